This is an optimization exercise on Yosys and OpenROAD, whose aim is a short achievable clock period and few clock cycles, not a production implementation.
The RTL was checked by simulation tests, not by an equivalence proof against the original design.
Order is by start time. A run may have started before the one above it ended, and the first run may already hold edits.
Some runs may be left out. An edit can pass the tests and still lose a function that they never use.
Power and IR drop assume default switching activity.

==> design/flow/design.v <==
module MUX #(parameter LENGTH = 1) (
  input  [LENGTH-1:0] in_1, 
  input  [LENGTH-1:0] in_2, 
  input               select,
  output [LENGTH-1:0] out
);
  assign out = select == 1'b0 ? in_1 : in_2;
endmodule
module MUX3 #(parameter LENGTH = 1) (
  input  [LENGTH-1:0] in_1,
  input  [LENGTH-1:0] in_2,
  input  [LENGTH-1:0] in_3,
  input  [1:0]        select,
  output [LENGTH-1:0] out
);
  assign out = 
    select == 2'b00 ? in_1 :
    select == 2'b01 ? in_2 :
    in_3;
endmodule
module ALU(
  input             cin,
  input      [3:0]  exec_cmd,
  input      [31:0] val_1,
  input      [31:0] val_2,
  output     [3:0]  status_bits,
  output reg [31:0] alu_res
);
  reg v, cout;
  wire z, n;
  assign n = alu_res[31];
  assign z = (alu_res == 32'b0) ? 1'b1 : 1'b0;
  assign status_bits = {z, cout, n, v};
  always @(*) begin
    alu_res = 32'b0;
    cout = 1'b0;
    v = 1'b0;
    case(exec_cmd)
      4'b0001: begin
        alu_res = val_2;
      end
      4'b1001: begin
        alu_res = ~val_2;
      end
      4'b0010: begin
        { cout, alu_res } = val_1 + val_2;
        v = ((val_1[31] == val_2[31]) & (alu_res[31] == ~val_1[31]));
      end
      4'b0011: begin
        { cout, alu_res } = val_1 + val_2 + cin;
        v = ((val_1[31] == val_2[31]) & (alu_res[31] == ~val_1[31]));
      end
      4'b0100: begin
        { cout, alu_res } = { val_1[31], val_1 } - { val_2[31], val_2 };
        v = ((val_1[31] == ~val_2[31]) & (alu_res[31] == ~val_1[31]));
      end
      4'b0101: begin
        { cout, alu_res } = { val_1[31], val_1 } - { val_2[31], val_2 } - { 32'b0, ~cin };
        v = cout ^ alu_res[31];
      end
      4'b0110: begin
        alu_res = val_1 & val_2;
      end
      4'b0111: begin
        alu_res = val_1 | val_2;
      end
      4'b1000: begin
        alu_res = val_1 ^ val_2;
      end
    endcase
  end
endmodule
module Condition_Check (
  input      [3:0] cond,
  input      [3:0] status,
  output reg       result
);
  wire z, c, n, v;
  assign { z, c, n, v } = status;
  always @(*) begin
    result = 1'b0;
    case (cond)
      4'b0000: begin
        result = z;
      end
      4'b0001: begin
        result = ~z;
      end
      4'b0010: begin
        result = c;
      end
      4'b0011: begin
        result = ~c;
      end
      4'b0100: begin
        result = n;
      end
      4'b0101: begin
        result = ~n;
      end
      4'b0110: begin
        result = v;
      end
      4'b0111: begin
        result = ~v;
      end
      4'b1000: begin
        result = c & ~z;
      end
      4'b1001: begin
        result = ~c & z;
      end
      4'b1010: begin
        result = (n & v) | (~n & ~v);
      end
      4'b1011: begin
        result = (n & ~v) | (~n & v);
      end
      4'b1100: begin
        result = ~z & ((n & v) | (~n & ~v));
      end
      4'b1101: begin
        result = z & ((n & ~v) | (~n & v));
      end
      4'b1110: begin
        result = 1'b1;
      end
      default begin
        result = 1'b0;
      end
    endcase
  end
endmodule
module Control_Unit(
  input            s_in,
  input      [1:0] mode,
  input      [3:0] op_code,
  output reg       MEM_r_en,
  output reg       MEM_w_en,
  output reg       WB_en,
  output reg       s_out,
  output reg       b,
  output reg [3:0] exec_cmd
);
  always @(op_code, mode, s_in) begin
    exec_cmd = 4'b0000;
    MEM_r_en = 1'b0;
    MEM_w_en = 1'b0;
    WB_en = 1'b0;
    b = 1'b0;
    s_out = s_in;
    case (mode)
      2'b00: begin
        case (op_code)
          4'b1101: begin
            WB_en = 1'b1;
            exec_cmd = 4'b0001;
          end
          4'b1111: begin
            WB_en = 1'b1;
            exec_cmd = 4'b1001;
          end
          4'b0100: begin
            WB_en = 1'b1;
            exec_cmd = 4'b0010;
          end
          4'b0101: begin
            WB_en = 1'b1;
            exec_cmd = 4'b0011;
          end
          4'b0010: begin
            WB_en = 1'b1;
            exec_cmd = 4'b0100;
          end
          4'b0110: begin
            WB_en = 1'b1;
            exec_cmd = 4'b0101;
          end
          4'b0000: begin
            WB_en = 1'b1;
            exec_cmd = 4'b0110;
          end
          4'b1100: begin
            WB_en = 1'b1;
            exec_cmd = 4'b0111;
          end
          4'b0001: begin
            WB_en = 1'b1;
            exec_cmd = 4'b1000;
          end
          4'b1010: begin
            exec_cmd = 4'b0100;
          end
          4'b1000: begin
            exec_cmd = 4'b0110;
          end 
        endcase
      end
      2'b01: begin
        case (s_in)
          1'b1: begin
            MEM_r_en = 1'b1;
            exec_cmd = 4'b0010;
            WB_en = 1'b1;
          end
          1'b0: begin
            MEM_w_en = 1'b1;
            exec_cmd = 4'b0010;
          end
        endcase
      end
      2'b10: begin
        b = 1'b1;
      end
    endcase
  end
endmodule
module Val2_Generator(
  input             imm,
  input             MEM_write_or_read_en,
  input      [11:0] shift_operand,
  input      [31:0] rm,
  output reg [31:0] val_2
);
  always @(*) begin
    if (MEM_write_or_read_en) begin
      val_2 = { 20'b0, shift_operand };
    end
    else if (imm) begin
      val_2 = { 24'b0, shift_operand[7:0] };
      val_2 = { val_2, val_2 } >> { shift_operand[11:8], 1'b0 };
    end
    else begin
      if (shift_operand[6:5] == 2'b00)
        val_2 = rm << shift_operand[11:7];
      else if (shift_operand[6:5] == 2'b01)
        val_2 = rm >> shift_operand[11:7];
      else if (shift_operand[6:5] == 2'b10)
        val_2 = rm >>> shift_operand[11:7];
      else if (shift_operand[6:5] == 2'b11) begin
        val_2 = { rm, rm } >> shift_operand[11:7];
      end
      else
        val_2 = rm << shift_operand[11:7];
    end
  end
endmodule
module Register_File (
  input clk, rst, write_back_en,
  input [3:0] src_1, src_2, WB_dest,
  input [31:0] WB_result,
  output [31:0] reg_1, reg_2
);
  reg [31:0] registers[0:14];
  assign reg_1 = registers[src_1];
  assign reg_2 = registers[src_2];
  integer i;
  always @(negedge clk, posedge rst) begin
    if (rst) begin
      for (i = 0; i < 15; i = i + 1)
        registers[i] <= i;
    end
    else if (write_back_en) begin
      registers[WB_dest] = WB_result;
    end
    else begin
      for (i = 0; i < 15; i = i + 1)
        registers[i] <= registers[i];
    end
	end
endmodule
module Status_Register (
  input            clk,
  input            rst,
  input            s,
  input      [3:0] status_bits_in,
  output reg [3:0] status_bits_out
);
	always @(negedge clk, posedge rst) 
	begin
		if (rst) begin
		  status_bits_out <= 4'b0;
		end
		else if (s) begin
      status_bits_out <= status_bits_in;
    end
    else begin
      status_bits_out <= status_bits_out;
    end
	end
endmodule
module Forwarding_Unit (
  input enable,
  input [3:0] src_1, src_2,
  input [3:0] WB_dest, MEM_dest,
  input WB_wb_en, MEM_wb_en,
  output reg [1:0] sel_src_1, sel_src_2
);
  always @(*) begin
    sel_src_1 = 2'b00;
    sel_src_2 = 2'b00;
    if (enable) begin
      if (WB_wb_en == 1'b1) begin
        if (WB_dest == src_1) begin
          sel_src_1 = 2'b10;
        end
        if (WB_dest == src_2) begin
          sel_src_2 = 2'b10; 
        end 
      end
      if (MEM_wb_en == 1'b1) begin
        if (MEM_dest == src_1) begin
          sel_src_1 = 2'b01;
        end
        if (MEM_dest == src_2) begin
          sel_src_2 = 2'b01; 
        end
      end
    end
  end
endmodule
module Hazard_Detection_Unit(
  input forwarding_enable, EXE_WB_en, MEM_WB_en, two_src, EXE_MEM_r_en,
  input [3:0] src_1, src_2, EXE_dest, MEM_dest,
	output reg hazard_detected
);
  always @(*) begin
    hazard_detected = 1'b0;
    if (~forwarding_enable) begin
      if (src_1 == EXE_dest & EXE_WB_en == 1'b1)
        hazard_detected = 1'b1;
      else if (src_1 == MEM_dest & MEM_WB_en == 1'b1)
        hazard_detected = 1'b1;
      else if (src_2 == EXE_dest & EXE_WB_en == 1'b1 & two_src == 1'b1)
        hazard_detected = 1'b1;
      else if (src_2 == MEM_dest & MEM_WB_en == 1'b1 & two_src == 1'b1)
        hazard_detected = 1'b1;
      else
        hazard_detected = 1'b0;
    end
    else if (EXE_MEM_r_en) begin
      if (src_1 == EXE_dest & EXE_WB_en == 1'b1)
        hazard_detected = 1'b1;
      else if (src_2 == EXE_dest & EXE_WB_en == 1'b1 & two_src == 1'b1)
        hazard_detected = 1'b1;
      else
        hazard_detected = 1'b0;
    end
    else
      hazard_detected = 1'b0;
  end
endmodule
module PC (
  input             clk,
  input             rst,
  input             freeze,
  input      [31:0] pc_in,
  output reg [31:0] pc_out
);
  always @(posedge clk, posedge rst) begin
    if (rst) pc_out <= 32'b0;
    else if (freeze) pc_out <= pc_out;
    else pc_out <= pc_in;
  end
endmodule
module IF_Stage (
  input         clk,
  input         rst,
  input         freeze,
  input         branch_taken,
  input  [31:0] branch_addr,
  input  [31:0] instruction_in,
  output [31:0] pc,
  output [31:0] instruction_address,
  output [31:0] instruction
);
  wire[31:0] mux_in, mux_out, pc_increment, pc_in, pc_out;
  MUX #(.LENGTH(32)) mux (
    .in_1(mux_in),
    .in_2(branch_addr),
    .select(branch_taken),
    .out(mux_out)
  );
  PC pc_module(
    .clk(clk),
    .rst(rst),
    .freeze(freeze),
    .pc_in(pc_in),
    .pc_out(pc_out)
  );
  assign instruction_address = pc_out;
  assign instruction = instruction_in;
  assign pc_in = mux_out;
  assign pc_increment = pc_out + 4;
  assign mux_in = pc_increment;
  assign pc = pc_increment;
endmodule
module IF_Stage_Reg (
  input             clk,
  input             rst,
  input             freeze,
  input             flush,
  input      [31:0] pc_in,
  input      [31:0] instruction_in,
  output reg [31:0] pc_out,
  output reg [31:0] instruction_out
);
  always @(posedge clk, posedge rst) begin
    if (rst) begin
      pc_out <= 32'b0;
      instruction_out <= 32'b0;
    end
    else if (flush) begin
      pc_out <= 32'b0;
      instruction_out <= 32'b0;
    end
    else if (freeze) begin
      pc_out <= pc_out;
      instruction_out <= instruction_out;
    end
    else begin
      pc_out <= pc_in;
      instruction_out <= instruction_in;
    end
  end
endmodule 
module ID_Stage (
  input clk, rst, hazard, WB_wb_en,
  input [3:0] WB_dest, status,
  input [31:0] pc_in, instruction, WB_value,
  output two_src, imm_out, MEM_r_en_out, MEM_w_en_out, WB_enable_out, s_out, b_out,
  output [3:0] dest, exec_cmd_out, src_1, src_2,
  output [11:0] shift_operand,
  output [23:0] signed_immed_24,
  output [31:0] pc_out, val_rm, val_rn
);
  wire [3:0] mux_1_out;
  wire MEM_w_en;
  assign src_1 = instruction[19:16];  
  assign src_2 = mux_1_out;
  MUX #(.LENGTH(4)) mux_1 (
    .in_1(instruction[3:0]),  
    .in_2(instruction[15:12]),  
    .select(MEM_w_en),
    .out(mux_1_out)
  );
  Register_File register_file (
    .clk(clk),
    .rst(rst),
    .write_back_en(WB_wb_en),
    .src_1(instruction[19:16]),  
    .src_2(mux_1_out),
    .WB_dest(WB_dest),
    .WB_result(WB_value),
    .reg_1(val_rn),
    .reg_2(val_rm)
  );
  wire MEM_r_en, WB_enable, s, b;
  wire [3:0] exec_cmd;
  Control_Unit control_unit (
		.mode(instruction[27:26]),  
    .op_code(instruction[24:21]),  
		.s_in(instruction[20]),  
		.exec_cmd(exec_cmd),
		.MEM_r_en(MEM_r_en),
    .MEM_w_en(MEM_w_en),
		.WB_en(WB_enable),
    .s_out(s),
		.b(b)
	);
  wire [8:0] control_unit_out;
  assign control_unit_out = {
    exec_cmd,
    MEM_r_en,
    MEM_w_en,
    WB_enable,
    s,
    b
  };
  wire condition_check_out;
  Condition_Check condition_check (
    .cond(instruction[31:28]),  
    .status(status),
    .result(condition_check_out)
  );
  wire [8:0] mux_2_out;
  MUX #(.LENGTH(9)) mux_2 (
    .in_1(control_unit_out),
    .in_2(9'b0),
    .select((~condition_check_out) | hazard),
    .out(mux_2_out)
  );
  assign {
    exec_cmd_out,
    MEM_r_en_out,
    MEM_w_en_out,
    WB_enable_out,
    s_out,
    b_out
  } = mux_2_out;
  assign two_src = ~instruction[25] | MEM_w_en;
  assign pc_out = pc_in;
  assign imm_out = instruction[25];  
  assign dest = instruction[15:12];  
  assign shift_operand = instruction[11:0];  
  assign signed_immed_24 = instruction[23:0];  
endmodule
module ID_Stage_Reg (
  input clk, rst, flush, freeze, imm_in, MEM_r_en_in, MEM_w_en_in, WB_enable_in, s_in, b_in,
  input [3:0] status_in, exec_cmd_in, dest_in, src_1_in, src_2_in,
  input [11:0] shift_operand_in,
  input [23:0] signed_immed_24_in,
  input [31:0] pc_in, val_rm_in, val_rn_in, 
  output reg imm_out, MEM_r_en_out, MEM_w_en_out, WB_enable_out, s_out, b_out,
  output reg [3:0] status_out, exec_cmd_out, dest_out, src_1_out, src_2_out,
  output reg [11:0] shift_operand_out,
  output reg [23:0] signed_immed_24_out,
  output reg [31:0] pc_out, val_rm_out, val_rn_out
);
  always @(posedge clk, posedge rst) begin
    if (rst) begin
      status_out <= 4'b0;
      imm_out <= 1'b0;
      MEM_r_en_out <= 1'b0;
      MEM_w_en_out <= 1'b0;
      WB_enable_out <= 1'b0;
      s_out <= 1'b0;
      b_out <= 1'b0;
      exec_cmd_out <= 4'b0;
      dest_out <= 4'b0;
      src_1_out <= 32'b0;
      src_2_out <= 32'b0;
      shift_operand_out <= 12'b0;
      signed_immed_24_out <= 24'b0;
      pc_out <= 32'b0;
      val_rm_out <= 32'b0;
      val_rn_out <= 32'b0;
    end
    else if (flush & ~freeze) begin
      status_out <= 4'b0;
      imm_out <= 1'b0;
      MEM_r_en_out <= 1'b0;
      MEM_w_en_out <= 1'b0;
      WB_enable_out <= 1'b0;
      s_out <= 1'b0;
      b_out <= 1'b0;
      exec_cmd_out <= 4'b0;
      dest_out <= 4'b0;
      src_1_out <= 32'b0;
      src_2_out <= 32'b0;
      shift_operand_out <= 12'b0;
      signed_immed_24_out <= 24'b0;
      pc_out <= 32'b0;
      val_rm_out <= 32'b0;
      val_rn_out <= 32'b0;
    end
    else if (freeze) begin
      status_out <= status_out;
      imm_out <= imm_out;
      MEM_r_en_out <= MEM_r_en_out;
      MEM_w_en_out <= MEM_w_en_out;
      WB_enable_out <= WB_enable_out;
      s_out <= s_out;
      b_out <= b_out;
      exec_cmd_out <= exec_cmd_out;
      dest_out <= dest_out;
      src_1_out <= src_1_out;
      src_2_out <= src_2_out;
      shift_operand_out <= shift_operand_out;
      signed_immed_24_out <= signed_immed_24_out;
      pc_out <= pc_out;
      val_rm_out <= val_rm_out;
      val_rn_out <= val_rn_out;
    end
    else begin
      status_out <= status_in;
      imm_out <= imm_in;
      MEM_r_en_out <= MEM_r_en_in;
      MEM_w_en_out <= MEM_w_en_in;
      WB_enable_out <= WB_enable_in;
      s_out <= s_in;
      b_out <= b_in;
      exec_cmd_out <= exec_cmd_in;
      dest_out <= dest_in;
      src_1_out <= src_1_in;
      src_2_out <= src_2_in;
      shift_operand_out <= shift_operand_in;
      signed_immed_24_out <= signed_immed_24_in;
      pc_out <= pc_in;
      val_rm_out <= val_rm_in;
      val_rn_out <= val_rn_in;
    end
  end
endmodule 
module EXE_Stage (
  input clk, rst, MEM_r_en_in, MEM_w_en_in, WB_en_in, imm,
  input [1:0] sel_src_1, sel_src_2,
  input [3:0] status, exec_cmd, dest_in,
  input [11:0] shift_operand,
  input [23:0] signed_immed_24,
  input [31:0] val_rm_in, val_rn, pc_in, WB_value, MEM_alu_res,
  output WB_en_out, MEM_r_en_out, MEM_w_en_out, branch_taken,
  output [31:0] branch_address, alu_res,
  output [3:0] status_bits,
  output [31:0] val_rm_out,
  output [3:0] dest_out
);
  wire MEM_write_or_read_en;
  wire [31:0] val_1, val_2, mux_2_out;
  assign MEM_r_en_out = MEM_r_en_in;
  assign MEM_w_en_out = MEM_w_en_in;
  assign WB_en_out = WB_en_in;
  assign dest_out = dest_in;
  assign val_rm_out = mux_2_out;
  assign MEM_write_or_read_en = MEM_r_en_in | MEM_w_en_in;
  MUX3 #(.LENGTH(32)) mux_1 (
    .in_1(val_rn),
    .in_2(MEM_alu_res),
    .in_3(WB_value),
    .select(sel_src_1),
    .out(val_1)
  );
  MUX3 #(.LENGTH(32)) mux_2 (
    .in_1(val_rm_in),
    .in_2(MEM_alu_res),
    .in_3(WB_value),
    .select(sel_src_2),
    .out(mux_2_out)
  );
  Val2_Generator val2_generator(
    .rm(mux_2_out),
    .shift_operand(shift_operand),
    .imm(imm),
    .MEM_write_or_read_en(MEM_write_or_read_en),
    .val_2(val_2)
  );
  ALU alu(
    .val_1(val_1), 
    .val_2(val_2),
    .exec_cmd(exec_cmd),
    .cin(status[2]),
    .alu_res(alu_res),
    .status_bits(status_bits)
  );
  assign branch_address = pc_in + { { 6{ signed_immed_24[23] } }, signed_immed_24, 2'b0 };
endmodule
module EXE_Stage_Reg (
  input             clk,
  input             rst,
  input             freeze,
  input             WB_en_in,
  input             MEM_r_en_in,
  input             MEM_w_en_in,
  input      [3:0]  dest_in,
  input      [31:0] alu_res_in,
  input      [31:0] val_rm_in,
  output reg        WB_en_out,
  output reg        MEM_r_en_out,
  output reg        MEM_w_en_out,
  output reg [3:0]  dest_out,
  output reg [31:0] alu_res_out,
  output reg [31:0] val_rm_out
);
  always @(posedge clk, posedge rst) begin
    if (rst) begin
      WB_en_out <= 1'b0;
      MEM_r_en_out <= 1'b0;
      MEM_w_en_out <= 1'b0;
      alu_res_out <= 32'b0;
      val_rm_out <= 32'b0;
      dest_out <= 4'b0;
    end
    else if (freeze) begin
      WB_en_out <= WB_en_out;
      MEM_r_en_out <= MEM_r_en_out;
      MEM_w_en_out <= MEM_w_en_out;
      alu_res_out <= alu_res_out;
      val_rm_out <= val_rm_out;
      dest_out <= dest_out;
    end
    else begin
      WB_en_out <= WB_en_in;
      MEM_r_en_out <= MEM_r_en_in;
      MEM_w_en_out <= MEM_w_en_in;
      alu_res_out <= alu_res_in;
      val_rm_out <= val_rm_in;
      dest_out <= dest_in;
    end
  end
endmodule
module SRAM_Controller(
  input clk, rst, write_en, read_en,
  input [31:0] address, write_data,
  output ready, SRAM_UB_N, SRAM_LB_N, SRAM_WE_N, SRAM_CE_N, SRAM_OE_N,
  output [16:0] SRAM_ADDR,
  output [31:0] read_data,
  output [31:0] SRAM_DQ_OUT,
  input  [31:0] SRAM_DQ_IN
);
  assign SRAM_UB_N = 1'b0;
  assign SRAM_LB_N = 1'b0;
  assign SRAM_CE_N = 1'b0;
  assign SRAM_OE_N = 1'b0;
  wire [31:0] base_address;
  assign base_address = address - 1024;
  wire [16:0] final_address;
  assign final_address = base_address[17:2];
  reg [1:0] present_state, next_state;
  parameter IDLE_STATE = 2'b00, READ_STATE = 2'b01, WRITE_STATE = 2'b10;
  reg [2:0] sram_counter, sram_next_counter;
  always @(posedge clk, posedge rst) begin
    if (rst) begin
      present_state <= 0;
      sram_counter <= 0;
    end
    else begin
      present_state <= next_state;
      sram_counter <= sram_next_counter;
    end
  end
  always @(*) begin
    next_state <= (present_state == IDLE_STATE && read_en) 
      ? READ_STATE 
      : (present_state == IDLE_STATE && write_en) 
        ? WRITE_STATE 
        : (present_state == READ_STATE && sram_counter != 3'd5) 
          ? READ_STATE 
          : (present_state == WRITE_STATE && sram_counter != 3'd5) 
            ? WRITE_STATE 
            : IDLE_STATE;
    sram_next_counter <= (present_state == READ_STATE && sram_counter != 3'd5) 
      ? sram_counter + 1 
      : (present_state == WRITE_STATE && sram_counter != 3'd5) 
        ? sram_counter + 1 
        : 3'b0;
  end
  assign ready = (present_state == READ_STATE && sram_counter != 3'd5) 
    ? 1'b0 
    : (present_state == WRITE_STATE && sram_counter != 3'd5) 
      ? 1'b0 
      : ((present_state == IDLE_STATE) && (read_en || write_en)) 
        ? 1'b0 
        : 1'b1;
  assign SRAM_DQ_OUT = write_data;
  assign SRAM_WE_N = (present_state == WRITE_STATE && sram_counter != 3'd5) ? 1'b0 : 1'b1;
  assign SRAM_ADDR = final_address;
  assign read_data = SRAM_DQ_IN;
endmodule
module MEM_Stage (
  input clk, rst, WB_en_in, MEM_r_en_in, MEM_w_en,
  input [3:0] dest_in,
  input [31:0] alu_res_in, val_rm,
  output WB_en_out, MEM_r_en_out, SRAM_WE_N, ready,
  output [16:0] SRAM_ADDR, 
  output [3:0] dest_out,
  output [31:0] data_mem_out, alu_res_out,
  output [31:0] SRAM_DQ_OUT,
  input  [31:0] SRAM_DQ_IN
);
  wire [3:0] SRAM_controller;
  assign alu_res_out = alu_res_in;
  assign WB_en_out = WB_en_in;
  assign MEM_r_en_out = MEM_r_en_in;
  assign dest_out = dest_in;
  SRAM_Controller sram_controller (
    .clk(clk), 
    .rst(rst), 
    .write_en(MEM_w_en), 
    .read_en(MEM_r_en_in),
    .address(alu_res_in), 
    .write_data(val_rm),
    .ready(ready), 
    .SRAM_UB_N(SRAM_controller[0]), 
    .SRAM_LB_N(SRAM_controller[1]), 
    .SRAM_WE_N(SRAM_WE_N), 
    .SRAM_CE_N(SRAM_controller[2]), 
    .SRAM_OE_N(SRAM_controller[3]),
    .SRAM_ADDR(SRAM_ADDR),
    .read_data(data_mem_out),
    .SRAM_DQ_OUT(SRAM_DQ_OUT),
    .SRAM_DQ_IN(SRAM_DQ_IN)
);
endmodule
module MEM_Stage_Reg (
  input clk, rst, freeze, WB_en_in, MEM_r_en_in, 
  input [3:0] dest_in,
  input [31:0] alu_res_in, data_mem_in,
  output reg WB_en_out, MEM_r_en_out, 
  output reg [3:0] dest_out,
  output reg [31:0] alu_res_out, data_mem_out
);
  always @(posedge clk, posedge rst) begin
    if (rst) begin
      WB_en_out <= 1'b0;
      MEM_r_en_out <= 1'b0;
      alu_res_out <= 32'b0;
      dest_out <= 4'b0;
      data_mem_out <= 32'b0;
    end
    else if (freeze) begin
      WB_en_out <= WB_en_out;
      MEM_r_en_out <= MEM_r_en_out;
      alu_res_out <= alu_res_out;
      dest_out <= dest_out;
      data_mem_out <= data_mem_out;
    end
    else begin
      WB_en_out <= WB_en_in;
      MEM_r_en_out <= MEM_r_en_in;
      alu_res_out <= alu_res_in;
      dest_out <= dest_in;
      data_mem_out <= data_mem_in;
    end
  end
endmodule
module WB_Stage(
	input         clk,
	input         rst,
	input         MEM_r_en,
	input  [31:0] alu_res,
	input  [31:0] data_mem,
	output [31:0] WB_value
);
  MUX #(.LENGTH(32)) mux (
    .in_1(alu_res),
    .in_2(data_mem),
    .select(MEM_r_en),
    .out(WB_value)
  );
endmodule
module ARM (
  input         clk,
  input         rst,
  output [31:0] IMEM_ADDR,
  input  [31:0] IMEM_DATA,
  output        SRAM_WE_N,
  output [16:0] SRAM_ADDR,
  output [31:0] SRAM_DQ_OUT,
  input  [31:0] SRAM_DQ_IN
);
  wire [3:0] SW = 4'b1000;
  wire branch_taken, s, WB_en, hazard, SRAM_freeze;
  wire [1:0] sel_src_1, sel_src_2;
  wire [3:0] status_bits, WB_dest, src_1, src_2, forwarding_src_1, forwarding_src_2;
  wire [31:0] branch_address, WB_value, MEM_alu_res_in;
  wire [31:0] IF_pc_out, IF_instruction_out;
  IF_Stage if_stage (
    .clk(clk),
    .rst(rst),
    .freeze(hazard | ~SRAM_freeze),
    .branch_taken(branch_taken),
    .branch_addr(branch_address),
    .instruction_in(IMEM_DATA),
    .pc(IF_pc_out),
    .instruction_address(IMEM_ADDR),
    .instruction(IF_instruction_out)
  );
  wire [31:0] ID_pc_in, ID_instruction_in;
  IF_Stage_Reg if_stage_reg (
    .clk(clk),
    .rst(rst),
    .freeze(hazard | ~SRAM_freeze),
    .flush(branch_taken),
    .pc_in(IF_pc_out),
    .instruction_in(IF_instruction_out),
    .pc_out(ID_pc_in),
    .instruction_out(ID_instruction_in)
  );
  wire ID_two_src, ID_imm, ID_MEM_r_en, ID_MEM_w_en, ID_WB_enable, ID_s, ID_b;
  wire [3:0] ID_dest, ID_exec_cmd;
  wire [11:0] ID_shift_operand;
  wire [23:0] ID_signed_immed_24;
  wire [31:0] ID_pc_out, ID_val_rm, ID_val_rn;
  ID_Stage id_stage (
    .clk(clk),
    .rst(rst),
    .hazard(hazard),
    .WB_value(WB_value),
    .WB_wb_en(WB_en),
    .status(status_bits),
    .WB_dest(WB_dest),
    .pc_in(ID_pc_in),
    .instruction(ID_instruction_in),
    .two_src(ID_two_src),
    .imm_out(ID_imm),
    .MEM_r_en_out(ID_MEM_r_en),
    .MEM_w_en_out(ID_MEM_w_en),
    .WB_enable_out(ID_WB_enable),
    .s_out(ID_s),
    .b_out(ID_b),
    .dest(ID_dest),
    .exec_cmd_out(ID_exec_cmd),
    .src_1(src_1),
    .src_2(src_2),
    .shift_operand(ID_shift_operand),
    .signed_immed_24(ID_signed_immed_24),
    .pc_out(ID_pc_out),
    .val_rm(ID_val_rm),
    .val_rn(ID_val_rn)
  );
  wire EXE_MEM_r_en_in, EXE_MEM_w_en_in, EXE_WB_enable_in, EXE_imm;
  wire [3:0] EXE_status, EXE_cmd, EXE_dest_in;
  wire [11:0] EXE_shift_operand;
  wire [23:0] EXE_signed_immed_24;
  wire [31:0] EXE_pc_in, EXE_val_rm_in, EXE_val_rn;
  ID_Stage_Reg id_stage_reg (
    .clk(clk),
    .rst(rst),
    .flush(branch_taken),
    .freeze(~SRAM_freeze),
    .status_in(status_bits),
    .imm_in(ID_imm),
    .MEM_r_en_in(ID_MEM_r_en), 
    .MEM_w_en_in(ID_MEM_w_en), 
    .WB_enable_in(ID_WB_enable), 
    .s_in(ID_s), 
    .b_in(ID_b),
    .exec_cmd_in(ID_exec_cmd), 
    .dest_in(ID_dest),
    .src_1_in(src_1),
    .src_2_in(src_2),
    .shift_operand_in(ID_shift_operand),
    .signed_immed_24_in(ID_signed_immed_24),
    .pc_in(ID_pc_out),
    .val_rm_in(ID_val_rm), 
    .val_rn_in(ID_val_rn),
    .status_out(EXE_status), 
    .imm_out(EXE_imm), 
    .MEM_r_en_out(EXE_MEM_r_en_in), 
    .MEM_w_en_out(EXE_MEM_w_en_in), 
    .WB_enable_out(EXE_WB_enable_in), 
    .s_out(s), 
    .b_out(branch_taken),
    .exec_cmd_out(EXE_cmd),
    .dest_out(EXE_dest_in),
    .src_1_out(forwarding_src_1),
    .src_2_out(forwarding_src_2),
    .shift_operand_out(EXE_shift_operand),
    .signed_immed_24_out(EXE_signed_immed_24),
    .pc_out(EXE_pc_in),
    .val_rm_out(EXE_val_rm_in), 
    .val_rn_out(EXE_val_rn)
  );
  wire EXE_WB_en_out, EXE_MEM_r_en_out, EXE_MEM_w_en_out;
  wire [3:0] EXE_status_bits, EXE_dest_out;
  wire [31:0] EXE_alu_res, EXE_val_rm_out;
  EXE_Stage exe_stage (
    .clk(clk), 
    .rst(rst), 
    .MEM_r_en_in(EXE_MEM_r_en_in), 
    .MEM_w_en_in(EXE_MEM_w_en_in), 
    .WB_en_in(EXE_WB_enable_in), 
    .imm(EXE_imm), 
    .sel_src_1(sel_src_1), 
    .sel_src_2(sel_src_2),
    .status(EXE_status),
    .exec_cmd(EXE_cmd), 
    .dest_in(EXE_dest_in),
    .shift_operand(EXE_shift_operand),
    .signed_immed_24(EXE_signed_immed_24),
    .val_rm_in(EXE_val_rm_in), 
    .val_rn(EXE_val_rn), 
    .pc_in(EXE_pc_in),
    .WB_value(WB_value), 
    .MEM_alu_res(MEM_alu_res_in),
    .WB_en_out(EXE_WB_en_out), 
    .MEM_r_en_out(EXE_MEM_r_en_out), 
    .MEM_w_en_out(EXE_MEM_w_en_out), 
    .branch_taken(branch_taken), 
    .branch_address(branch_address), 
    .alu_res(EXE_alu_res),
    .status_bits(EXE_status_bits),
    .val_rm_out(EXE_val_rm_out),
    .dest_out(EXE_dest_out)
  );
  Status_Register status_register (
    .clk(clk), 
    .rst(rst),
    .s(s),
    .status_bits_in(EXE_status_bits),
    .status_bits_out(status_bits)
  );
  wire MEM_r_en_in, MEM_w_en, MEM_WB_en_in;
  wire [3:0] MEM_dest_in;
  wire [31:0] MEM_val_rm;
  EXE_Stage_Reg exe_stage_reg (
    .clk(clk), 
    .rst(rst), 
    .freeze(~SRAM_freeze),
    .WB_en_in(EXE_WB_en_out), 
    .MEM_r_en_in(EXE_MEM_r_en_out),
    .MEM_w_en_in(EXE_MEM_w_en_out),
    .dest_in(EXE_dest_out),
    .alu_res_in(EXE_alu_res),
    .val_rm_in(EXE_val_rm_out),
    .WB_en_out(MEM_WB_en_in), 
    .MEM_r_en_out(MEM_r_en_in), 
    .MEM_w_en_out(MEM_w_en),
    .dest_out(MEM_dest_in),
    .alu_res_out(MEM_alu_res_in), 
    .val_rm_out(MEM_val_rm)
  );
  wire MEM_WB_en_out, MEM_r_en_out;
  wire [3:0] MEM_dest_out;
  wire [31:0] MEM_alu_res_out, data_mem_out;
  MEM_Stage mem_stage (
    .clk(clk), 
    .rst(rst), 
    .WB_en_in(MEM_WB_en_in), 
    .MEM_r_en_in(MEM_r_en_in), 
    .MEM_w_en(MEM_w_en), 
    .dest_in(MEM_dest_in),
    .alu_res_in(MEM_alu_res_in), 
    .val_rm(MEM_val_rm),
    .ready(SRAM_freeze),
    .SRAM_WE_N(SRAM_WE_N),
    .SRAM_ADDR(SRAM_ADDR),
    .WB_en_out(MEM_WB_en_out), 
    .MEM_r_en_out(MEM_r_en_out), 
    .dest_out(MEM_dest_out),
    .data_mem_out(data_mem_out), 
    .alu_res_out(MEM_alu_res_out),
    .SRAM_DQ_OUT(SRAM_DQ_OUT),
    .SRAM_DQ_IN(SRAM_DQ_IN)
  );
  wire WB_MEM_r_en;
  wire [31:0] WB_alu_res, WB_data_mem;
  MEM_Stage_Reg mem_stage_reg (
    .clk(clk), 
    .rst(rst), 
    .freeze(~SRAM_freeze),
    .WB_en_in(MEM_WB_en_out), 
    .MEM_r_en_in(MEM_r_en_out), 
    .dest_in(MEM_dest_out),
    .alu_res_in(MEM_alu_res_out), 
    .data_mem_in(data_mem_out),
    .WB_en_out(WB_en), 
    .MEM_r_en_out(WB_MEM_r_en), 
    .alu_res_out(WB_alu_res),
    .dest_out(WB_dest),
    .data_mem_out(WB_data_mem)
  );
  WB_Stage wb_stage (
    .clk(clk),
    .rst(rst),
    .MEM_r_en(WB_MEM_r_en),
    .alu_res(WB_alu_res),
    .data_mem(WB_data_mem),
    .WB_value(WB_value)
  );
  Hazard_Detection_Unit hazard_detection_unit (
    .forwarding_enable(SW[3]),
    .EXE_WB_en(EXE_WB_en_out),
    .MEM_WB_en(MEM_WB_en_out),
    .two_src(ID_two_src),
    .EXE_MEM_r_en(EXE_MEM_r_en_in),
    .src_1(src_1),
    .src_2(src_2),
    .EXE_dest(EXE_dest_out),
    .MEM_dest(MEM_dest_out),
    .hazard_detected(hazard)
  );
  Forwarding_Unit forwarding_unit (
    .enable(SW[3]),
    .src_1(forwarding_src_1), 
    .src_2(forwarding_src_2),
    .WB_dest(WB_dest), 
    .MEM_dest(MEM_dest_out),
    .WB_wb_en(WB_en), 
    .MEM_wb_en(MEM_WB_en_out),
    .sel_src_1(sel_src_1), 
    .sel_src_2(sel_src_2)
  );
endmodule
==> design/flow/run.sh <==
#!/bin/bash
# synth_recipe.tcl (not shown) runs the flow's synth.tcl, then flattens the netlist and writes it again
# the make line also repeats each setting of config.mk as NAME=value (left out here)
make -C /OpenROAD-flow-scripts/flow DESIGN_CONFIG=/design/flow/config.mk WORK_HOME=/design/flow/orfs CLKGATE_MAP_FILE= SYNTH_SCRIPT=/design/flow/synth_recipe.tcl finish
==> design/flow/config.mk <==
export PLATFORM = sky130hd
export DESIGN_NAME = ARM
export DESIGN_NICKNAME = ARM
export VERILOG_FILES = /design/flow/design.v
export SDC_FILE = /design/flow/constraint.sdc
export NUM_CORES = 4
export LEC_CHECK = 0
export CAP_MARGIN = 40
export CORE_MARGIN = 2
export CORE_UTILIZATION = 40
export SETUP_SLACK_MARGIN = 1.0
export SLEW_MARGIN = 30
==> design/flow/constraint.sdc <==
create_clock -name core_clock -period 20.0 [get_ports {clk}]
set_input_delay 4.0000 -clock core_clock [delete_from_list [all_inputs] [get_ports {clk}]]
set_output_delay 4.0000 -clock core_clock [all_outputs]
set_load 0.01 [all_outputs]
==> out/results.ini, run 1 <==
[timing]
max_slew.worst_pin.slew_ns = 1.10
slew_violations = 0
skew_ns = 0.104
hold_ws_ns = 0.442
rsz0062_at_grt = false
final_hold_viol_count = 0
timing.slew.headroom_pct = 26.7
setup_viol = 0

[cts]
cts.clk_slew.worst_paths_ns = 0.06
cts_root_buf = clkbuf_16
cts_tree = done
htreeDepth = 3
cts_made_buffers = 99
cts_max_path_buffers = 3
clk_latency_ns = 0.75
clkSinkCount = 861

[hold_path]
hp-class = reg2reg
worstHoldStart = id_stage.register_file.registers[0][14]

[synthesis]
syn-cell-area_um2 = 56600
synth.top_cell.area_share_pct = 20.2
synthFlopType = dfrtn_1
synth_cells = 6682
async_flop_share_pct = 100
ys_warn_count = 15
ys_types = 110
synth_edf_count = 0
synth_seq_cells = 861
ys_top_cells_by_area = dfrtn_1 (20%), dfrtp_1 (17%), nand2_1 (5.8%)
synth-seq-area-share_pct = 38.1
syn_area_per_cell_um2 = 8.47
yosys.area.top_type = dfrtn_1

[routing]
initialDrtViolationCount = 7736
vias = 57416
drc = 0
wl_mm = 282
routedWlPerCell_um = 32.3
final_antenna_net_count = 0
viasPerCell = 6.57
first_pass_iters = 8

[cells_and_area]
stdcell_count = 8745
fin_util_pct = 46.4
area_delta_synth_final_pct = 15.8
drive_above_1_share_pct = 13.0
layout.nets = 6978
layout_common_cells = nand2_1 (869), nor2_1 (675), o21ai_0 (565)
final_common_cell = nand2_1
fin_area_um2 = 65500

[global_routing]
met1_usage_pct = 50.6
grt_pass1_vias = 54016
met2_usage_pct = 57.3
grt_pass1_wl_mm = 400
grt_util_met3_pct = 7.82
busiest_layer = met2
overflow = 0
grtUsageTotal_pct = 37.8
grt_max_degree = 208
antenna_found_initial = 12

[floorplan]
die_h_um = 380
initial_core_util_pct = 40.1
fp.coreArea_um2 = 141000
io_pins = 148
die_area_um2 = 144000
fp-row-count = 138
die_w_um = 380

[worst_setup_path]
rrSetupSlack_ns = 1.23
path_class = reg2reg
rr_worst_depth = 27
critical-path-max-stage-delay_ns = 0.63
start_kind = register
rr_startpoint = mem_stage_reg.MEM_r_en_out
cp_slowest_cell = mux2i_1
crit_path_end = status_register.status_bits_out[3]
crit_start = mem_stage_reg.MEM_r_en_out
rr_endpoint = status_register.status_bits_out[3]
critPathCaptureType = register
cp.required_ns = 10.67
worstPathArrival_ns = 9.44
crit_fanout = 15

[placed_design]
hpwlAfterDp_mm = 198
portBuffers = 146
post_dp_cell_area_um2 = 61400
dp.cells = 8507
gp_congestion = 1.04

[flow_run]
maxCapViolCount = 0

[status]
status = finished clean

==> worst min-delay path by stage <==
stage	slack [ns]	cells after the start	endpoint
2_1_floorplan	0.42	2	id_stage.register_file.registers[0][0]
3_3_place_gp	0.44	2	id_stage.register_file.registers[0][12]
3_5_place_dp	0.45	2	id_stage.register_file.registers[0][13]
4_1_cts	0.45	2	id_stage.register_file.registers[0][13]
5_1_grt	0.47	2	id_stage.register_file.registers[0][1]
6_report	0.44	2	id_stage.register_file.registers[0][14]
==> timing repair <==
item	4_1_cts	5_1_grt
endpoints found under the hold margin	0	0
hold buffers	0	0
setup endpoints to repair	1	4
pin swaps	0	7
gates cloned	0	3
buffers inserted	0	6
gates resized for setup	2	37
==> layout make-up <==
cell class / instances / area, µm²
Fill cell: 13800 / 75600
Clock buffer: 139 / 2960
Multi-Input combinational cell: 5124 / 32800
Clock inverter: 74 / 642
Tap cell: 1890 / 2360
Timing Repair Buffer: 512 / 4610
Inverter: 144 / 547
Antenna cell: 1 / 2.50
Sequential cell: 861 / 21600
==> Yosys cell counts (all sizes together) (21+ instances only) <==
cell	number
a211oi	57
a21o	21
a21oi	532
a221oi	105
a222oi	63
a22o	81
a22oi	214
a31oi	37
and2	29
and3	72
buf	121
clkbuf	433
dfrtn	456
dfrtp	377
dfstp	28
ha	139
inv	142
mux2	96
mux2i	128
mux4	71
nand2	871
nand2b	45
nand3	193
nand4	91
nor2	708
nor3	108
nor4	40
o2111ai	23
o211ai	40
o21a	21
o21ai	582
o221ai	40
o22ai	53
o311ai	33
o31a	42
o31ai	125
or3	21
xnor2	109
xor2	67
==> sequential cells by signal (all words and copies together), names as in the netlist, 24 cells and up <==
name,flops
if_stage.pc_module.pc_out,32
id_stage_reg.pc_out,32
mem_stage_reg.alu_res_out,32
id_stage_reg.val_rn_out,32
if_stage_reg.pc_out,32
id_stage_reg.signed_immed_24_out,24
exe_stage_reg.alu_res_out,32
if_stage_reg.instruction_out,32
id_stage_reg.val_rm_out,32
exe_stage_reg.val_rm_out,32
mem_stage_reg.data_mem_out,32
id_stage.register_file.registers,480
==> layer usage <==
metal  up-vias  part of all wire, %
met2      3362                   44
met4        12                  6.4
met3       872                  9.6
li1      24839                    -
met5         -                0.030
met1     28331                   40
==> cell families (layout without fill, tap and decap cells) <==
group,count (synthesis),after routing,share of synthesized area (%)
multiplexers,295,295,7.00
AND/OR/NAND/NOR,2269,2271,17.8
flip-flops,861,861,38.1
AO/OA/AOI/OAI,2238,2238,26.2
other,1,2,0.00663
adder cells (fa/ha/maj),143,143,3.20
buffers and inverters,699,869,4.99
XOR/XNOR,176,176,2.72
==> critical path: cells and delay by family, from the launching register on <==
| family | cells | cell delay [ns] |
|---|---|---|
| flops | 1 | 0.62 |
| fa+ha+maj | 1 | 0.34 |
| compound gates | 7 | 2.06 |
| simple gates | 11 | 2.89 |
| buf+inv | 3 | 0.68 |
| xor+xnor | 1 | 0.20 |
| mux | 4 | 1.90 |
==> per-stage QoR <==
step / setup WS, ns / TNS [ns]
finish: 1.23 / 0
global route: 1.01 / 0
CTS: 1.12 / 0
detailed placement: 0.969 / 0
global placement: 0.618 / 0
floorplan: -5.48 / -2568.17
Testbench counts, summed over its fixed seeds: cycles 195,958.
Power of run 1 is not shown: the default activity estimate is doubtful for this run.
==> run 2, diff against run 1 <==
==> design/flow/design.v (replaced) <==
module ARM (
  input         clk,
  input         rst,
  output [31:0] IMEM_ADDR,
  input  [31:0] IMEM_DATA,
  output        SRAM_WE_N,
  output [16:0] SRAM_ADDR,
  output [31:0] SRAM_DQ_OUT,
  input  [31:0] SRAM_DQ_IN
);
  integer i;
  reg  [9:0]  pc;                        
  reg  [31:0] ir;                        
  reg         d_valid;
  reg  [9:0]  d_pc;
  reg         e_valid;                   
  reg  [3:0]  e_cond;
  reg         e_s;
  reg         e_wb, e_load, e_store;
  reg         e_arith, e_sub, e_adc, e_and, e_orr, e_eor, e_mov, e_mvn;
  reg  [3:0]  e_dest;
  reg  [31:0] e_a, e_b, e_sd;
  reg  [17:0] e_off;
  reg         e_a_ex, e_a_ld, e_b_ex, e_b_ld, e_sd_ex, e_sd_ld;
  reg         e_br_check;                
  reg  [9:0]  e_target;
  reg  [3:0]  flags;                     
  reg         m_we, m_ld;                
  reg  [3:0]  m_dest;
  reg  [31:0] m_res;
  reg         sram_we_n;
  reg  [15:0] sram_addr;
  reg  [31:0] sram_dq;
  reg         w_we;                      
  reg  [3:0]  w_dest;
  reg  [31:0] w_data;
  reg  [31:0] rf [0:14];
  assign IMEM_ADDR   = {20'b0, pc, 2'b00};
  assign SRAM_WE_N   = sram_we_n;
  assign SRAM_ADDR   = {1'b0, sram_addr};
  assign SRAM_DQ_OUT = sram_dq;
  function cond_ok(input [3:0] c, input [3:0] f);
    reg z, cf, n, v;
    begin
      {z, cf, n, v} = f;
      case (c)
        4'b0000: cond_ok = z;
        4'b0001: cond_ok = ~z;
        4'b0010: cond_ok = cf;
        4'b0011: cond_ok = ~cf;
        4'b0100: cond_ok = n;
        4'b0101: cond_ok = ~n;
        4'b0110: cond_ok = v;
        4'b0111: cond_ok = ~v;
        4'b1000: cond_ok = cf & ~z;
        4'b1001: cond_ok = ~cf & z;
        4'b1010: cond_ok = n == v;
        4'b1011: cond_ok = n != v;
        4'b1100: cond_ok = ~z & (n == v);
        4'b1101: cond_ok = z & (n != v);
        4'b1110: cond_ok = 1'b1;
        default: cond_ok = 1'b0;
      endcase
    end
  endfunction
  wire [3:0] d_cond = ir[31:28];
  wire [1:0] d_mode = ir[27:26];
  wire       d_imm  = ir[25];
  wire [3:0] d_op   = ir[24:21];
  wire       d_sbit = ir[20];
  wire [3:0] d_rn   = ir[19:16];
  wire [3:0] d_rd   = ir[15:12];
  wire [3:0] d_rm   = ir[3:0];
  wire [4:0] d_amt  = ir[11:7];
  wire [1:0] d_sh   = ir[6:5];
  wire d_dp    = d_mode == 2'b00;
  wire d_mem   = d_mode == 2'b01;
  wire d_br    = d_mode == 2'b10;
  wire d_load  = d_mem & d_sbit;
  wire d_store = d_mem & ~d_sbit;
  wire op_mov = d_dp & (d_op == 4'b1101);
  wire op_mvn = d_dp & (d_op == 4'b1111);
  wire op_add = d_dp & (d_op == 4'b0100);
  wire op_adc = d_dp & (d_op == 4'b0101);
  wire op_sub = d_dp & (d_op == 4'b0010);
  wire op_sbc = d_dp & (d_op == 4'b0110);
  wire op_and = d_dp & (d_op == 4'b0000);
  wire op_orr = d_dp & (d_op == 4'b1100);
  wire op_eor = d_dp & (d_op == 4'b0001);
  wire op_cmp = d_dp & (d_op == 4'b1010);
  wire op_tst = d_dp & (d_op == 4'b1000);
  wire d_wb     = op_mov | op_mvn | op_add | op_adc | op_sub | op_sbc |
                  op_and | op_orr | op_eor | d_load;
  wire d_arith  = op_add | op_adc | op_sub | op_sbc | op_cmp | d_mem;
  wire d_subop  = op_sub | op_sbc | op_cmp;
  wire d_adcop  = op_adc | op_sbc;
  wire d_andop  = op_and | op_tst;
  wire d_use_b  = op_mov | op_mvn | d_arith | op_and | op_tst | op_orr | op_eor;
  wire d_use_a  = d_use_b & ~op_mov & ~op_mvn;
  wire d_use_rm = d_use_b & ~d_mem & ~d_imm;      
  wire d_shifted = d_use_rm & (d_amt != 5'd0);
  wire [3:0] d_r2 = d_store ? d_rd : d_rm;
  function [31:0] dread(input [3:0] r);
    begin
      if (m_we & ~m_ld & (m_dest == r))
        dread = m_res;
      else if (w_we & (w_dest == r))
        dread = w_data;
      else if (r == 4'd15)
        dread = 32'b0;
      else
        dread = rf[r];
    end
  endfunction
  wire [31:0] d_va = dread(d_rn);
  wire [31:0] d_v2 = dread(d_r2);
  wire [31:0] d_rot_src = {24'b0, ir[7:0]};
  wire [63:0] d_rot_dbl = {d_rot_src, d_rot_src} >> {ir[11:8], 1'b0};
  wire [63:0] d_ror_dbl = {d_v2, d_v2} >> d_amt;
  reg  [31:0] d_shv;
  always @(*) begin
    case (d_sh)
      2'b00: d_shv = d_v2 << d_amt;
      2'b01: d_shv = d_v2 >> d_amt;
      2'b10: d_shv = d_v2 >> d_amt;
      default: d_shv = d_ror_dbl[31:0];
    endcase
  end
  wire [31:0] d_b = d_mem ? {20'b0, ir[11:0]} : d_imm ? d_rot_dbl[31:0] : d_shv;
  wire e_w_any = e_valid & e_wb;
  wire a_hit_e  = d_use_a  & e_w_any & (e_dest == d_rn);
  wire b_hit_e  = d_use_rm & e_w_any & (e_dest == d_rm);
  wire sd_hit_e = d_store  & e_w_any & (e_dest == d_rd);
  wire a_hit_ml  = d_use_a  & m_we & m_ld & (m_dest == d_rn);
  wire b_hit_ml  = d_use_rm & m_we & m_ld & (m_dest == d_rm);
  wire sd_hit_ml = d_store  & m_we & m_ld & (m_dest == d_rd);
  wire d_stall = d_valid & (
      (e_load & (a_hit_e | b_hit_e | sd_hit_e)) |
      (d_shifted & (b_hit_e | b_hit_ml)));
  wire [9:0] d_target = d_pc + 10'd1 + ir[9:0];
  wire d_flags_known = ~(e_valid & e_s);
  wire d_cond_now = cond_ok(d_cond, flags);
  wire d_br_sure  = (d_cond == 4'b1110) | (d_cond == 4'b1111) | d_flags_known;
  wire d_taken    = d_valid & d_br & d_br_sure & d_cond_now;
  wire e_sel_a_ex  = e_a_ex  & m_we & ~m_ld;
  wire e_sel_b_ex  = e_b_ex  & m_we & ~m_ld;
  wire e_sel_sd_ex = e_sd_ex & m_we & ~m_ld;
  wire [31:0] a  = e_sel_a_ex  ? m_res : e_a_ld  ? w_data : e_a;
  wire [31:0] b  = e_sel_b_ex  ? m_res : e_b_ld  ? w_data : e_b;
  wire [31:0] sd = e_sel_sd_ex ? m_res : e_sd_ld ? w_data : e_sd;
  wire e_pass = cond_ok(e_cond, flags);
  wire e_exec = e_valid & e_pass;
  wire [32:0] x   = e_sub ? {a[31], a} : {1'b0, a};
  wire [32:0] y   = e_sub ? ~{b[31], b} : {1'b0, b};
  wire        cin = e_adc ? flags[2] : e_sub;
  wire [32:0] sum = x + y + {32'b0, cin};
  wire [31:0] res =
      ({32{e_arith}} & sum[31:0]) |
      ({32{e_and}}   & (a & b)) |
      ({32{e_orr}}   & (a | b)) |
      ({32{e_eor}}   & (a ^ b)) |
      ({32{e_mov}}   & b) |
      ({32{e_mvn}}   & ~b);
  wire f_z = res == 32'b0;
  wire f_n = res[31];
  wire f_c = e_arith & sum[32];
  wire f_v = e_arith & (e_sub ? (sum[32] ^ sum[31])
                              : ((a[31] == b[31]) & (sum[31] != a[31])));
  wire [17:0] e_addr = a[17:0] + e_off;
  wire e_redirect = e_valid & e_br_check & e_pass;
  always @(posedge clk or posedge rst) begin
    if (rst) begin
      pc <= 10'd0;
      ir <= 32'b0;
      d_valid <= 1'b0;
      d_pc <= 10'd0;
      e_valid <= 1'b0;
      e_cond <= 4'b0;
      e_s <= 1'b0;
      e_wb <= 1'b0; e_load <= 1'b0; e_store <= 1'b0;
      e_arith <= 1'b0; e_sub <= 1'b0; e_adc <= 1'b0; e_and <= 1'b0;
      e_orr <= 1'b0; e_eor <= 1'b0; e_mov <= 1'b0; e_mvn <= 1'b0;
      e_dest <= 4'b0;
      e_a <= 32'b0; e_b <= 32'b0; e_sd <= 32'b0;
      e_off <= 18'b0;
      e_a_ex <= 1'b0; e_a_ld <= 1'b0; e_b_ex <= 1'b0; e_b_ld <= 1'b0;
      e_sd_ex <= 1'b0; e_sd_ld <= 1'b0;
      e_br_check <= 1'b0;
      e_target <= 10'd0;
      flags <= 4'b0;
      m_we <= 1'b0; m_ld <= 1'b0; m_dest <= 4'b0; m_res <= 32'b0;
      sram_we_n <= 1'b1; sram_addr <= 16'b0; sram_dq <= 32'b0;
      w_we <= 1'b0; w_dest <= 4'b0; w_data <= 32'b0;
      for (i = 0; i < 15; i = i + 1)
        rf[i] <= i;
    end else begin
      if (e_redirect) begin
        pc <= e_target;
        d_valid <= 1'b0;
      end else if (d_stall) begin
      end else if (d_taken) begin
        pc <= d_target;
        d_valid <= 1'b0;
      end else begin
        pc <= pc + 10'd1;
        ir <= IMEM_DATA;
        d_pc <= pc;
        d_valid <= 1'b1;
      end
      e_valid <= d_valid & ~d_stall & ~e_redirect;
      e_cond <= d_cond;
      e_s <= d_sbit;
      e_wb <= d_wb;
      e_load <= d_load;
      e_store <= d_store;
      e_arith <= d_arith;
      e_sub <= d_subop;
      e_adc <= d_adcop;
      e_and <= d_andop;
      e_orr <= op_orr;
      e_eor <= op_eor;
      e_mov <= op_mov;
      e_mvn <= op_mvn;
      e_dest <= d_rd;
      e_a <= d_va;
      e_b <= d_b;
      e_sd <= d_v2;
      e_off <= {6'b0, ir[11:0]} - 18'd1024;
      e_a_ex <= a_hit_e;
      e_a_ld <= a_hit_ml;
      e_b_ex <= b_hit_e & ~d_shifted;
      e_b_ld <= b_hit_ml & ~d_shifted;
      e_sd_ex <= sd_hit_e;
      e_sd_ld <= sd_hit_ml;
      e_br_check <= d_br & ~d_br_sure;
      e_target <= d_target;
      if (e_exec & e_s)
        flags <= {f_z, f_c, f_n, f_v};
      m_we <= e_exec & e_wb;
      m_ld <= e_load;
      m_dest <= e_dest;
      m_res <= res;
      sram_we_n <= ~(e_exec & e_store);
      sram_addr <= e_addr[17:2];
      sram_dq <= sd;
      w_we <= m_we & m_ld;
      w_dest <= m_dest;
      w_data <= SRAM_DQ_IN;
      for (i = 0; i < 15; i = i + 1) begin
        if (m_we & ~m_ld & (m_dest == i))
          rf[i] <= m_res;
        else if (w_we & (w_dest == i))
          rf[i] <= w_data;
      end
    end
  end
endmodule
==> out/results.ini, run 2 <==
[pwr]
power.switching_mw = 4.59
p_comb_share_pct = 49.4
power.density_nw_per_um2 = 156
p_leak_nw = 26.7
vdd_ir_drop_max_mv = 0.0821
p_seq_share_pct = 30.8
p_clk_share_pct = 19.8
internal_power_mw = 5.01
switching_share_pct = 47.8
power_mw = 9.60

[routing]
final_antenna_net_count = 0  ; unchanged
initialDrtViolationCount = 9637  ; was 7736
drc = 0  ; unchanged
routedWlPerCell_um = 34.2  ; was 32.3 µm
wl_mm = 267  ; was 282 mm
first_pass_iters = 10  ; was 8
viasPerCell = 6.79  ; was 6.57
vias = 53048  ; was 57416

[timing]
skew_ns = 0.0700  ; was 0.104 ns
slew_violations = 0  ; unchanged
timing.fmax_mhz = 143
hold_ws_ns = 0.421  ; was 0.442 ns
timing.slew.headroom_pct = 33.3  ; was 26.7%
tns_ns = 0  ; unchanged
final_hold_viol_count = 0  ; unchanged
rsz0062_at_grt = false  ; unchanged
period_minus_slack_ns = 6.98
setup_viol = 0  ; unchanged
fin_crit_sh_pct = 34.9
layout_setup_ws_ns = 13.02  ; was 1.23 ns
max_slew.worst_pin.slew_ns = 1.00  ; was 1.10 ns

[cells_and_area]
stdcell_count = 7811  ; was 8745
drive_above_1_share_pct = 11.8  ; was 13.0%
fin_util_pct = 45.6  ; was 46.4%
layout.nets = 6136  ; was 6978
regMostFlops = rf  ; was id_stage.register_file.registers
fin_area_um2 = 61500  ; was 65500 µm²
layout_common_cells = mux2i_1 (758), dfrtp_1 (758), nand2_1 (590)  ; was nand2_1 (869), nor2_1 (675), o21ai_0 (565)
final.fill_count = 12810  ; was 13800
area_delta_synth_final_pct = 13.5  ; was 15.8%
largest_reg_flops = 480  ; unchanged

[synthesis]
synth-seq-area-share_pct = 37.4  ; was 38.1%
synth_edf_count = 0  ; unchanged
synth.top_cell.area_share_pct = 36.0  ; was 20.2%
synth_cells = 6057  ; was 6682
syn-cell-area_um2 = 54200  ; was 56600 µm²
ys_top_cells_by_area = dfrtp_1 (36%), mux2i_1 (14%), nand2_1 (4.2%)  ; was dfrtn_1 (20%), dfrtp_1 (17%), nand2_1 (5.8%)
yosysMostFrequentCell = dfrtp_1  ; was nand2_1
yosys.area.top_type = dfrtp_1  ; was dfrtn_1
synth_common_cells = dfrtp_1 (779), mux2i_1 (764), nand2_1 (600)  ; was nand2_1 (871), nor2_1 (708), o21ai_0 (574)
synth_seq_cells = 808  ; was 861
syn_area_per_cell_um2 = 8.95  ; was 8.47 µm²
ys_warn_count = 2  ; was 15
synthFlopType = dfrtp_1  ; was dfrtn_1
async_flop_share_pct = 100  ; unchanged
ys_types = 105  ; was 110

[global_routing]
grt_util_met3_pct = 14.5  ; was 7.82%
met2_usage_pct = 52.4  ; was 57.3%
grt_max_degree = 142  ; was 208
grt_pass1_vias = 49839  ; was 54016
grt_pass1_wl_mm = 375  ; was 400 mm
met1_usage_pct = 47.8  ; was 50.6%
antenna_found_initial = 18  ; was 12
busiest_layer = met2  ; unchanged
grtUsageTotal_pct = 37.7  ; was 37.8%
overflow = 0  ; unchanged

[cts]
cts_made_buffers = 96  ; was 99
cts.clk_slew.worst_paths_ns = 0.06  ; about the same
cts_hold_buf = 0  ; unchanged
clkSinkCount = 808  ; was 861
post_cts_buffers = 0  ; unchanged
cts_tree = done  ; unchanged
clk_latency_ns = 0.77  ; was 0.75 ns
cts.repair.resized = 0  ; was 2
cts_root_buf = clkbuf_16  ; unchanged
htreeDepth = 3  ; unchanged
cts_max_path_buffers = 3  ; unchanged

[worst_setup_path]
start_kind = register  ; unchanged
cp.required_ns = 20.66  ; was 10.67 ns
worstPathArrival_ns = 7.65  ; was 9.44 ns
crit_path_frequent_cell = buf_4
critPathTopFamily = compound AO/OA/AOI/OAI gates  ; was simple AND/OR/NAND/NOR gates
crit_fanout = 51  ; was 15
cp_cell_sequence = or3b_4 -> buf_4 -> buf_4 -> mux2i_4 -> xnor2_2 -> buf_4 -> or3_1 -> buf_4 -> nand2_2 -> o211ai_1 -> mux2i_1 -> o21ai_0 -> a22oi_1 -> o22a_1 -> or2_2 -> a31oi_1
critical-path-max-stage-delay_ns = 0.71  ; was 0.63 ns
cp_slowest_cell = o211ai_1  ; was mux2i_1
path_class = reg2reg  ; unchanged
critPathCaptureType = register  ; unchanged
critPathBufInv = 4  ; was 3

[floorplan]
fp-row-count = 135  ; was 138
die_h_um = 372  ; was 380 µm
fp.coreArea_um2 = 135000  ; was 141000 µm²
die_area_um2 = 138000  ; was 144000 µm²
io_pins = 148  ; unchanged
initial_core_util_pct = 40.1  ; about the same
die_w_um = 372  ; was 380 µm

[placed_design]
post_dp_cell_area_um2 = 57900  ; was 61400 µm²
dp.cells = 7605  ; was 8507
hpwlAfterDp_mm = 174  ; was 198 mm
gp_congestion = 1.02  ; was 1.04
portBuffers = 124  ; was 146
pre_cts_ws_ns = 12.91  ; was 0.969 ns

[status]
status = finished clean  ; unchanged

[flow_run]
maxCapViolCount = 0  ; unchanged

[hold_path]
hp-class = reg2reg  ; unchanged

run 2: logic make-up after synthesis:
logic type      synth area share, %
flops                          37.4
fa+ha+maj                      2.97
other cells                 0.00692
compound gates                 20.5
simple gates                   13.8
xor+xnor                       1.93
buf+inv                        5.84
mux                            17.6
run 2: power groups by stage:
stage / Clock, mW / Sequential (mW) / Combinational (mW)
after CTS: 1.91 / 2.92 / 4.49
after global placement: 0 / 2.99 / 4.33
after detailed placement: 0 / 2.94 / 4.47
final: 1.90 / 2.96 / 4.74
after global routing: 1.97 / 2.99 / 4.94
after floorplan: 0 / 2.60 / 2.82
run 2: per-layer routing:
metal / wire (µm) / up-vias
met4: 22500 / 22
met3: 38100 / 1173
li1: - / 21839
met2: 107000 / 4310
met5: 294 / -
met1: 99100 / 25704
run 2: final cells by class:
cell class / instances / area (µm²) / area share (%)
Clock inverter: 37 / 473 / 0.769
Timing Repair Buffer: 387 / 3780 / 6.16
Inverter: 157 / 593 / 0.965
Multi-Input combinational cell: 4493 / 31200 / 50.8
Sequential cell: 808 / 20300 / 33.0
Clock buffer: 144 / 2880 / 4.69
Tap cell: 1781 / 2230 / 3.62
Antenna cell: 4 / 10.0 / 0.0163
run 2: final timing paths:
kind / start / end / slack, ns / cells after the start
min in group asynchronous: rst / rf[4][3] / 3.68 / 2
hold reg to reg: ir[20] / e_s / 0.42 / 0
hold / removal: ir[20] / e_s / 0.42 / 0
setup / recovery: ir[26] / e_b[28] / 13.02 / 16
max in group asynchronous: rst / w_data[11] / 13.78 / 6
setup reg to reg: ir[26] / e_b[28] / 13.02 / 16
Testbench counts for the RTL of run 2, summed over its fixed seeds: cycles 85,393.
==> run 3, diff against run 2 <==
==> design/flow/design.v (replaced) <==
module ARM (
  input         clk,
  input         rst,
  output [31:0] IMEM_ADDR,
  input  [31:0] IMEM_DATA,
  output        SRAM_WE_N,
  output [16:0] SRAM_ADDR,
  output [31:0] SRAM_DQ_OUT,
  input  [31:0] SRAM_DQ_IN
);
  integer i;
  reg  [9:0]  pc;                        
  reg  [9:0]  pc_o;                      
  reg         sram_we_n;
  reg  [31:0] ir;                        
  reg         d_valid;
  reg         d_pre;                     
  reg         d_pred;                    
  reg  [9:0]  d_pc;
  reg         e_valid;                   
  reg  [3:0]  e_cond;
  reg         e_s;
  reg         e_wb, e_load, e_store;
  reg         e_arith, e_sub, e_adc, e_and, e_orr, e_eor, e_mov, e_mvn;
  reg  [3:0]  e_dest;
  reg  [31:0] e_a, e_b, e_sd;
  reg  [17:0] e_off;
  reg         e_a_ex, e_a_ld, e_b_ex, e_b_ld, e_sd_ex, e_sd_ld;
  reg         e_br_check;                
  reg         e_pred;                    
  reg  [9:0]  e_target;
  reg  [9:0]  e_next;                    
  reg  [3:0]  flags;                     
  reg         m_we, m_ld;                
  reg  [3:0]  m_dest;
  reg  [31:0] m_res;
  reg  [15:0] sram_addr;
  reg  [31:0] sram_dq;
  reg         w_we;                      
  reg  [3:0]  w_dest;
  reg  [31:0] w_data;
  reg  [31:0] rf [0:14];
  assign IMEM_ADDR   = {20'b0, pc_o, 2'b00};
  assign SRAM_WE_N   = sram_we_n;
  assign SRAM_ADDR   = {1'b0, sram_addr};
  assign SRAM_DQ_OUT = sram_dq;
  function cond_ok(input [3:0] c, input [3:0] f);
    reg z, cf, n, v;
    begin
      {z, cf, n, v} = f;
      case (c)
        4'b0000: cond_ok = z;
        4'b0001: cond_ok = ~z;
        4'b0010: cond_ok = cf;
        4'b0011: cond_ok = ~cf;
        4'b0100: cond_ok = n;
        4'b0101: cond_ok = ~n;
        4'b0110: cond_ok = v;
        4'b0111: cond_ok = ~v;
        4'b1000: cond_ok = cf & ~z;
        4'b1001: cond_ok = ~cf & z;
        4'b1010: cond_ok = n == v;
        4'b1011: cond_ok = n != v;
        4'b1100: cond_ok = ~z & (n == v);
        4'b1101: cond_ok = z & (n != v);
        4'b1110: cond_ok = 1'b1;
        default: cond_ok = 1'b0;
      endcase
    end
  endfunction
  wire e_pass = cond_ok(e_cond, flags);
  wire [3:0] d_cond = ir[31:28];
  wire [1:0] d_mode = ir[27:26];
  wire       d_imm  = ir[25];
  wire [3:0] d_op   = ir[24:21];
  wire       d_sbit = ir[20];
  wire [3:0] d_rn   = ir[19:16];
  wire [3:0] d_rd   = ir[15:12];
  wire [3:0] d_rm   = ir[3:0];
  wire [4:0] d_amt  = ir[11:7];
  wire [1:0] d_sh   = ir[6:5];
  wire d_dp    = d_mode == 2'b00;
  wire d_mem   = d_mode == 2'b01;
  wire d_br    = d_mode == 2'b10;
  wire d_load  = d_mem & d_sbit;
  wire d_store = d_mem & ~d_sbit;
  wire op_mov = d_dp & (d_op == 4'b1101);
  wire op_mvn = d_dp & (d_op == 4'b1111);
  wire op_add = d_dp & (d_op == 4'b0100);
  wire op_adc = d_dp & (d_op == 4'b0101);
  wire op_sub = d_dp & (d_op == 4'b0010);
  wire op_sbc = d_dp & (d_op == 4'b0110);
  wire op_and = d_dp & (d_op == 4'b0000);
  wire op_orr = d_dp & (d_op == 4'b1100);
  wire op_eor = d_dp & (d_op == 4'b0001);
  wire op_cmp = d_dp & (d_op == 4'b1010);
  wire op_tst = d_dp & (d_op == 4'b1000);
  wire d_wb     = op_mov | op_mvn | op_add | op_adc | op_sub | op_sbc |
                  op_and | op_orr | op_eor | d_load;
  wire d_arith  = op_add | op_adc | op_sub | op_sbc | op_cmp | d_mem;
  wire d_subop  = op_sub | op_sbc | op_cmp;
  wire d_adcop  = op_adc | op_sbc;
  wire d_andop  = op_and | op_tst;
  wire d_use_b  = op_mov | op_mvn | d_arith | op_and | op_tst | op_orr | op_eor;
  wire d_use_a  = d_use_b & ~op_mov & ~op_mvn;
  wire d_use_rm = d_use_b & ~d_mem & ~d_imm;      
  wire d_shifted = d_use_rm & (d_amt != 5'd0);
  function [31:0] dread(input [3:0] r);
    begin
      if (m_we & ~m_ld & (m_dest == r))
        dread = m_res;
      else if (w_we & (w_dest == r))
        dread = w_data;
      else if (r == 4'd15)
        dread = 32'b0;
      else
        dread = rf[r];
    end
  endfunction
  wire [31:0] d_va = dread(d_rn);
  wire [31:0] d_v2 = dread(d_rm);
  wire [31:0] d_vd = dread(d_rd);
  wire [31:0] d_rot_src = {24'b0, ir[7:0]};
  wire [63:0] d_rot_dbl = {d_rot_src, d_rot_src} >> {ir[11:8], 1'b0};
  wire [63:0] d_ror_dbl = {d_v2, d_v2} >> d_amt;
  reg  [31:0] d_shv;
  always @(*) begin
    case (d_sh)
      2'b00: d_shv = d_v2 << d_amt;
      2'b01: d_shv = d_v2 >> d_amt;
      2'b10: d_shv = d_v2 >> d_amt;
      default: d_shv = d_ror_dbl[31:0];
    endcase
  end
  wire [31:0] d_b = d_mem ? {20'b0, ir[11:0]} : d_imm ? d_rot_dbl[31:0] : d_shv;
  wire e_w_any = e_valid & e_wb;
  wire a_hit_e  = d_use_a  & e_w_any & (e_dest == d_rn);
  wire b_hit_e  = d_use_rm & e_w_any & (e_dest == d_rm);
  wire sd_hit_e = d_store  & e_w_any & (e_dest == d_rd);
  wire a_hit_ml  = d_use_a  & m_we & m_ld & (m_dest == d_rn);
  wire b_hit_ml  = d_use_rm & m_we & m_ld & (m_dest == d_rm);
  wire sd_hit_ml = d_store  & m_we & m_ld & (m_dest == d_rd);
  wire d_stall = d_valid & (
      (e_load & (a_hit_e | b_hit_e | sd_hit_e)) |
      (d_shifted & (b_hit_e | b_hit_ml)));
  wire [9:0] d_target = d_pc + 10'd1 + ir[9:0];
  wire d_flags_known = ~(e_valid & e_s);
  wire e_sets_flags  = e_valid & e_s & e_pass;
  wire d_cond_now = cond_ok(d_cond, {e_sets_flags ? f_z : flags[3], flags[2:0]});
  wire d_br_sure  = (d_cond == 4'b1110) | (d_cond == 4'b1111) | d_flags_known |
                    (d_cond[3:1] == 3'b000);
  wire [9:0] d_next = d_pc + 10'd1;
  wire d_fix      = d_valid & d_br & ~d_pre & d_br_sure & (d_cond_now != d_pred);
  wire d_taken    = d_fix;
  wire [9:0] d_fix_pc = d_cond_now ? d_target : d_next;
  wire f_flags_known = ~(d_valid & ir[20]) & ~(e_valid & e_s & e_pass);
  reg  [15:0] f_tk, f_nt;                
  integer c;
  always @(*) begin
    for (c = 0; c < 16; c = c + 1) begin
      if (f_flags_known | (c >= 14)) begin
        f_tk[c] = cond_ok(c, flags);
        f_nt[c] = cond_ok(c, flags);
      end else begin
        f_tk[c] = 1'b1;
        f_nt[c] = 1'b0;
      end
    end
  end
  wire [3:0] f_cond = IMEM_DATA[31:28];
  wire f_br = IMEM_DATA[27:26] == 2'b10;
  wire f_sure  = (f_cond == 4'b1110) | (f_cond == 4'b1111) | f_flags_known;
  wire f_taken = f_br & (IMEM_DATA[23] ? f_tk[f_cond] : f_nt[f_cond]);
  wire [10:0] f_sum   = {pc, 1'b1} + {IMEM_DATA[9:0], 1'b1};    
  wire [9:0]  f_target = f_sum[10:1];
  wire [31:0] a  = e_a_ex  ? m_res : e_a_ld  ? w_data : e_a;
  wire [31:0] b  = e_b_ex  ? m_res : e_b_ld  ? w_data : e_b;
  wire [31:0] sd = e_sd_ex ? m_res : e_sd_ld ? w_data : e_sd;
  wire e_exec = e_valid & e_pass;
  wire [32:0] x   = e_sub ? {a[31], a} : {1'b0, a};
  wire [32:0] y   = e_sub ? ~{b[31], b} : {1'b0, b};
  wire        cin = e_adc ? flags[2] : e_sub;
  wire [32:0] sum = x + y + {32'b0, cin};
  wire [31:0] lres =
      ({32{e_and}}   & (a & b)) |
      ({32{e_orr}}   & (a | b)) |
      ({32{e_eor}}   & (a ^ b)) |
      ({32{e_mov}}   & b) |
      ({32{e_mvn}}   & ~b);
  wire [31:0] res = e_arith ? sum[31:0] : lres;
  wire [31:0] zc  = {x[30:0] | y[30:0], cin};
  wire        z_a = &(~(x[31:0] ^ y[31:0] ^ zc));
  wire f_z = e_arith ? z_a : ~|lres;
  wire f_n = res[31];
  wire f_c = e_arith & sum[32];
  wire f_v = e_arith & (e_sub ? (sum[32] ^ sum[31])
                              : ((a[31] == b[31]) & (sum[31] != a[31])));
  wire [17:0] e_addr = a[17:0] + e_off;
  wire e_redirect = e_valid & e_br_check & (e_pass != e_pred);
  wire [9:0] e_fix_pc = e_pass ? e_target : e_next;
  wire       pc_slow = e_redirect | d_stall | d_taken;
  wire [9:0] pc_other = e_redirect ? e_fix_pc : d_stall ? pc : d_taken ? d_fix_pc : pc + 10'd1;
  wire [9:0] pc_next = (~pc_slow & f_taken) ? f_target : pc_other;
  reg rst_q;
  always @(posedge clk)
    rst_q <= rst;
  always @(posedge clk or posedge rst) begin
    if (rst) begin
      pc <= 10'd0;
      d_valid <= 1'b0;
      e_valid <= 1'b0;
      flags <= 4'b0;
      m_we <= 1'b0;
      w_we <= 1'b0;
    end else begin
      pc <= pc_next;
      if (e_redirect | d_taken)
        d_valid <= 1'b0;
      else if (~d_stall)
        d_valid <= 1'b1;
      e_valid <= d_valid & ~d_stall & ~e_redirect;
      if (e_exec & e_s)
        flags <= {f_z, f_c, f_n, f_v};
      m_we <= e_exec & e_wb;
      w_we <= m_we & m_ld;
    end
  end
  always @(posedge clk) begin
    pc_o <= rst ? 10'd0 : pc_next;
    sram_we_n <= rst | ~(e_exec & e_store);
    if (~e_redirect & ~d_stall & ~d_taken) begin
      ir <= IMEM_DATA;
      d_pc <= pc;
      d_pre <= f_br & f_sure;
      d_pred <= f_taken;
    end
    e_cond <= d_cond;
    e_s <= d_sbit;
    e_wb <= d_wb;
    e_load <= d_load;
    e_store <= d_store;
    e_arith <= d_arith;
    e_sub <= d_subop;
    e_adc <= d_adcop;
    e_and <= d_andop;
    e_orr <= op_orr;
    e_eor <= op_eor;
    e_mov <= op_mov;
    e_mvn <= op_mvn;
    e_dest <= d_rd;
    e_a <= d_va;
    e_b <= d_b;
    e_sd <= d_vd;
    e_off <= {6'b0, ir[11:0]} - 18'd1024;
    e_a_ex <= a_hit_e & e_pass & ~e_load;
    e_a_ld <= a_hit_ml & ~(a_hit_e & e_pass);
    e_b_ex <= b_hit_e & e_pass & ~e_load & ~d_shifted;
    e_b_ld <= b_hit_ml & ~(b_hit_e & e_pass) & ~d_shifted;
    e_sd_ex <= sd_hit_e & e_pass & ~e_load;
    e_sd_ld <= sd_hit_ml & ~(sd_hit_e & e_pass);
    e_br_check <= d_br & ~d_pre & ~d_br_sure;
    e_target <= d_target;
    e_next <= d_next;
    e_pred <= d_pred;
    m_ld <= e_load;
    m_dest <= e_dest;
    m_res <= res;
    sram_addr <= e_addr[17:2];
    sram_dq <= sd;
    w_dest <= m_dest;
    w_data <= SRAM_DQ_IN;
    for (i = 0; i < 15; i = i + 1) begin
      if (rst_q)
        rf[i] <= i;
      else if (m_we & ~m_ld & (m_dest == i))
        rf[i] <= m_res;
      else if (w_we & (w_dest == i))
        rf[i] <= w_data;
    end
  end
endmodule
==> design/flow/flow/run.sh (new file) <==
#!/bin/bash
# The standard layout (standard.sh, the standard flow's own ORFS run), with these changes:
#  - repair_timing is asked for 15.3 ns of setup slack, so the resizer works
#    on every path longer than 4.7 ns (the SDC and clock period are unchanged);
#  - the resizer may swap a cell for one of another footprint;
#  - the port buffers are buf_4 cells.
# make's output goes to make_finish.log; ORFS writes each step's log under orfs/logs.
set -euo pipefail
bash standard.sh SETUP_SLACK_MARGIN=15.3 MATCH_CELL_FOOTPRINT=0 \
  "BUFFER_PORTS_ARGS=-buffer_cell sky130_fd_sc_hd__buf_4" finish > make_finish.log 2>&1
==> design/flow/standard.sh (new file) <==
#!/bin/bash
# synth_recipe.tcl (not shown) runs the flow's synth.tcl, then flattens the netlist and writes it again
# the make line also repeats each setting of config.mk as NAME=value (left out here)
make -C /OpenROAD-flow-scripts/flow DESIGN_CONFIG=/design/flow/config.mk WORK_HOME=/design/flow/orfs CLKGATE_MAP_FILE= SYNTH_SCRIPT=/design/flow/synth_recipe.tcl "${@:-finish}"
--- a/design/flow/config.mk
+++ b/design/flow/config.mk
@@ -8,5 +8,4 @@
 export CAP_MARGIN = 40
 export CORE_MARGIN = 2
 export CORE_UTILIZATION = 40
-export SETUP_SLACK_MARGIN = 1.0
 export SLEW_MARGIN = 30
removed: design/flow/run.sh
==> out/results.ini, run 3 <==
[timing]
setup_viol = 0  ; unchanged
timing.fmax_mhz = 189  ; was 143 MHz
tns_ns = 0  ; unchanged
rsz0062_at_grt = true  ; was false
slew_violations = 0  ; unchanged
period_minus_slack_ns = 5.30  ; was 6.98 ns
max_slew.worst_pin.slew_ns = 1.04  ; was 1.00 ns
skew_ns = 0.0474  ; was 0.0700 ns
final_hold_viol_count = 0  ; unchanged
fin_crit_sh_pct = 26.5  ; was 34.9%
timing.slew.headroom_pct = 30.8  ; was 33.3%

[cts]
clk_latency_ns = 0.79  ; was 0.77 ns
cts_tree = done  ; unchanged
cts.clk_slew.worst_paths_ns = 0.06  ; about the same
htreeDepth = 3  ; unchanged
clkSinkCount = 832  ; was 808
cts_max_path_buffers = 3  ; unchanged
cts_root_buf = clkbuf_16  ; unchanged
cts_hold_buf = 0  ; unchanged
cts_made_buffers = 98  ; was 96

[worst_setup_path]
start_kind = input port  ; was register
crit_fanout = 6  ; was 51
path_class = in2reg  ; was reg2reg
worstPathArrival_ns = 5.99  ; was 7.65 ns
cp.required_ns = 20.69  ; was 20.66 ns
critPathCaptureType = register  ; unchanged

[floorplan]
die_w_um = 379  ; was 372 µm
io_pins = 148  ; unchanged
die_h_um = 379  ; was 372 µm
initial_core_util_pct = 40.3  ; was 40.1%
fp.coreArea_um2 = 139000  ; was 135000 µm²
fp-row-count = 137  ; was 135
die_area_um2 = 143000  ; was 138000 µm²

[synthesis]
synth_seq_cells = 832  ; was 808
synth-simple-area-share_pct = 13.8  ; about the same
syn_area_per_cell_um2 = 8.42  ; was 8.95 µm²
yosys.area_share.adder_pct = 3.82  ; was 2.97%
synthXorXnorAreaFrac_pct = 2.76  ; was 1.93%
ys_types = 100  ; was 105
ys_top_cells_by_area = dfxtp_1 (27%), mux2i_1 (13%), a211oi_1 (6.7%)  ; was dfrtp_1 (36%), mux2i_1 (14%), nand2_1 (4.2%)
synth_top_family_by_area = compound AO/OA/AOI/OAI gates  ; unchanged
ys_warn_count = 2  ; unchanged
yosys-mux-area-fraction_pct = 15.8  ; was 17.6%
synth_edf_count = 44  ; was 0
yosysMostFrequentCell = dfxtp_1  ; was dfrtp_1
synth_cells = 6664  ; was 6057
syn-cell-area_um2 = 56100  ; was 54200 µm²
async_flop_share_pct = 2.16  ; was 100%
synth_common_cells = dfxtp_1 (770), nor2_1 (730), mux2i_1 (720)  ; was dfrtp_1 (779), mux2i_1 (764), nand2_1 (600)
yosys.area.top_type = dfxtp_1  ; was dfrtp_1
synth-seq-area-share_pct = 30.6  ; was 37.4%
synth-compound-area-share_pct = 26.6  ; was 20.5%
synth.top_cell.area_share_pct = 27.5  ; was 36.0%
synthFlopType = dfxtp_1  ; was dfrtp_1

[pwr]
power.switching_mw = 5.18  ; was 4.59 mW
vdd_ir_drop_max_mv = 0.122  ; was 0.0821 mV
p_leak_nw = 25.1  ; was 26.7 nW
p_clk_share_pct = 19.0  ; was 19.8%
power.density_nw_per_um2 = 157  ; was 156 nW/µm²
p_seq_share_pct = 24.5  ; was 30.8%
switching_share_pct = 50.2  ; was 47.8%
p_comb_share_pct = 56.5  ; was 49.4%
internal_power_mw = 5.14  ; was 5.01 mW

[cells_and_area]
largest_reg_flops = 480  ; unchanged
ff_latch_area_um2 = 17300  ; was 20300 µm²
final_common_cell = nor2_1
drive_above_1_share_pct = 17.2  ; was 11.8%
layout_common_cells = nor2_1 (697), dfxtp_1 (687), mux2i_1 (680)  ; was mux2i_1 (758), dfrtp_1 (758), nand2_1 (590)
stdcell_count = 8487  ; was 7811
area_delta_synth_final_pct = 17.0  ; was 13.5%
fin_util_pct = 47.1  ; was 45.6%
final.fill_count = 13259  ; was 12810
layout.nets = 6756  ; was 6136
regMostFlops = rf  ; unchanged
multi_input_area_um2 = 37000  ; was 31200 µm²

[routing]
first_pass_iters = 15  ; was 10
drc = 0  ; unchanged
initialDrtViolationCount = 12028  ; was 9637
routedWlPerCell_um = 37.0  ; was 34.2 µm
final_antenna_net_count = 0  ; unchanged
viasPerCell = 7.18  ; was 6.79
wl_mm = 314  ; was 267 mm
vias = 60929  ; was 53048

[global_routing]
overflow = 0  ; unchanged
grtUsageTotal_pct = 41.7  ; was 37.7%
grt_pass1_vias = 56470  ; was 49839
grt_max_degree = 82  ; was 142
grt_pass1_wl_mm = 430  ; was 375 mm
antenna_found_initial = 29  ; was 18

[placed_design]
gp_congestion = 1.02  ; about the same
dp.cells = 8189  ; was 7605
hpwlAfterDp_mm = 194  ; was 174 mm
portBuffers = 124  ; unchanged

[status]
status = finished clean  ; unchanged

[flow_run]
maxCapViolCount = 0  ; unchanged

[hold_path]
hp-class = reg2reg  ; unchanged

## run 3: kinds of logic after synthesis
logic type / count (synthesis)
buffers and inverters: 893
other: 1
adder cells (fa/ha/maj): 169
XOR/XNOR: 175
flip-flops: 832
multiplexers: 837
AO/OA/AOI/OAI: 2067
AND/OR/NAND/NOR: 1690
## run 3: per-stage QoR
step | hold WS, ns | setup slack (ns) | power, mW | instance area (µm²)
after floorplan | 0.326 | 13.89 | 5.35 | 56300
after global placement | 0.412 | 13.42 | 7.39 | 58200
after detailed placement | 0.410 | 13.58 | 7.47 | 59300
after CTS | 0.419 | 14.70 | 9.70 | 64200
after global routing | 0.432 | 14.61 | 10.5 | 65600
final | 0.425 | 14.70 | 10.3 | 65600
## run 3: timing repair
item | 4_1_cts | 5_1_grt
pin swaps | 33 | 31
gates resized for setup | 305 | 150
setup endpoints to repair | 173 | 160
gates cloned | 8 | 7
setup buffers | 46 | 26
## run 3: layout make-up
| cell class | count | area share, % |
|---|---|---|
| inverters | 150 | 0.882 |
| multi-input cells | 4967 | 56.4 |
| flip-flops and latches | 832 | 26.3 |
| clock buffers | 135 | 4.30 |
| clock inverters | 44 | 0.858 |
| diodes | 11 | 0.0419 |
| well taps | 1876 | 3.58 |
| repair buffers | 472 | 7.60 |
## run 3: path summary, 6_finish.rpt
path,from,end,slack [ns],cells after the start
min in group asynchronous,rst,w_we,3.44,2
hold reg to reg,e_store,sram_we_n,0.42,1
max in group asynchronous,rst,pc[7],16.19,2
setup reg to reg,e_b_ld,pc_o[4],15.08,20
hold / removal,e_store,sram_we_n,0.42,1
setup / recovery,IMEM_DATA[29],pc_o[2],14.70,10
## run 3: power by group through the flow
stage          clock [mW]  sequential, mW  combinational (mW)
4_1_cts              1.95            2.52                5.23
6_report             1.96            2.53                5.83
5_1_grt              2.02            2.54                5.96
3_3_place_gp            0            2.61                4.77
2_1_floorplan           0            2.24                3.12
3_5_place_dp            0            2.52                4.95
## run 3: metal layers
| layer | up-vias | wire length (µm) | global-route usage (%) |
|---|---|---|---|
| met5 | - | 339 | 0.858 |
| met4 | 24 | 32100 | 31.0 |
| met3 | 1896 | 45400 | 17.4 |
| met2 | 5448 | 125000 | 59.5 |
| met1 | 28774 | 111000 | 49.7 |
| li1 | 24787 | - | - |
## run 3: worst max-delay path, stage by stage
cell and delay, ns:
buf_12 0.08, mux4_2 0.52, xor2_2 0.17, o311ai_2 0.24, a21oi_2 0.13, buf_6 0.16, a21o_1 0.15, a32oi_1 0.21
a32o_1 0.19, and2_1 0.13
Testbench counts for the RTL of run 3, summed over its fixed seeds: cycles 79,398.
==> run 4, diff against run 3 <==
--- a/design/flow/design.v
+++ b/design/flow/design.v
@@ -1,3 +1,33 @@
+module IF_Stage (
+  input         rst,
+  input  [31:0] instr,                   
+  input  [9:0]  pc,
+  input  [9:0]  pc_other,                
+  input         pc_slow,                 
+  input  [15:0] tk,                      
+  input  [15:0] nt,                      
+  input  [15:0] known,                   
+  output [9:0]  pc_next,
+  output [9:0]  pc_o_next,               
+  output        pre,                     
+  output        pred                     
+);
+  wire [3:0]  c      = instr[31:28];
+  wire [15:0] dec    = 16'b1 << c;
+  wire        hit_tk = |(dec & tk);
+  wire        hit_nt = |(dec & nt);
+  wire        br     = instr[27:26] == 2'b10;
+  wire        taken  = br & (instr[23] ? hit_tk : hit_nt);
+  wire [10:0] sum    = {pc, 1'b1} + {instr[9:0], 1'b1};    
+  wire [9:0]  other   = pc_slow ? pc_other : pc + 10'd1;
+  wire        sel     = taken & ~pc_slow;
+  wire        sel_o   = sel & ~rst;
+  wire [9:0]  other_o = rst ? 10'd0 : other;
+  assign pc_next   = sel ? sum[10:1] : other;
+  assign pc_o_next = sel_o ? sum[10:1] : other_o;
+  assign pre       = br & |(dec & known);
+  assign pred      = taken;
+endmodule
 module ARM (
   input         clk,
   input         rst,
@@ -40,6 +70,7 @@
   reg  [3:0]  w_dest;
   reg  [31:0] w_data;
   reg  [31:0] rf [0:14];
+  reg  [14:0] rf_eq1;                    
   assign IMEM_ADDR   = {20'b0, pc_o, 2'b00};
   assign SRAM_WE_N   = sram_we_n;
   assign SRAM_ADDR   = {1'b0, sram_addr};
@@ -153,26 +184,42 @@
   wire d_fix      = d_valid & d_br & ~d_pre & d_br_sure & (d_cond_now != d_pred);
   wire d_taken    = d_fix;
   wire [9:0] d_fix_pc = d_cond_now ? d_target : d_next;
-  wire f_flags_known = ~(d_valid & ir[20]) & ~(e_valid & e_s & e_pass);
+  wire d_ops_ready = ~a_hit_e & ~a_hit_ml;
+  wire d_sub1 = (op_sub | op_cmp) & d_imm & (ir[11:0] == 12'd1);
+  wire m_eq1 = m_res == 32'd1;
+  wire w_eq1 = w_data == 32'd1;
+  wire d_rn_eq1 =
+      (m_we & ~m_ld & (m_dest == d_rn)) ? m_eq1 :
+      (w_we & (w_dest == d_rn)) ? w_eq1 :
+      (d_rn == 4'd15) ? 1'b0 : rf_eq1[d_rn];
+  wire e_sf   = e_valid & e_s & e_pass;
+  wire d_sets = d_valid & d_sbit;
+  wire d_exec_known = ~e_sf | (d_cond[3:1] == 3'b111);
+  wire d_exec = d_valid & ((d_cond == 4'b1110) | (~e_sf & cond_ok(d_cond, flags)));
+  wire f_all_known = ~e_sf & ~(d_sets & d_exec);
+  wire f_z_known   = f_all_known |
+                     (d_sets & d_exec & d_exec_known & d_ops_ready & d_sub1);
+  wire f_zv        = (d_sets & d_exec) ? d_rn_eq1 : flags[3];
   reg  [15:0] f_tk, f_nt;                
+  reg  [15:0] f_known;
   integer c;
   always @(*) begin
     for (c = 0; c < 16; c = c + 1) begin
-      if (f_flags_known | (c >= 14)) begin
+      if (f_all_known | (c >= 14)) begin
         f_tk[c] = cond_ok(c, flags);
         f_nt[c] = cond_ok(c, flags);
+        f_known[c] = 1'b1;
+      end else if (f_z_known & (c < 2)) begin
+        f_tk[c] = (c == 0) ? f_zv : ~f_zv;
+        f_nt[c] = (c == 0) ? f_zv : ~f_zv;
+        f_known[c] = 1'b1;
       end else begin
         f_tk[c] = 1'b1;
         f_nt[c] = 1'b0;
+        f_known[c] = 1'b0;
       end
     end
   end
-  wire [3:0] f_cond = IMEM_DATA[31:28];
-  wire f_br = IMEM_DATA[27:26] == 2'b10;
-  wire f_sure  = (f_cond == 4'b1110) | (f_cond == 4'b1111) | f_flags_known;
-  wire f_taken = f_br & (IMEM_DATA[23] ? f_tk[f_cond] : f_nt[f_cond]);
-  wire [10:0] f_sum   = {pc, 1'b1} + {IMEM_DATA[9:0], 1'b1};    
-  wire [9:0]  f_target = f_sum[10:1];
   wire [31:0] a  = e_a_ex  ? m_res : e_a_ld  ? w_data : e_a;
   wire [31:0] b  = e_b_ex  ? m_res : e_b_ld  ? w_data : e_b;
   wire [31:0] sd = e_sd_ex ? m_res : e_sd_ld ? w_data : e_sd;
@@ -199,8 +246,23 @@
   wire e_redirect = e_valid & e_br_check & (e_pass != e_pred);
   wire [9:0] e_fix_pc = e_pass ? e_target : e_next;
   wire       pc_slow = e_redirect | d_stall | d_taken;
-  wire [9:0] pc_other = e_redirect ? e_fix_pc : d_stall ? pc : d_taken ? d_fix_pc : pc + 10'd1;
-  wire [9:0] pc_next = (~pc_slow & f_taken) ? f_target : pc_other;
+  wire [9:0] pc_other = e_redirect ? e_fix_pc : d_stall ? pc : d_fix_pc;
+  wire [9:0] pc_next, pc_o_next;
+  wire       f_pre, f_pred;
+  IF_Stage if_stage (
+    .rst(rst),
+    .instr(IMEM_DATA),
+    .pc(pc),
+    .pc_other(pc_other),
+    .pc_slow(pc_slow),
+    .tk(f_tk),
+    .nt(f_nt),
+    .known(f_known),
+    .pc_next(pc_next),
+    .pc_o_next(pc_o_next),
+    .pre(f_pre),
+    .pred(f_pred)
+  );
   reg rst_q;
   always @(posedge clk)
     rst_q <= rst;
@@ -226,13 +288,13 @@
     end
   end
   always @(posedge clk) begin
-    pc_o <= rst ? 10'd0 : pc_next;
+    pc_o <= pc_o_next;
     sram_we_n <= rst | ~(e_exec & e_store);
     if (~e_redirect & ~d_stall & ~d_taken) begin
       ir <= IMEM_DATA;
       d_pc <= pc;
-      d_pre <= f_br & f_sure;
-      d_pred <= f_taken;
+      d_pre <= f_pre;
+      d_pred <= f_pred;
     end
     e_cond <= d_cond;
     e_s <= d_sbit;
@@ -270,12 +332,16 @@
     w_dest <= m_dest;
     w_data <= SRAM_DQ_IN;
     for (i = 0; i < 15; i = i + 1) begin
-      if (rst_q)
+      if (rst_q) begin
         rf[i] <= i;
-      else if (m_we & ~m_ld & (m_dest == i))
+        rf_eq1[i] <= i == 1;
+      end else if (m_we & ~m_ld & (m_dest == i)) begin
         rf[i] <= m_res;
-      else if (w_we & (w_dest == i))
+        rf_eq1[i] <= m_eq1;
+      end else if (w_we & (w_dest == i)) begin
         rf[i] <= w_data;
+        rf_eq1[i] <= w_eq1;
+      end
     end
   end
 endmodule
--- a/design/flow/config.mk
+++ b/design/flow/config.mk
@@ -9,3 +9,4 @@
 export CORE_MARGIN = 2
 export CORE_UTILIZATION = 40
 export SLEW_MARGIN = 30
+export SYNTH_HIERARCHICAL = 1
==> out/results.ini, run 4 <==
[status]
status = finished clean  ; unchanged

[worst_setup_path]
crit_fanout = 2  ; was 6
cp.required_ns = 20.68  ; was 20.69 ns
start_kind = input port  ; unchanged
worstPathArrival_ns = 6.17  ; was 5.99 ns
critPathCaptureType = register  ; unchanged
rr_worst_depth = 20  ; unchanged
path_class = in2reg  ; unchanged

[synthesis]
yosysMostFrequentCell = nor2_1  ; was dfxtp_1
synth_seq_cells = 847  ; was 832
yosys-mux-area-fraction_pct = 16.1  ; was 15.8%
syn-cell-area_um2 = 57800  ; was 56100 µm²
ys_types = 110  ; was 100
async_flop_share_pct = 2.13  ; was 2.16%
yosys.area.top_type = dfxtp_1  ; unchanged
synth.top_cell.area_share_pct = 27.2  ; was 27.5%
ys_warn_count = 8  ; was 2
syn_area_per_cell_um2 = 8.29  ; was 8.42 µm²
synth_common_cells = nor2_1 (810), mux2i_1 (802), dfxtp_1 (785)  ; was dfxtp_1 (770), nor2_1 (730), mux2i_1 (720)
synth_edf_count = 44  ; unchanged
synthXorXnorAreaFrac_pct = 2.62  ; was 2.76%
synth_top_family_by_area = compound AO/OA/AOI/OAI gates  ; unchanged
synthFlopType = dfxtp_1  ; unchanged
yosys.area_share.adder_pct = 3.73  ; was 3.82%
synth_cells = 6969  ; was 6664
synth-simple-area-share_pct = 14.8  ; was 13.8%
synth-seq-area-share_pct = 30.3  ; was 30.6%
ys_top_cells_by_area = dfxtp_1 (27%), mux2i_1 (14%), a211oi_1 (6.2%)  ; was dfxtp_1 (27%), mux2i_1 (13%), a211oi_1 (6.7%)
synth-compound-area-share_pct = 25.8  ; was 26.6%

[routing]
viasPerCell = 7.28  ; was 7.18
initialDrtViolationCount = 13738  ; was 12028
final_antenna_net_count = 0  ; unchanged
drc = 0  ; unchanged
routedWlPerCell_um = 36.4  ; was 37.0 µm
vias = 64937  ; was 60929
wl_mm = 325  ; was 314 mm
first_pass_iters = 15  ; unchanged

[cells_and_area]
multi_input_area_um2 = 38200  ; was 37000 µm²
final_common_cell = nor2_1  ; unchanged
ff_latch_area_um2 = 17600  ; was 17300 µm²
final.fill_count = 13661  ; was 13259
layout_common_cells = nor2_1 (781), mux2i_1 (773), dfxtp_1 (716)  ; was nor2_1 (697), dfxtp_1 (687), mux2i_1 (680)
layout.nets = 7144  ; was 6756
fin_util_pct = 47.6  ; was 47.1%
largest_reg_flops = 480  ; unchanged
drive_above_1_share_pct = 17.3  ; was 17.2%
area_delta_synth_final_pct = 18.3  ; was 17.0%
regMostFlops = rf  ; unchanged

[timing]
skew_ns = 0.0618  ; was 0.0474 ns
layout_setup_ws_ns = 14.51  ; was 14.70 ns
period_minus_slack_ns = 5.49  ; was 5.30 ns
fin_crit_sh_pct = 27.4  ; was 26.5%
tns_ns = 0  ; unchanged
timing.fmax_mhz = 182  ; was 189 MHz
slew_violations = 0  ; unchanged
hold_ws_ns = 0.423  ; was 0.425 ns
timing.slew.headroom_pct = 28.2  ; was 30.8%
rsz0062_at_grt = true  ; unchanged
max_slew.worst_pin.slew_ns = 1.08  ; was 1.04 ns
final_hold_viol_count = 0  ; unchanged
setup_viol = 0  ; unchanged

[placed_design]
gp_congestion = 1.06  ; was 1.02
hpwlAfterDp_mm = 196  ; was 194 mm
pre_cts_ws_ns = 13.90  ; was 13.58 ns
portBuffers = 124  ; unchanged

[floorplan]
initial_core_util_pct = 40.3  ; about the same
io_pins = 148  ; unchanged
fp-row-count = 139  ; was 137
die_area_um2 = 148000  ; was 143000 µm²
die_w_um = 384  ; was 379 µm
die_h_um = 384  ; was 379 µm
fp.coreArea_um2 = 143000  ; was 139000 µm²

[cts]
htreeDepth = 3  ; unchanged
clk_latency_ns = 0.78  ; was 0.79 ns
cts_root_buf = clkbuf_16  ; unchanged
cts.clk_slew.worst_paths_ns = 0.06  ; about the same
cts_tree = done  ; unchanged
cts_made_buffers = 104  ; was 98
clkSinkCount = 847  ; was 832
cts_max_path_buffers = 3  ; unchanged

[flow_run]
maxCapViolCount = 0  ; unchanged

[pwr]
vdd_ir_drop_max_mv = 0.0952  ; was 0.122 mV
power.density_nw_per_um2 = 139  ; was 157 nW/µm²
p_leak_nw = 26.5  ; was 25.1 nW

[hold_path]
hp-class = reg2reg  ; unchanged
whs_path_depth = 0  ; was 1

[global_routing]
antenna_found_initial = 27  ; was 29
grt_pass1_vias = 59447  ; was 56470
overflow = 0  ; unchanged
grt_pass1_wl_mm = 453  ; was 430 mm
grt_max_degree = 76  ; was 82
grtUsageTotal_pct = 42.1  ; was 41.7%

run 4: changes by cell type after synthesis, moves of 15 or more:
| cell | change |
|---|---|
| and2_1 | -34 |
| nor2b_1 | +21 |
| a21oi_1 | +31 |
| clkbuf_1 | +42 |
| dfxtp_1 | +15 |
| mux2i_1 | +82 |
| nand2_1 | +68 |
| mux2_2 | -27 |
| buf_1 | -21 |
| nand3_1 | +27 |
| a22oi_1 | -25 |
| nor2_1 | +80 |
| a2111oi_0 | -22 |
| a211oi_1 | -22 |
run 4: per-stage QoR:
step | instance area, µm² | instances | total power, mW
floorplan | 58200 | 6996 | 4.88
global placement | 60400 | 8488 | 6.54
detailed placement | 61100 | 8525 | 6.57
CTS | 67300 | 8838 | 9.04
global route | 68300 | 8901 | 9.71
finish | 68300 | 8920 | 9.52
run 4: area by class of cell:
cell class,instances,area share [%]
inverters,162,0.917
clock buffers,140,4.26
clock inverters,56,1.12
multi-input cells,5226,56.0
diodes,19,0.0696
repair inverters,1,0.00732
flip-flops and latches,847,25.7
well taps,1903,3.48
repair buffers,566,8.45
run 4: timing repair:
item | in CTS | in global routing
setup buffers | 89 | 46
cloned | 28 | 3
setup endpoints to repair | 182 | 171
hold buffers | 0 | 0
pin swaps | 43 | 44
gates resized for setup | 355 | 83
run 4: cells by family after synthesis:
| family | count (synthesis) |
|---|---|
| AO/OA/AOI/OAI | 2084 |
| XOR/XNOR | 173 |
| adder cells (fa/ha/maj) | 170 |
| buffers and inverters | 927 |
| flip-flops | 847 |
| multiplexers | 888 |
| other | 2 |
| AND/OR/NAND/NOR | 1878 |
run 4: path summary, 6_finish.rpt:
path                             end  slack, ns    startpoint
max reg2reg                  pc_o[8]      14.83        e_b_ld
min reg2reg                m_dest[2]       0.42     e_dest[2]
max                          pc_o[8]      14.51  IMEM_DATA[0]
min                        m_dest[2]       0.42     e_dest[2]
max in group asynchronous   flags[1]      16.13           rst
min in group asynchronous      pc[1]       3.39           rst
run 4: worst max-delay path: stages:
cell and delay (ns):
buf_8 0.11, clkinv_8 0.04, ha_4 0.13, inv_2 0.04, fa_2 0.35, a21oi_2 0.19
o211ai_1 0.12, or3_4 0.40, a31oi_4 0.17, xnor2_2 0.13, mux2i_1 0.08, o21ai_1 0.21
nor2b_2 0.20
run 4: layer usage:
layer / vias to the layer above / wire length [µm] / global-route usage [%] / part of all wire, %
li1: 25948 / - / - / -
met5: - / 1300 / 5.00 / 0.40
met3: 2257 / 48900 / 19.5 / 15
met4: 39 / 34200 / 33.1 / 11
met1: 30517 / 115000 / 50.1 / 36
met2: 6176 / 125000 / 57.5 / 38
run 4: where the power goes:
group | total [mW] | internal, mW | switching [mW]
Combinational | 5.08 | 1.74 | 3.33
Clock | 2.09 | 1.22 | 0.874
Sequential | 2.35 | 2.02 | 0.323
run 4: modules after synthesis (local to each module, per instance):
module	times used	flip-flops and latches
ARM	1	847
IF_Stage	1	0
Testbench counts for the RTL of run 4, summed over its fixed seeds: cycles 77,320.
==> run 5, diff against run 4 <==
--- a/design/flow/design.v
+++ b/design/flow/design.v
@@ -1,5 +1,4 @@
 module IF_Stage (
-  input         rst,
   input  [31:0] instr,                   
   input  [9:0]  pc,
   input  [9:0]  pc_other,                
@@ -8,7 +7,6 @@
   input  [15:0] nt,                      
   input  [15:0] known,                   
   output [9:0]  pc_next,
-  output [9:0]  pc_o_next,               
   output        pre,                     
   output        pred                     
 );
@@ -21,10 +19,7 @@
   wire [10:0] sum    = {pc, 1'b1} + {instr[9:0], 1'b1};    
   wire [9:0]  other   = pc_slow ? pc_other : pc + 10'd1;
   wire        sel     = taken & ~pc_slow;
-  wire        sel_o   = sel & ~rst;
-  wire [9:0]  other_o = rst ? 10'd0 : other;
   assign pc_next   = sel ? sum[10:1] : other;
-  assign pc_o_next = sel_o ? sum[10:1] : other_o;
   assign pre       = br & |(dec & known);
   assign pred      = taken;
 endmodule
@@ -247,10 +242,9 @@
   wire [9:0] e_fix_pc = e_pass ? e_target : e_next;
   wire       pc_slow = e_redirect | d_stall | d_taken;
   wire [9:0] pc_other = e_redirect ? e_fix_pc : d_stall ? pc : d_fix_pc;
-  wire [9:0] pc_next, pc_o_next;
+  wire [9:0] pc_next;
   wire       f_pre, f_pred;
   IF_Stage if_stage (
-    .rst(rst),
     .instr(IMEM_DATA),
     .pc(pc),
     .pc_other(pc_other),
@@ -259,7 +253,6 @@
     .nt(f_nt),
     .known(f_known),
     .pc_next(pc_next),
-    .pc_o_next(pc_o_next),
     .pre(f_pre),
     .pred(f_pred)
   );
@@ -269,6 +262,7 @@
   always @(posedge clk or posedge rst) begin
     if (rst) begin
       pc <= 10'd0;
+      pc_o <= 10'd0;
       d_valid <= 1'b0;
       e_valid <= 1'b0;
       flags <= 4'b0;
@@ -276,6 +270,7 @@
       w_we <= 1'b0;
     end else begin
       pc <= pc_next;
+      pc_o <= pc_next;
       if (e_redirect | d_taken)
         d_valid <= 1'b0;
       else if (~d_stall)
@@ -288,7 +283,6 @@
     end
   end
   always @(posedge clk) begin
-    pc_o <= pc_o_next;
     sram_we_n <= rst | ~(e_exec & e_store);
     if (~e_redirect & ~d_stall & ~d_taken) begin
       ir <= IMEM_DATA;
--- a/design/flow/config.mk
+++ b/design/flow/config.mk
@@ -7,6 +7,6 @@
 export LEC_CHECK = 0
 export CAP_MARGIN = 40
 export CORE_MARGIN = 2
-export CORE_UTILIZATION = 40
+export CORE_UTILIZATION = 50
 export SLEW_MARGIN = 30
 export SYNTH_HIERARCHICAL = 1
==> out/results.ini, run 5 <==
[status]
status = finished clean  ; unchanged

[floorplan]
fp-row-count = 124  ; was 139
fp.coreArea_um2 = 114000  ; was 143000 µm²
die_area_um2 = 118000  ; was 148000 µm²
initial_core_util_pct = 50.3  ; was 40.3%
die_h_um = 343  ; was 384 µm
io_pins = 148  ; unchanged
die_w_um = 343  ; was 384 µm

[cts]
cts_root_buf = clkbuf_16  ; unchanged
cts_max_path_buffers = 3  ; unchanged
cts.clk_slew.worst_paths_ns = 0.06  ; about the same
htreeDepth = 3  ; unchanged
cts_made_buffers = 99  ; was 104
cts_hold_buf = 0  ; unchanged
clk_latency_ns = 0.78  ; about the same
clkSinkCount = 837  ; was 847
cts_tree = done  ; unchanged

[placed_design]
portBuffers = 124  ; unchanged
hpwlAfterDp_mm = 207  ; was 196 mm
gp_congestion = 1.06  ; about the same
dp.cells = 8525  ; unchanged

[worst_setup_path]
cp_cell_sequence = buf_6  ; was buf_8 -> clkinv_8 -> ha_4 -> inv_2 -> fa_2 -> a21oi_2 -> o211ai_1 -> or3_4 -> a31oi_4 -> xnor2_2 -> mux2i_1 -> o21ai_1 -> nor2b_2
cp.required_ns = 16.00  ; was 20.68 ns
critPathCaptureType = output pin  ; was register
cp_slowest_cell = dfrtp_2  ; was or3_4
path_class = reg2out  ; was in2reg
worstPathArrival_ns = 1.30  ; was 6.17 ns
critical-path-max-stage-delay_ns = 0.44  ; was 0.40 ns
critPathTopFamily = flip-flops  ; was compound AO/OA/AOI/OAI gates
crit_fanout = 2  ; unchanged
critPathBufInv = 1  ; was 3
start_kind = register  ; was input port

[global_routing]
grt_max_degree = 211  ; was 76
grt_pass1_vias = 60384  ; was 59447
overflow = 0  ; unchanged
grt_pass1_wl_mm = 465  ; was 453 mm
grtUsageTotal_pct = 55.2  ; was 42.1%
antenna_found_initial = 33  ; was 27

[synthesis]
ys_types = 122  ; was 110
syn_area_per_cell_um2 = 7.77  ; was 8.29 µm²
synth_common_cells = nor2_1 (986), nand2_1 (810), dfxtp_1 (775)  ; was nor2_1 (810), mux2i_1 (802), dfxtp_1 (785)
synth_seq_cells = 837  ; was 847
synth.top_cell.area_share_pct = 27.0  ; was 27.2%
synth-seq-area-share_pct = 30.1  ; was 30.3%
synth_edf_count = 44  ; unchanged
ys_top_cells_by_area = dfxtp_1 (27%), nor2_1 (6.4%), mux2i_1 (6.0%)  ; was dfxtp_1 (27%), mux2i_1 (14%), a211oi_1 (6.2%)
async_flop_share_pct = 2.15  ; was 2.13%
ys_warn_count = 8  ; unchanged
yosysMostFrequentCell = nor2_1  ; unchanged
synth_cells = 7394  ; was 6969
yosys.area.top_type = dfxtp_1  ; unchanged
syn-cell-area_um2 = 57400  ; was 57800 µm²
synthFlopType = dfxtp_1  ; unchanged

[hold_path]
hp-class = reg2reg  ; unchanged

[routing]
wl_mm = 342  ; was 325 mm
routedWlPerCell_um = 38.3  ; was 36.4 µm
first_pass_iters = 17  ; was 15
initialDrtViolationCount = 15772  ; was 13738
final_antenna_net_count = 0  ; unchanged
drc = 0  ; unchanged
viasPerCell = 7.68  ; was 7.28
vias = 68422  ; was 64937

[cells_and_area]
largest_reg_flops = 480  ; unchanged
stdcell_count = 8914  ; was 8920
layout.nets = 7529  ; was 7144
final_common_cell = nor2_1  ; unchanged
area_delta_synth_final_pct = 17.7  ; was 18.3%
layout_common_cells = nor2_1 (954), nand2_1 (781), dfxtp_1 (711)  ; was nor2_1 (781), mux2i_1 (773), dfxtp_1 (716)
drive_above_1_share_pct = 17.5  ; was 17.3%
regMostFlops = rf  ; unchanged
ff_latch_area_um2 = 17400  ; was 17600 µm²
multi_input_area_um2 = 38200  ; about the same
final.fill_count = 10266  ; was 13661

[timing]
rsz0062_at_grt = true  ; unchanged
max_slew.worst_pin.slew_ns = 1.08  ; about the same
period_minus_slack_ns = 5.30  ; was 5.49 ns
slew_violations = 0  ; unchanged
timing.slew.headroom_pct = 28.0  ; was 28.2%
skew_ns = 0.0598  ; was 0.0618 ns
fin_crit_sh_pct = 26.5  ; was 27.4%
tns_ns = 0  ; unchanged
timing.fmax_mhz = 189  ; was 182 MHz
setup_viol = 0  ; unchanged
final_hold_viol_count = 0  ; unchanged

[flow_run]
maxCapViolCount = 0  ; unchanged

[pwr]
p_leak_nw = 26.2  ; was 26.5 nW
vdd_ir_drop_max_mv = 0.0993  ; was 0.0952 mV
power.density_nw_per_um2 = 137  ; was 139 nW/µm²

==> run 5: changes by cell type in the layout (fill, tap and decap cells not counted), moves of 158 or more <==
cell      previous run  this run
a211oi_1           471       288
a21oi_1            280       438
a311oi_1             8       201
mux2i_1            773       312
nand2_1            392       781
nor2_1             781       954
==> run 5: power breakdown <==
group	switching [mW]	internal (mW)
Sequential	0.287	1.98
Clock	0.833	1.21
Combinational	3.30	1.67
==> run 5: metal layers <==
layer	part of all wire, %	track usage [%]	up-vias
li1	-	-	27067
met1	34	65.2	31791
met2	37	73.2	6999
met3	17	29.0	2523
met4	12	44.5	42
met5	0.30	5.13	-
==> run 5: cell type report <==
class,instances,area share [%]
timing repair inverter,1,0.0111
inverter,181,1.07
multi-input combinational,5612,56.5
antenna,26,0.0963
clock buffer,131,4.17
timing repair buffer,561,8.43
sequential,837,25.7
clock inverter,53,1.13
tap,1512,2.80
==> run 5: stage by stage <==
step | util, % | instance area (µm²) | hold WS (ns) | setup slack [ns] | power (mW)
floorplan | - | 58000 | 0.326 | 14.34 | 4.75
global placement | 52.2 | 59700 | 0.353 | 13.13 | 6.39
finish | 59.2 | 67600 | 0.388 | 14.70 | 9.28
detailed placement | 52.8 | 60300 | 0.357 | 13.32 | 6.42
CTS | 57.6 | 65700 | 0.386 | 14.71 | 8.66
global route | 59.1 | 67500 | 0.396 | 14.69 | 9.40
==> run 5: per-module statistics from Yosys, one instance, submodules excluded <==
module | flip-flops and latches | area [µm²] | cells
IF_Stage | 0 | 1460 | 200
ARM | 837 | 56000 | 7194
==> run 5: timing repair <==
item / in CTS / in global routing
gates cloned: 10 / 7
gates resized for setup: 281 / 173
setup buffers: 70 / 71
endpoints found under the setup margin: 171 / 149
pin swaps: 51 / 50
==> run 5: logic make-up (layout without fill, tap and decap cells) <==
family | Yosys count | count (layout) | share of synthesized area (%)
compound gates | 2270 | 2272 | 28.2
xor+xnor | 181 | 181 | 2.77
fa+ha+maj | 170 | 170 | 3.76
buf+inv | 975 | 927 | 7.03
flops | 837 | 837 | 30.1
mux | 465 | 465 | 8.90
other cells | 2 | 55 | 0.0131
simple gates | 2494 | 2495 | 19.2
==> run 5: worst paths after layout <==
kind,startpoint,end,slack [ns],cells after the start
min,e_load,m_ld,0.39,0
min in group asynchronous,rst,flags[3],3.38,3
max reg2reg,e_b_ld,ir[5],15.03,20
min reg2reg,e_load,m_ld,0.39,0
max in group asynchronous,rst,pc[9],16.31,3
max,pc[3],IMEM_ADDR[5],14.70,1
Testbench counts for the RTL of run 5, summed over its fixed seeds: cycles 77,320.
==> run 6, diff against run 5 <==
--- a/design/flow/design.v
+++ b/design/flow/design.v
@@ -1,3 +1,10 @@
+module PC (
+  input        rst,
+  input  [9:0] pc_next,
+  output [9:0] pc_o_next
+);
+  assign pc_o_next = pc_next & ~{10{rst}};
+endmodule
 module IF_Stage (
   input  [31:0] instr,                   
   input  [9:0]  pc,
@@ -256,13 +263,18 @@
     .pre(f_pre),
     .pred(f_pred)
   );
+  wire [9:0] pc_o_next;
+  PC pc_out (
+    .rst(rst),
+    .pc_next(pc_next),
+    .pc_o_next(pc_o_next)
+  );
   reg rst_q;
   always @(posedge clk)
     rst_q <= rst;
   always @(posedge clk or posedge rst) begin
     if (rst) begin
       pc <= 10'd0;
-      pc_o <= 10'd0;
       d_valid <= 1'b0;
       e_valid <= 1'b0;
       flags <= 4'b0;
@@ -270,7 +282,6 @@
       w_we <= 1'b0;
     end else begin
       pc <= pc_next;
-      pc_o <= pc_next;
       if (e_redirect | d_taken)
         d_valid <= 1'b0;
       else if (~d_stall)
@@ -283,6 +294,7 @@
     end
   end
   always @(posedge clk) begin
+    pc_o <= pc_o_next;
     sram_we_n <= rst | ~(e_exec & e_store);
     if (~e_redirect & ~d_stall & ~d_taken) begin
       ir <= IMEM_DATA;
--- a/design/flow/config.mk
+++ b/design/flow/config.mk
@@ -7,6 +7,6 @@
 export LEC_CHECK = 0
 export CAP_MARGIN = 40
 export CORE_MARGIN = 2
-export CORE_UTILIZATION = 50
+export CORE_UTILIZATION = 55
 export SLEW_MARGIN = 30
 export SYNTH_HIERARCHICAL = 1
==> out/results.ini, run 6 <==
[floorplan]
die_w_um = 329  ; was 343 µm
die_h_um = 329  ; was 343 µm
fp.coreArea_um2 = 105000  ; was 114000 µm²
io_pins = 148  ; unchanged
die_area_um2 = 108000  ; was 118000 µm²
initial_core_util_pct = 55.3  ; was 50.3%
fp-row-count = 119  ; was 124

[placed_design]
gp_congestion = 1.08  ; was 1.06
post_dp_cell_area_um2 = 60700  ; was 60300 µm²
hpwlAfterDp_mm = 188  ; was 207 mm
portBuffers = 124  ; unchanged
dp.cells = 8026  ; was 8525

[routing]
initialDrtViolationCount = 15143  ; was 15772
wl_mm = 314  ; was 342 mm
routedWlPerCell_um = 37.7  ; was 38.3 µm
final_antenna_net_count = 0  ; unchanged
drc = 0  ; unchanged
vias = 65182  ; was 68422
first_pass_iters = 22  ; was 17
viasPerCell = 7.81  ; was 7.68

[pwr]
power_mw = 9.35  ; was 9.28 mW
vdd_ir_drop_max_mv = 0.143  ; was 0.0993 mV
power.density_nw_per_um2 = 139  ; was 137 nW/µm²
p_leak_nw = 26.0  ; was 26.2 nW

[worst_setup_path]
cp.required_ns = 20.60  ; was 16.00 ns
crit_fanout = 22  ; was 2
rr_worst_depth = 18  ; was 20
path_class = reg2reg  ; was reg2out
rr_startpoint = w_data[14]  ; was e_b_ld
rrSetupSlack_ns = 14.66  ; was 15.03 ns
crit_start = w_data[14]  ; was pc[3]
start_kind = register  ; unchanged
rr_endpoint = pc_o[9]  ; was ir[5]
worstPathArrival_ns = 5.94  ; was 1.30 ns
critPathCaptureType = register  ; was output pin

[hold_path]
min_to = m_ld  ; unchanged
hp-class = reg2reg  ; unchanged
whs_path_depth = 0  ; unchanged
worstHoldStart = e_load  ; unchanged

[global_routing]
grt_max_degree = 97  ; was 211
antenna_found_initial = 18  ; was 33
overflow = 0  ; unchanged
grt_pass1_vias = 59351  ; was 60384
grtUsageTotal_pct = 55.6  ; was 55.2%
grt_pass1_wl_mm = 435  ; was 465 mm

[cts]
clk_latency_ns = 0.77  ; was 0.78 ns
cts_root_buf = clkbuf_16  ; unchanged
cts_made_buffers = 98  ; was 99
htreeDepth = 3  ; unchanged
clkSinkCount = 847  ; was 837
cts_tree = done  ; unchanged
cts_hold_buf = 0  ; unchanged
cts_max_path_buffers = 3  ; unchanged
cts.clk_slew.worst_paths_ns = 0.06  ; about the same

[synthesis]
yosys.area_share.adder_pct = 3.72  ; was 3.76%
synthFlopType = dfxtp_1  ; unchanged
synth-compound-area-share_pct = 26.0  ; was 28.2%
synth_top_family_by_area = compound AO/OA/AOI/OAI gates  ; unchanged
synth-simple-area-share_pct = 15.0  ; was 19.2%
syn-cell-area_um2 = 57900  ; was 57400 µm²
synth_edf_count = 44  ; unchanged
synth-seq-area-share_pct = 30.2  ; was 30.1%
synth_seq_cells = 847  ; was 837
yosys-mux-area-fraction_pct = 15.8  ; was 8.90%
yosysMostFrequentCell = nor2_1  ; unchanged
ys_types = 118  ; was 122
async_flop_share_pct = 2.13  ; was 2.15%
synth.top_cell.area_share_pct = 27.1  ; was 27.0%
synth_cells = 6985  ; was 7394
synthXorXnorAreaFrac_pct = 2.62  ; was 2.77%
syn_area_per_cell_um2 = 8.29  ; was 7.77 µm²
yosys.area.top_type = dfxtp_1  ; unchanged
ys_warn_count = 8  ; unchanged
synth_common_cells = nor2_1 (811), mux2i_1 (787), dfxtp_1 (785)  ; was nor2_1 (986), nand2_1 (810), dfxtp_1 (775)
ys_top_cells_by_area = dfxtp_1 (27%), mux2i_1 (14%), a211oi_1 (6.2%)  ; was dfxtp_1 (27%), nor2_1 (6.4%), mux2i_1 (6.0%)

[timing]
tns_ns = 0  ; unchanged
hold_ws_ns = 0.413  ; was 0.388 ns
timing.fmax_mhz = 187  ; was 189 MHz
skew_ns = 0.0669  ; was 0.0598 ns
setup_viol = 0  ; unchanged
fin_crit_sh_pct = 26.7  ; was 26.5%
period_minus_slack_ns = 5.34  ; was 5.30 ns
slew_violations = 0  ; unchanged
max_slew.worst_pin.slew_ns = 1.11  ; was 1.08 ns
rsz0062_at_grt = true  ; unchanged
final_hold_viol_count = 0  ; unchanged
timing.slew.headroom_pct = 26.3  ; was 28.0%

[cells_and_area]
largest_reg_flops = 480  ; unchanged
stdcell_count = 8342  ; was 8914
multi_input_area_um2 = 38300  ; was 38200 µm²
layout.nets = 7091  ; was 7529
drive_above_1_share_pct = 16.6  ; was 17.5%
area_delta_synth_final_pct = 15.9  ; was 17.7%
layout_common_cells = nor2_1 (775), mux2i_1 (758), dfxtp_1 (712)  ; was nor2_1 (954), nand2_1 (781), dfxtp_1 (711)
final_common_cell = nor2_1  ; unchanged
regMostFlops = rf  ; unchanged
final.fill_count = 8853  ; was 10266
fin_area_um2 = 67100  ; was 67600 µm²
ff_latch_area_um2 = 17600  ; was 17400 µm²

[flow_run]
maxCapViolCount = 0  ; unchanged

[status]
status = finished clean  ; unchanged

[run 6: Yosys stat by module (local to each module, per instance)]
module    cells  copies in the design  area [µm²]
ARM        6775                     1       56400
IF_Stage    200                     1        1460
PC           10                     1        62.6
[run 6: layout make-up]
cell class	count	area share, %
Antenna cell	16	0.0597
Clock buffer	135	4.28
Clock inverter	45	0.791
Inverter	162	0.953
Multi-Input combinational cell	5237	57.1
Sequential cell	847	26.2
Tap cell	1391	2.59
Timing Repair Buffer	507	7.97
Timing Repair inverter	2	0.0186
[run 6: where the power goes]
| part | internal (mW) | switching, mW |
|---|---|---|
| clock network | 1.13 | 0.827 |
| logic | 1.70 | 3.31 |
| registers | 2.02 | 0.349 |
| total | 4.86 | 4.49 |
[run 6: what timing repair did]
action | in CTS | in global routing
endpoints found under the setup margin | 174 | 163
buffers inserted | 65 | 23
cloned | 13 | 6
gates resized for setup | 286 | 112
pin swaps | 50 | 28
[run 6: logic make-up (layout without fill, tap and decap cells)]
group	after synthesis	after routing
DFF	847	847
other	2	45
buffers and inverters	929	851
adders and majority gates	170	170
AOI/OAI and AO/OA	2097	2098
xor gates and xnor gates	173	173
muxes	873	873
and+or+nand+nor	1894	1894
[run 6: worst max path at each step]
stage | slack (ns) | cells past startpoint | end
after global placement | 13.78 | 12 | pc_o[8]
after floorplan | 14.22 | 11 | pc_o[8]
final | 14.66 | 18 | pc_o[9]
after CTS | 14.73 | 12 | pc_o[8]
after global routing | 14.52 | 23 | pc_o[9]
after detailed placement | 13.81 | 12 | pc_o[8]
[run 6: stage by stage]
stage / util [%] / setup slack (ns)
after floorplan: - / 14.22
after global placement: 57.2 / 13.78
after detailed placement: 57.9 / 13.81
after CTS: 63.0 / 14.73
after global routing: 64.0 / 14.52
final: 64.0 / 14.66
[run 6: critical path, cell delays in order, from the launching register on]
cell,delay [ns]
dfxtp_2,0.77
mux2i_1,0.17
o21a_1,0.34
xnor2_1,0.20
ha_1,0.42
xnor2_1,0.18
nor4_1,0.30
nand4_1,0.23
nor4_4,0.26
a21oi_4,0.13
mux2_4,0.33
o41ai_4,0.33
o211ai_1,0.16
buf_6,0.17
xor2_4,0.14
a41o_4,0.29
or3b_4,0.38
o221a_1,0.24
nor2b_1,0.12
[run 6: layer usage]
| metal | global-route usage, % | vias up | part of all wire (%) |
|---|---|---|---|
| met5 | 3.33 | - | 0.23 |
| met4 | 45.9 | 28 | 11 |
| met3 | 29.7 | 2534 | 17 |
| met2 | 73.2 | 6474 | 37 |
| met1 | 65.4 | 30327 | 34 |
| li1 | - | 25819 | - |
Testbench counts for the RTL of run 6, summed over its fixed seeds: cycles 77,320.

==> static timing again, ports no longer ideal <==
The flow's constraints put no driver on any port. The routed layouts listed below were extracted and timed again, unchanged, in two steps. Step 1 sets driving cells, clkbuf_16 on the clock port and buf_2 on the other inputs (assumed; they add their load-dependent delay and slew). Step 2, shift: input delay + t, output delay - t, t = (earliest + latest rising clock arrival at the registers) / 2. This alone moves slack from input paths to output paths. a / b / c = ideal / step 1 / step 2; a / b = the first two.
run	t (ns)	slack for setup (ns)	cell pins on the clock port's net
run 2	0.809	13.017 / 13.017 / 13.017	1
run 3	0.850	14.702 / 14.675 / 13.875	1
run 4	0.837	14.513 / 14.552 / 13.715	1
run 5	0.829	14.701 / 14.619 / 13.979	1
run 6	0.818	14.657 / 14.657 / 13.934	1
After both steps every run listed still meets setup and hold. For run 3, which loses most, drivers alone change the setup slack by -0.027 ns; drivers and shift together by -0.827 ns.
